From an optimization exercise on the open Yosys and OpenROAD flow, aimed at small area; shortcuts taken in it are not production practice.
Where RTL was checked, it was by simulation tests only, not by an equivalence proof against the original.
Runs are listed by start time; runs that overlapped did not see each other's results, and the first one shown may already differ from the original design.
The series may have gaps, and a smaller design here may also do less where the tests do not look.
Only the layout flow was run in runs 1, 2 and 4 to 6; the RTL was not checked for function there.
The flow treats the clock pin as an ideal source, which a real chip does not have.

**run.sh**
```bash
#!/bin/bash
# synth_recipe.tcl (not shown) runs the flow's synth.tcl, then flattens the netlist and writes it again
# the make line also repeats each setting of config.mk as NAME=value (left out here)
make -C /OpenROAD-flow-scripts/flow DESIGN_CONFIG=/design/flow/config.mk WORK_HOME=/design/flow/orfs CLKGATE_MAP_FILE= SYNTH_SCRIPT=/design/flow/synth_recipe.tcl finish
```
**config.mk**
```make
export PLATFORM = sky130hd
export DESIGN_NAME = battleship
export DESIGN_NICKNAME = battleship
export VERILOG_FILES = /design/flow/design.v
export SDC_FILE = /design/flow/constraint.sdc
export NUM_CORES = 4
export LEC_CHECK = 0
export CAP_MARGIN = 20
export CORE_MARGIN = 2
export CORE_UTILIZATION = 40
export SLEW_MARGIN = 20
```
**constraint.sdc**
```tcl
create_clock -name core_clock -period 10.0 [get_ports {clk}]
set_input_delay 2.0000 -clock core_clock [delete_from_list [all_inputs] [get_ports {clk}]]
set_output_delay 2.0000 -clock core_clock [all_outputs]
set_load 0.01 [all_outputs]
```
**design.v**
```verilog
module battleship (
    input            clk  ,
    input            rst  ,
    input            start,
    input      [1:0] X    ,
    input      [1:0] Y    ,
    input            pAb  ,
    input            pBb  ,
    output reg [7:0] disp0,
    output reg [7:0] disp1,
    output reg [7:0] disp2,
    output reg [7:0] disp3,
    output reg [7:0] led
  );
  parameter IDLE       = 4'b0000;
  parameter SHOW_A     = 4'b0001;
  parameter A_IN       = 4'b0010;
  parameter ERROR_A    = 4'b0011;
  parameter SHOW_B     = 4'b0100;
  parameter B_IN       = 4'b0101;
  parameter ERROR_B    = 4'b0110;
  parameter SHOW_SCORE = 4'b0111;
  parameter A_SHOOT    = 4'b1000;
  parameter A_SINK     = 4'b1001;
  parameter A_WIN      = 4'b1010;
  parameter B_SHOOT    = 4'b1011;
  parameter B_SINK     = 4'b1100;
  parameter B_WIN      = 4'b1101;
  parameter NEW  = 4'b1110;
  reg [3:0] state;
  reg [5:0] counter;
  reg [5:0] counter_error;
  reg [2:0] WinA;
  reg [2:0] WinB;
  reg check;
  reg [2:0] input_counter;
  reg [15:0] A_MAP;
  reg [15:0] B_MAP;
  reg [1:0] roundCount;
  reg [1:0] scoreA;
  reg [1:0] scoreB;
  reg       nextStarter;
  always @(posedge clk or posedge rst)
    begin
      if (rst)
      begin
        state <= IDLE;
        counter <= 0;
        counter_error <= 0;
        WinA <= 0;
        WinB <= 0;
        input_counter <= 0;
        A_MAP <= 16'b0000000000000000;
        B_MAP <= 16'b0000000000000000;
        check <= 0;
        roundCount <= 0;
        scoreA <= 0;
        scoreB <= 0;
        nextStarter <= 0;
      end
      else
      begin
        case (state)
          IDLE:
            begin
              if (start) begin
                state <= SHOW_A;
              end
            end
          SHOW_A:
            begin
              counter <= counter + 1;
              if (counter == 49)
              begin
                counter <= 0;
                state <= A_IN;
              end
            end
          ERROR_A:
            begin
              counter_error <= counter_error + 1;
              if (counter_error == 49)
              begin
                counter_error <= 0;
                state <= A_IN;
              end
            end
          A_IN:
            begin
              if (pAb)
              begin
                if (A_MAP[X*4+Y])
                  state <= ERROR_A;
                else
                begin
                  if (input_counter == 3)
                  begin
                    A_MAP[X*4+Y] <= 1;
                    input_counter <= 0;
                    if (nextStarter == 0)
                      state <= SHOW_B;
                    else
                      state <= SHOW_SCORE;
                  end
                  else
                  begin
                    input_counter <= input_counter + 1;
                    A_MAP[X*4+Y] <= 1;
                  end
                end
              end
            end
          B_IN:
            begin
              if (pBb)
              begin
                if (B_MAP[X*4+Y])
                  state <= ERROR_B;
                else
                begin
                  if (input_counter == 3)
                  begin
                    B_MAP[X*4+Y] <= 1;
                    input_counter <= 0;
                    if(nextStarter == 0)
                      state <= SHOW_SCORE;
                    else
                      state <= SHOW_A;
                  end
                  else
                  begin
                    input_counter <= input_counter + 1;
                    B_MAP[X*4+Y] <= 1;
                  end
                end
              end
            end
          SHOW_B:
            begin
              counter <= counter + 1;
              if (counter == 49)
              begin
                counter <= 0;
                state <= B_IN;
              end
            end
          ERROR_B:
            begin
              counter_error <= counter_error + 1;
              if (counter_error == 49)
              begin
                counter_error <= 0;
                state <= B_IN;
              end
            end
          SHOW_SCORE:
            begin
              counter <= counter + 1;
              if (counter == 49)
              begin
                counter <= 0;
                if(nextStarter == 0)
                begin
                  state <= A_SHOOT;
                end
                else
                begin
                  state <= B_SHOOT;
                end
              end
            end
          A_SHOOT:
            begin
              if (pAb)
              begin
                if (B_MAP[X*4+Y])
                begin
                  WinA <= WinA + 1;
                  B_MAP[X*4+Y] <= 0;
                  check <= 1;
                end
                else
                begin
                  check <= 0;
                  WinA <= WinA;
                end
                state <= A_SINK;  
              end
              else
              begin
                check <= 0;
                WinA <= WinA;
                state <= A_SHOOT;
              end
            end
          A_SINK:
            begin
              counter <= counter + 1;
              if (counter == 49)
              begin
                counter <= 0;
                if(WinA > 3) begin
                  scoreA <= scoreA + 1;
                  nextStarter <= 0;
                  if(scoreA == 1) begin
                    state <= A_WIN;
                  end
                  else begin
                    state <= NEW;
                  end
                end
                else begin
                  state <= B_SHOOT;
                end
              end
            end
          A_WIN:
            begin
              counter <= counter + 1;
            end
          NEW:
            begin
              counter <= counter + 1;
              A_MAP <= 16'b0000000000000000;
              B_MAP <= 16'b0000000000000000;
              WinA <= 0;
              WinB <= 0;
              check <= 0;
              input_counter <= 0;
              if (counter == 0) begin
                roundCount <= roundCount + 1;
              end
              if (counter == 49)
              begin
                counter <= 0;
                if(roundCount < 3) begin
                  if(nextStarter == 0)
                    state <= A_IN;
                  else
                    state <= B_IN;
                end
                else begin
                  state <= IDLE;
                end
              end
            end
          B_SHOOT:
            begin
              if (pBb)
              begin
                if (A_MAP[X*4+Y])
                begin
                  WinB <= WinB + 1;
                  A_MAP[X*4+Y] <= 0;
                  check <= 1;
                end
                else
                begin
                  check <= 0;
                  WinB <= WinB;
                end
                state <= B_SINK;  
              end
              else
              begin
                check <= 0;
                WinB <= WinB;
                state <= B_SHOOT;
              end
            end
          B_SINK:
          begin
            counter <= counter + 1;
            if (counter == 49)
            begin
              counter <= 0;
              if(WinB > 3) begin
                scoreB <= scoreB + 1;
                nextStarter <= 1;
                if(scoreB == 1) begin
                  state <= B_WIN;
                end
                else begin
                  state <= NEW;
                end
              end
              else begin
                state <= A_SHOOT;
              end
            end
          end
          B_WIN:
            begin
              counter <= counter + 1;
            end
          default:
            begin
              state <= IDLE;
            end
        endcase
      end
    end
  always @(*)
    begin
      case (state)
        IDLE:
          begin
            disp0 = 8'b01111001;  
            disp1 = 8'b00111000;  
            disp2 = 8'b01011110;  
            disp3 = 8'b00000110;  
            led   = 8'b10011001;
          end
        SHOW_A:
          begin
            disp0 = 8'b00000000;
            disp1 = 8'b00000000;
            disp2 = 8'b00000000;
            disp3 = 8'b01110111;  
            led   = 8'b10000000;
          end
        A_IN:
          begin
            disp3 = 8'b00000000;
            disp2 = 8'b00000000;
            led   = 8'b10000000;
            case (Y)
              2'b00: disp0 = 8'b00111111;
              2'b01: disp0 = 8'b00000110;
              2'b10: disp0 = 8'b01011011;
              2'b11: disp0 = 8'b01001111;
              default: disp0 = 8'b00000000;
            endcase
            case (X)
              2'b00: disp1 = 8'b00111111;
              2'b01: disp1 = 8'b00000110;
              2'b10: disp1 = 8'b01011011;
              2'b11: disp1 = 8'b01001111;
              default: disp1 = 8'b00000000;
            endcase
            case(input_counter)
              2'b00: led[5:4] = 2'b00;
              2'b01: led[5:4] = 2'b01;
              2'b10: led[5:4] = 2'b10;
              2'b11: led[5:4] = 2'b11;
              default: led[5:4] = 2'b00;
            endcase
          end
        ERROR_A:
          begin
            disp0 = 8'b00111111;  
            disp1 = 8'b01110111;  
            disp2 = 8'b01110111;  
            disp3 = 8'b01111001;  
            led   = 8'b10011001;
          end
        SHOW_B:
          begin
            disp0 = 8'b00000000;
            disp1 = 8'b00000000;
            disp2 = 8'b00000000;
            disp3 = 8'b01111100;  
            led   = 8'b00000001;
          end
        B_IN:
          begin
            disp3 = 8'b00000000;
            disp2 = 8'b00000000;
            led   = 8'b00000001;
            case (Y)
              2'b00: disp0 = 8'b00111111;
              2'b01: disp0 = 8'b00000110;
              2'b10: disp0 = 8'b01011011;
              2'b11: disp0 = 8'b01001111;
              default: disp0 = 8'b00000000;
            endcase
            case (X)
              2'b00: disp1 = 8'b00111111;
              2'b01: disp1 = 8'b00000110;
              2'b10: disp1 = 8'b01011011;
              2'b11: disp1 = 8'b01001111;
              default : disp1 = 8'b00000000;
            endcase
            case(input_counter)
              2'b00: led[3:2] = 2'b00;
              2'b01: led[3:2] = 2'b01;
              2'b10: led[3:2] = 2'b10;
              2'b11: led[3:2] = 2'b11;
              default: led[5:4] = 2'b00;
            endcase
          end
        ERROR_B:
          begin
            disp0 = 8'b00111111;  
            disp1 = 8'b01110111;  
            disp2 = 8'b01110111;  
            disp3 = 8'b01111001;  
            led   = 8'b10011001;
          end
        SHOW_SCORE:
          begin
            disp0 = 8'b00111111;  
            disp1 = 8'b01000000;  
            disp2 = 8'b00111111;  
            disp3 = 8'b00000000;
            led   = 8'b10011001;
          end
        A_SHOOT:
          begin
            disp2 = 8'b00000000;
            disp3 = 8'b00000000;
            led   = 8'b10000000;
            case (Y)
              2'b00: disp0 = 8'b00111111;
              2'b01: disp0 = 8'b00000110;
              2'b10: disp0 = 8'b01011011;
              2'b11: disp0 = 8'b01001111;
            default: disp0 = 8'b00000000;
            endcase
            case (X)
              2'b00: disp1 = 8'b00111111;
              2'b01: disp1 = 8'b00000110;
              2'b10: disp1 = 8'b01011011;
              2'b11: disp1 = 8'b01001111;
              default: disp1 = 8'b00000000;
            endcase
            case(WinA)
              2'b00: led[5:4] = 2'b00;
              2'b01: led[5:4] = 2'b01;
              2'b10: led[5:4] = 2'b10;
              2'b11: led[5:4] = 2'b11;
              default:  led[5:4] = 2'b00;
            endcase
            case(WinB)
              2'b00: led[3:2] = 2'b00;
              2'b01: led[3:2] = 2'b01;
              2'b10: led[3:2] = 2'b10;
              2'b11: led[3:2] = 2'b11;
              default:  led[3:2] = 2'b00;
            endcase
          end
        A_SINK:
          begin
            disp1 = 8'b01000000;
            disp3 = 8'b00000000;
            case(WinB)
              2'b00: disp0 = 8'b00111111;
              2'b01: disp0 = 8'b00000110;
              2'b10: disp0 = 8'b01011011;
              2'b11: disp0 = 8'b01001111;
              default: disp0 = 8'b00000000;
            endcase
            case(WinA)
              2'b00: disp2 = 8'b00111111;
              2'b01: disp2 = 8'b00000110;
              2'b10: disp2 = 8'b01011011;
              2'b11: disp2 = 8'b01001111;
              default: disp2 = 8'b00000000;
            endcase
            case(check)
              1'b0: led = 8'b00000000;
              1'b1: led = 8'b11111111;
              default: led = 8'b00000000;
            endcase
          end
        A_WIN:
          begin
            disp3 = 8'b01110111;  
            disp1 = 8'b01000000;  
            case(counter % 4)
              2'b00: led = 8'b10000001;
              2'b01: led = 8'b01000010;
              2'b10: led = 8'b00100100;
              2'b11: led = 8'b00011000;
              default: led = 8'b00000000;
            endcase
            case(WinB)
              2'b00: disp0 = 8'b00111111;
              2'b01: disp0 = 8'b00000110;
              2'b10: disp0 = 8'b01011011;
              2'b11: disp0 = 8'b01001111;
              default: disp0 = 8'b00000000;
            endcase
            disp2 = 8'b01100110;
          end
        B_SHOOT:
          begin
            disp2 = 8'b00000000;
            disp3 = 8'b00000000;
            led   = 8'b00000001;
            case (Y)
              2'b00: disp0 = 8'b00111111;
              2'b01: disp0 = 8'b00000110;
              2'b10: disp0 = 8'b01011011;
              2'b11: disp0 = 8'b01001111;
              default: disp0 = 8'b00000000;
            endcase
            case (X)
              2'b00: disp1 = 8'b00111111;
              2'b01: disp1 = 8'b00000110;
              2'b10: disp1 = 8'b01011011;
              2'b11: disp1 = 8'b01001111;
              default: disp1 = 8'b00000000;
            endcase
            case(WinA)
              2'b00: led[5:4] = 2'b00;
              2'b01: led[5:4] = 2'b01;
              2'b10: led[5:4] = 2'b10;
              2'b11: led[5:4] = 2'b11;
              default: led[5:4] = 2'b00;
            endcase
            case(WinB)
              2'b00: led[3:2] = 2'b00;
              2'b01: led[3:2] = 2'b01;
              2'b10: led[3:2] = 2'b10;
              2'b11: led[3:2] = 2'b11;
              default: led[3:2] = 2'b00;
            endcase
          end
        B_SINK:
          begin
            disp1 = 8'b01000000;
            disp3 = 8'b00000000;
            case(WinB)
              2'b00: disp0 = 8'b00111111;
              2'b01: disp0 = 8'b00000110;
              2'b10: disp0 = 8'b01011011;
              2'b11: disp0 = 8'b01001111;
              default: disp0 = 8'b00000000;
            endcase
            case(WinA)
              2'b00: disp2 = 8'b00111111;
              2'b01: disp2 = 8'b00000110;
              2'b10: disp2 = 8'b01011011;
              2'b11: disp2 = 8'b01001111;
              default: disp2 = 8'b00000000;
            endcase
            case(check)
              1'b0: led = 8'b00000000;
              1'b1: led = 8'b11111111;
              default: led = 8'b00000000;
            endcase
          end
        B_WIN:
          begin
            disp3 = 8'b01111100;  
            disp1 = 8'b01000000;  
            case(counter % 4)
              2'b00: led = 8'b10000001;
              2'b01: led = 8'b01000010;
              2'b10: led = 8'b00100100;
              2'b11: led = 8'b00011000;
              default: led = 8'b00000000;
            endcase
            disp0 = 8'b01100110;
            case(WinA)
              2'b00: disp2 = 8'b00111111;
              2'b01: disp2 = 8'b00000110;
              2'b10: disp2 = 8'b01011011;
              2'b11: disp2 = 8'b01001111;
              default: disp2 = 8'b00000000;
            endcase
          end
        NEW:
          begin
            disp1 = 8'b01000000;
            disp3 = 8'b00000000;
            case(scoreB)
              2'b00: disp0 = 8'b00111111;
              2'b01: disp0 = 8'b00000110;
              2'b10: disp0 = 8'b01011011;
              2'b11: disp0 = 8'b01001111;
            endcase
            case(scoreA)
              2'b00: disp2 = 8'b00111111;
              2'b01: disp2 = 8'b00000110;
              2'b10: disp2 = 8'b01011011;
              2'b11: disp2 = 8'b01001111;
            endcase
            led = 8'b10011001;
          end
        default :
          begin
            disp0 = 8'b00000000;
            disp1 = 8'b00000000;
            disp2 = 8'b00000000;
            disp3 = 8'b00000000;
            led   = 8'b00000000;
          end
        endcase
    end
endmodule
```
==> results of run 1 <==
-- flip-flops by register name, summed over array words and instances (netlist names) --
register and count:
scoreA 2, roundCount 2, check 1, counter 6
B_MAP 16, state 4, WinA 3, A_MAP 16
nextStarter 1, scoreB 2, WinB 3, input_counter 3
counter_error 6
-- through the flow --
stage	util, %	worst slack (ns)	area (um^2)
6_report	46.01	3.199	6312
5_1_grt	46.01	3.075	6312
4_1_cts	46.01	3.253	6312
3_5_place_dp	44.18	3.249	6061
3_3_place_gp	44.18	3.325	6061
2_1_floorplan	-	4.641	5585
-- per-layer routing --
layer	part of all wire, %	wire [um]	global-route usage, %
met2	47	8121	39.21
met3	5.1	879	4.588
met4	3.0	521	10.06
met5	0	0	0
met1	45	7675	31.98
-- layout make-up --
cell class                      instances  area, um^2
Clock buffer                           10       229.0
Clock inverter                          4       22.52
Fill cell                            1366        7407
Inverter                               34       127.6
Multi-Input combinational cell        541        3565
Sequential cell                        65        1628
Tap cell                              180       225.2
Timing Repair Buffer                   54       515.5
-- worst max path at each step --
stage	start	to	slack, ns	cells past startpoint
detailed placement	Y[1]	disp0[5]	3.25	8
CTS	Y[1]	disp0[4]	3.25	8
finish	Y[1]	disp0[5]	3.20	8
global placement	Y[1]	disp0[4]	3.33	8
floorplan	Y[1]	disp0[3]	4.64	8
global route	Y[1]	disp0[5]	3.08	8
-- synth_stat cells (7+ instances only) --
cell      count
clkbuf_1     32
buf_2         7
a22oi_1       7
dfrtp_1      65
nor2b_1      12
a21oi_1      37
o311ai_0     17
a21boi_0      8
o22ai_1      11
ha_1         42
nor3_1       18
inv_1        33
nand3_1      17
nand2_1      61
a211oi_1      7
mux2i_1      15
nor2_1       62
o221ai_1      7
o211ai_1     19
buf_1         7
o21ai_0      73
mux2_2        8
buf_4         7
-- cell families (layout without fill, tap and decap cells) --
| logic type | Yosys count | after routing | synth area share (%) |
|---|---|---|---|
| fa+ha+maj | 42 | 42 | 9.428 |
| mux | 26 | 26 | 5.118 |
| xor+xnor | 11 | 11 | 1.728 |
| simple gates | 216 | 216 | 18.63 |
| flops | 65 | 65 | 29.18 |
| compound gates | 242 | 242 | 28.71 |
| buf+inv | 90 | 102 | 7.138 |
| other cells | 1 | 4 | 0.06728 |
==> impl_metrics.yaml, run 1 <==
logic_synthesis:
  synthFlopType: "dfrtp_1"
  async_flop_share_pct: 100.0
  yosysWarnings: 1
  synth-seq-cells: 65
  synth_edf_count: 0
  yosys-top-cells-area: "dfrtp_1, ha_1, o21ai_0, nor2_1, nand2_1"
  netlist_instances: 693
  synth_cell_types: 72
  synth_area_leader_cell: "dfrtp_1"
  synthesis.area_um2: 5574
  seq_area_frac_synth_pct: 29.18
  synth.top_cell.area_share_pct: 29.18
  syn_avg_cell_area_um2: 8.043
worst_setup_path:
  crit_top_cell: "o21ai_0"
  reg2reg_setup_slack_ns: 6.49
  crit_arrival_ns: 4.80
  slowest_delay_ns: 0.80
  end_kind: "output port"
  rr_worst_depth: 7
  crit_chain: "clkdlybuf4s50_1 > inv_1 > ha_1 > o21ai_0 > o21ai_0 > a221oi_1 > o21ai_0 > clkdlybuf4s50_1"
  path_delay_family: "buffers and inverters"
  slowest_stage: "clkdlybuf4s50_1"
  worstSetupStartpointType: "primary input"
  path_buf_inv: 3
  worstPathMaxFanout: 15
  crit_type: "in -> out"
  r2r-end: "B_MAP[11]$_DFFE_PP0P_"
  reg2reg_from: "state[2]$_DFFE_PP0P_"
  crit_required_ns: 8.00
global_route:
  antenna_found_initial: 0
  grt_pass1_vias: 5276
  grt_max_degree: 71
  grt-ovfl-total: 0
  grt.total_usage_pct: 24.32
  grt_pass1_wl_um: 28160
cells_and_area:
  fin_cells: 888
  nets: 756
  final_cell_mix: "o21ai_0, dfrtp_1, nor2_1"
  n_antenna_cell: 0
  syn_to_final_growth_pct: 13.24
  layout_commonest_cell: "o21ai_0"
  drive_above_1_share_pct: 6.638
sta:
  hold_slack_ns: 0.4782
  fin_crit_sh_pct: 68.01
  setup_viol_count_final: 0
  drv_slew: 0
  finalSetupTns_ns: 0
  min_period_ns: 6.801
  grt_setup_unrepaired: "no"
  skew_ns: 0.01192
  worst_pin_slew_ns: 1.014
  fmax_mhz: 147.0
  slew_headroom_pct: 32.42
  finalHoldViolCount: 0
floorplanning:
  fp-row-count: 43
  die_w_um: 122.0
  initial_core_util_pct: 40.63
  die_h_um: 122.0
  fp.dieArea_um2: 14900
  core_um2: 13720
  ios: 49
worst_hold_path:
  hold_class: "reg -> reg"
  worst_hold_path.endpoint: "roundCount[0]$_DFFE_PP0P_"
  hold_depth: 1
  min_from: "roundCount[0]$_DFFE_PP0P_"
placement:
  gp_congestion: 0.9103
  numPortBuffers: 44
  place_inst: 874
  hpwl_um: 12180
routing:
  first_pass_iters: 5
  wire_per_inst_um: 19.37
  wl_um: 17200
  antenna_left: 0
  drt-initial-drc-count: 612
  dr_total_vias: 5449
  viasPerCell: 6.136
  drc: 0
run:
  maxCapViolCount: 0
clocking:
  cts_made_buffers: 9
  postCtsHoldBufs: 0
  cts_sinks: 65
  clk_pin_slew_ns: 0.05
  htreeDepth: 3
  post_cts_resized: 0
  clk_latency_ns: 0.34
  cts_tree: "built"
  cts_root_buf: "clkbuf_16"
  clockBufferDepth: 2
  postCtsSetupRepairBufs: 0
status:
  status: "timing/DRC/antenna clean"
Power of run 1 is not shown: the default activity estimate is doubtful for this run.
==> run 2: changes to the inputs <==
==> design.v (replaced) <==
module battleship (
    input            clk  ,
    input            rst  ,
    input            start,
    input      [1:0] X    ,
    input      [1:0] Y    ,
    input            pAb  ,
    input            pBb  ,
    output reg [7:0] disp0,
    output reg [7:0] disp1,
    output reg [7:0] disp2,
    output reg [7:0] disp3,
    output reg [7:0] led
  );
  localparam [2:0] T_IN    = 3'd0;  
  localparam [2:0] T_SHOOT = 3'd1;  
  localparam [2:0] T_SHOW  = 3'd2;  
  localparam [2:0] T_ERR   = 3'd3;  
  localparam [2:0] T_SINK  = 3'd4;  
  localparam [2:0] T_WIN   = 3'd5;  
  localparam [2:0] T_NEW   = 3'd6;  
  localparam [2:0] T_MISC  = 3'd7;  
  reg  [2:0] t;
  reg        p;
  reg  [5:0] cnt;       
  reg  [1:0] wa, wb;    
  reg        chk;       
  reg        sca, scb;  
  reg        ns;        
  reg [15:0] ma, mb;    
  wire [3:0] idx  = {X, Y};
  wire       ra   = ma[idx];
  wire       rb   = mb[idx];
  wire       own  = p ? rb : ra;
  wire       oth  = p ? ra : rb;
  wire       btn  = p ? pBb : pAb;
  wire [1:0] myw  = p ? wb : wa;
  wire       mysc = p ? scb : sca;
  wire       done = cnt[5] & cnt[4] & cnt[0];    
  wire idle  = (t == T_MISC) & ~p;
  wire clr   = idle | (t == T_NEW);
  wire win4  = chk & (myw == 2'd0);
  wire place = (t == T_IN) & btn & ~own;
  wire hit   = (t == T_SHOOT) & btn & oth;
  wire inc   = place | hit | (t == T_WIN);
  wire count = ~((t == T_IN) | (t == T_SHOOT) | idle);
  always @(posedge clk or posedge rst)
    if (rst) begin
      t <= T_MISC;
      p <= 1'b0;
    end else begin
      case (t)
        T_IN:
          if (btn) begin
            if (own)
              t <= T_ERR;
            else if (myw == 2'd3) begin
              if (p == ns) begin
                t <= T_SHOW;
                p <= ~p;
              end else begin
                t <= T_MISC;
                p <= 1'b1;
              end
            end
          end
        T_SHOOT:
          if (btn) t <= T_SINK;
        T_SHOW, T_ERR, T_NEW:
          if (done) t <= T_IN;
        T_SINK:
          if (done) begin
            if (win4)
              t <= mysc ? T_WIN : T_NEW;
            else begin
              t <= T_SHOOT;
              p <= ~p;
            end
          end
        T_WIN: ;
        default:  
          if (~p) begin
            if (start) t <= T_SHOW;
          end else if (done) begin
            t <= T_SHOOT;
            p <= ns;
          end
      endcase
    end
  always @(posedge clk) begin
    cnt <= (count & ~done) ? cnt + 6'd1 : 6'd0;
    if (t != T_SINK) chk <= oth;
    if (clr) begin
      wa <= 2'd0;
      wb <= 2'd0;
      ma <= 16'd0;
      mb <= 16'd0;
    end else begin
      if (inc & ~p) wa <= wa + 2'd1;
      if (inc &  p) wb <= wb + 2'd1;
      if (btn & (((t == T_IN) & ~p) | ((t == T_SHOOT) & p)))
        ma[idx] <= (t == T_IN);
      if (btn & (((t == T_IN) & p) | ((t == T_SHOOT) & ~p)))
        mb[idx] <= (t == T_IN);
    end
    if (idle) begin
      sca <= 1'b0;
      scb <= 1'b0;
      ns  <= 1'b0;
    end else if ((t == T_SINK) & done & win4) begin
      if (~p) sca <= 1'b1;
      if (p)  scb <= 1'b1;
      ns <= p;
    end
  end
  function [7:0] dig;
    input [1:0] v;
    case (v)
      2'd0: dig = 8'b00111111;
      2'd1: dig = 8'b00000110;
      2'd2: dig = 8'b01011011;
      default: dig = 8'b01001111;
    endcase
  endfunction
  function [7:0] rot;
    input [1:0] v;
    case (v)
      2'd0: rot = 8'b10000001;
      2'd1: rot = 8'b01000010;
      2'd2: rot = 8'b00100100;
      default: rot = 8'b00011000;
    endcase
  endfunction
  always @(*) begin
    disp0 = 8'b00000000;
    disp1 = 8'b00000000;
    disp2 = 8'b00000000;
    disp3 = 8'b00000000;
    led   = 8'b10011001;
    case (t)
      T_IN, T_SHOOT: begin
        disp0 = dig(Y);
        disp1 = dig(X);
        led   = {~p, 1'b0, wa, wb, 1'b0, p};
      end
      T_SHOW: begin
        disp3 = p ? 8'b01111100 : 8'b01110111;
        led   = {~p, 6'b000000, p};
      end
      T_ERR: begin
        disp0 = 8'b00111111;
        disp1 = 8'b01110111;
        disp2 = 8'b01110111;
        disp3 = 8'b01111001;
      end
      T_SINK: begin
        disp0 = (p & win4) ? 8'b00000000 : dig(wb);
        disp1 = 8'b01000000;
        disp2 = (~p & win4) ? 8'b00000000 : dig(wa);
        led   = {8{chk}};
      end
      T_WIN: begin
        disp0 = p ? 8'b01100110 : dig(wb);
        disp1 = 8'b01000000;
        disp2 = p ? dig(wa) : 8'b01100110;
        disp3 = p ? 8'b01111100 : 8'b01110111;
        led   = rot(myw);
      end
      T_NEW: begin
        disp0 = dig({1'b0, scb});
        disp1 = 8'b01000000;
        disp2 = dig({1'b0, sca});
      end
      default:
        if (~p) begin
          disp0 = 8'b01111001;
          disp1 = 8'b00111000;
          disp2 = 8'b01011110;
          disp3 = 8'b00000110;
        end else begin
          disp0 = 8'b00111111;
          disp1 = 8'b01000000;
          disp2 = 8'b00111111;
        end
    endcase
  end
endmodule
--- a/config.mk
+++ b/config.mk
@@ -7,2 +7,3 @@
 export LEC_CHECK = 0
+export ABC_AREA = 1
 export CAP_MARGIN = 20
==> run 2 against run 1 <==
Hold slack got worse by 0.023 ns. Setup slack improved by 0.088 ns. Still clean. Critical path depth decreased by 1.
==> impl_metrics.yaml, run 2 <==
logic_synthesis:
  yosys.cell_count.top_type: "nand2_1"
  synth_edf_count: 1
  async_flop_share_pct: 8.000
  yosys-top-cells-count: "nand2_1, inv_1, o21ai_0, nor2_1"
  syn_avg_cell_area_um2: 6.384
  yosysWarnings: 1
  synthFlopType: "dfxtp_1"
  netlist_instances: 586
  yosys-top-cells-area: "dfxtp_1, nand2_1, o21ai_0, inv_1, a21oi_1"
  synth_cell_types: 46
  synth_area_leader_cell: "dfxtp_1"
  synth-seq-cells: 50
  synth.top_cell.area_share_pct: 24.08
  seq_area_frac_synth_pct: 27.66
  synthesis.area_um2: 3741
sta:
  skew_ns: 0.009582
  worst_pin_slew_ns: 0.9030
  grt_setup_unrepaired: "no"
  drv_slew: 0
  finalSetupTns_ns: 0
  fmax_mhz: 149.0
  fin_crit_sh_pct: 67.13
  min_period_ns: 6.713
  post-route-worst-setup-slack_ns: 3.287
  slew_headroom_pct: 39.80
  setup_viol_count_final: 0
  finalHoldViolCount: 0
routing:
  drc: 0
  antenna_left: 0
  dr_total_vias: 3768
  wire_per_inst_um: 14.31
  first_pass_iters: 4
  wl_um: 10390
  viasPerCell: 5.190
  drt-initial-drc-count: 107
worst_setup_path:
  worstSetupStartpointType: "primary input"
  reg2reg_from: "p$_DFFE_PP0P_"
  worstPathMaxFanout: 24
  end_kind: "output port"
  rr_worst_depth: 8
  cp-startpoint: "Y[0]"
  crit_required_ns: 8.00
  reg2reg_setup_slack_ns: 7.25
  r2r-end: "mb[0]$_SDFFE_PP0P_"
  crit_type: "in -> out"
  crit_arrival_ns: 4.71
run:
  maxCapViolCount: 0
placement:
  pre_cts_ws_ns: 3.328
  gp_congestion: 0.9067
  numPortBuffers: 44
  place_inst: 718
  dpl_cell_area_um2: 4138
  hpwl_um: 8117
floorplanning:
  ios: 49
  fp.dieArea_um2: 10140
  core_um2: 9153
  initial_core_util_pct: 40.87
  fp-row-count: 35
  die_h_um: 100.7
  die_w_um: 100.7
cells_and_area:
  reg.largest.list: "ma: 16 flops, mb: 16 flops, cnt: 6 flops"
  final_area_um2: 4250
  final_cell_mix: "nand2_1, inv_1, o21ai_0"
  layout_commonest_cell: "nand2_1"
  fin_cells: 726
  nets: 641
  syn_to_final_growth_pct: 13.61
  drive_above_1_share_pct: 8.130
  n_antenna_cell: 0
worst_hold_path:
  min_from: "cnt[5]$_SDFF_PN0_"
  hold_depth: 2
  worst_hold_path.endpoint: "cnt[5]$_SDFF_PN0_"
  hold_class: "reg -> reg"
clocking:
  post_cts_resized: 0
  postCtsSetupRepairBufs: 0
  cts_tree: "built"
  clockBufferDepth: 2
  clk_pin_slew_ns: 0.10
  cts_sinks: 50
  cts_root_buf: "clkbuf_8"
  postCtsHoldBufs: 0
  clk_latency_ns: 0.31
  htreeDepth: 2
  cts_made_buffers: 5
global_route:
  grt_pass1_vias: 3637
  grt_max_degree: 29
  grt.total_usage_pct: 21.26
  grt_pass1_wl_um: 17370
  grt-ovfl-total: 0
  antenna_found_initial: 0
status:
  status: "timing/DRC/antenna clean"
## run 2: cell count changes in the layout (fill, tap and decap cells not counted), sizes merged, moves of 12 or more
cell / previous run / this run
nand3: 17 / 48
nor2b: 12 / 0
mux2i: 15 / 0
ha: 42 / 18
o311ai: 18 / 0
nand2: 61 / 153
o211ai: 19 / 4
inv: 33 / 85
o21ai: 74 / 61
dfrtp: 65 / 1
dfxtp: 0 / 45
## run 2: cells by family (layout without fill, tap and decap cells)
group	count (synthesis)	in the layout	share of synthesized area [%]
other	1	4	0.1002
DFF	50	50	27.66
AOI/OAI and AO/OA	122	122	17.89
and+or+nand+nor	282	282	33.38
xor gates and xnor gates	3	3	1.204
buffers and inverters	110	136	13.75
adders and majority gates	18	18	6.020
## run 2: area by class of cell
| cell class | count | area (um^2) |
|---|---|---|
| fill | 997 | 4902 |
| multi-input combinational | 429 | 2203 |
| sequential | 50 | 1035 |
| timing repair buffer | 44 | 440.4 |
| inverter | 84 | 320.3 |
| tap | 111 | 138.9 |
| clock buffer | 5 | 68.82 |
| clock inverter | 3 | 43.79 |
## run 2: per-layer routing
layer / vias to the layer above / part of all wire [%] / track usage, %
li1: 1939 / - / -
met1: 1737 / 45 / 26.69
met2: 73 / 49 / 37.28
met3: 19 / 3.1 / 2.635
met4: 0 / 2.9 / 7.587
met5: - / 0 / 0
## run 2: how the worst max path moves through the flow
stage	endpoint	slack, ns	depth (start not counted)
global route	disp0[2]	3.08	7
finish	disp0[2]	3.29	7
global placement	disp0[2]	3.34	7
detailed placement	disp0[2]	3.33	7
floorplan	disp0[2]	5.01	7
CTS	disp0[2]	3.31	7
## run 2: through the flow
step / hold slack [ns] / utilization (%)
floorplan: 0.4261 / -
global placement: 0.4379 / 45.21
detailed placement: 0.4446 / 45.21
CTS: 0.4600 / 46.44
global route: 0.4837 / 46.44
finish: 0.4555 / 46.44
## run 2: worst max-delay path: stages
cell and delay, ns:
clkdlybuf4s50_1 0.84, inv_2 0.53, ha_1 0.38, nor2_1 0.08, nor4_1 0.27, a21oi_1 0.10
clkdlybuf4s50_1 0.50
Power of run 2 is not shown: the default activity estimate is doubtful for this run.
==> run 3: changes to the inputs <==
--- a/design.v
+++ b/design.v
@@ -89,2 +89,9 @@
     end
+  wire       wea = btn & (((t == T_IN) & ~p) | ((t == T_SHOOT) & p));
+  wire       web = btn & (((t == T_IN) & p) | ((t == T_SHOOT) & ~p));
+  wire       v   = (t == T_IN);
+  wire [3:0] rxa = ({4{wea}} & (4'b0001 << X)) | {4{clr}};
+  wire [3:0] rxb = ({4{web}} & (4'b0001 << X)) | {4{clr}};
+  wire [3:0] cy  = (4'b0001 << Y) | {4{clr}};
+  integer i;
   always @(posedge clk) begin
@@ -95,4 +102,2 @@
       wb <= 2'd0;
-      ma <= 16'd0;
-      mb <= 16'd0;
     end else begin
@@ -100,6 +105,6 @@
       if (inc &  p) wb <= wb + 2'd1;
-      if (btn & (((t == T_IN) & ~p) | ((t == T_SHOOT) & p)))
-        ma[idx] <= (t == T_IN);
-      if (btn & (((t == T_IN) & p) | ((t == T_SHOOT) & ~p)))
-        mb[idx] <= (t == T_IN);
+    end
+    for (i = 0; i < 16; i = i + 1) begin
+      if (rxa[i/4] & cy[i%4]) ma[i] <= v;
+      if (rxb[i/4] & cy[i%4]) mb[i] <= v;
     end
==> run 3 against run 2 <==
Still clean on timing, DRC and antenna. Non-clock buffer count grew 2. Final cell count shrank 18%. Hold slack gained 0.018 ns. Via count decreased by 20%. Area after synthesis is 13% lower. Global-route usage decreased by 1.2 points. Sequential cell count unchanged. Count of clock-buffer cells in the layout did not move. Register-to-register slack improved by 0.23 ns. Sequential share of layout area grew 11 points. Core utilization rose by 2.4 points. Design area fell by 10%. Highest routed layer unchanged.
==> impl_metrics.yaml, run 3 <==
cells_and_area:
  register_area_um2: 1355
  n_antenna_cell: 0
  multi_input_area_um2: 1603
  reg.largest.list: "ma: 16 flops, mb: 16 flops, cnt: 6 flops"
  nets: 513
  num-fill-cells: 782
  syn_to_final_growth_pct: 17.25
  final_area_um2: 3810
  final_core_util_pct: 48.80
  final_cell_mix: "nand2_1, nor2_1, clkdlybuf4s50_1"
  layout_commonest_cell: "nand2_1"
  drive_above_1_share_pct: 6.694
routing:
  viasPerCell: 5.097
  wl_um: 8571
  first_pass_iters: 6
  antenna_left: 0
  wire_per_inst_um: 14.41
  drt-initial-drc-count: 198
  drc: 0
  dr_total_vias: 3033
sta:
  slew_headroom_pct: 43.45
  setup_viol_count_final: 0
  worst_pin_slew_ns: 0.8482
  finalHoldViolCount: 0
  fmax_mhz: 162.7
  drv_slew: 0
  grt_setup_unrepaired: "no"
  hold_slack_ns: 0.4733
  finalSetupTns_ns: 0
  min_period_ns: 6.146
  skew_ns: 0.007669
  fin_crit_sh_pct: 61.46
worst_setup_path:
  slowest_delay_ns: 0.78
  end_kind: "output port"
  path_delay_family: "buffers and inverters"
  cp.depth: 5
  crit_chain: "clkdlybuf4s50_1 > clkinv_1 > o21ai_0 > a41oi_1 > clkdlybuf4s50_1"
  worstSetupStartpointType: "primary input"
  crit_top_cell: "clkdlybuf4s50_1"
  rr_worst_depth: 8
  path_buf_inv: 3
  worstPathMaxFanout: 13
  crit_arrival_ns: 4.15
  crit_required_ns: 8.00
  crit_type: "in -> out"
  slowest_stage: "clkdlybuf4s50_1"
floorplanning:
  ios: 49
  die_w_um: 94.13
  die_h_um: 94.13
  fp-row-count: 32
  fp.dieArea_um2: 8860
  initial_core_util_pct: 41.62
  core_um2: 7807
clocking:
  cts_root_buf: "clkbuf_8"
  clk_latency_ns: 0.30
  cts_made_buffers: 5
  postCtsHoldBufs: 0
  clockBufferDepth: 2
  cts_tree: "built"
  post_cts_resized: 0
  postCtsSetupRepairBufs: 0
  htreeDepth: 2
  cts_sinks: 50
  clk_pin_slew_ns: 0.10
run:
  maxCapViolCount: 0
worst_hold_path:
  hold_class: "reg -> reg"
  hold_depth: 1
global_route:
  antenna_found_initial: 0
  grt_max_degree: 39
  grt_pass1_vias: 2849
  grt_pass1_wl_um: 13770
  grt-ovfl-total: 0
  grt.total_usage_pct: 20.04
placement:
  hpwl_um: 6435
  numPortBuffers: 44
  gp_congestion: 0.8689
  dpl_cell_area_um2: 3721
logic_synthesis:
  seq_area_frac_synth_pct: 41.70
  synthesis.area_um2: 3249
  synth_edf_count: 33
  async_flop_share_pct: 8.000
  synth-seq-cells: 50
  yosysWarnings: 1
  yosys.cell_count.top_type: "nand2_1"
  netlist_instances: 455
  yosys-top-cells-area: "edfxtp_1, nand2_1, nor2_1, dfxtp_1, ha_1"
  synth_cell_types: 38
  synthFlopType: "edfxtp_1"
  syn_avg_cell_area_um2: 7.141
  synth_area_leader_cell: "edfxtp_1"
  yosys-top-cells-count: "nand2_1, nor2_1, inv_1, edfxtp_1, o21ai_0"
  synth.top_cell.area_share_pct: 30.50
status:
  status: "timing/DRC/antenna clean"
-- run 3: logic make-up after synthesis --
family / after synthesis / share of synthesized area (%)
buffers and inverters: 67 / 9.318
other: 1 / 0.1154
and+or+nand+nor: 257 / 32.04
xor gates and xnor gates: 2 / 0.5392
AOI/OAI and AO/OA: 65 / 11.36
muxes: 1 / 0.3081
DFF: 50 / 41.70
adders and majority gates: 12 / 4.621
-- run 3: final cells by class --
type | count | share of cell area [%]
clock buffers | 5 | 1.806
repair buffers | 46 | 11.95
inverters | 48 | 4.729
clock inverters | 3 | 0.5255
multi-input cells | 341 | 42.07
flip-flops and latches | 50 | 35.57
well taps | 102 | 3.350
-- run 3: worst paths after layout --
path | start | slack, ns | to
setup / recovery | Y[1] | 3.85 | disp0[2]
hold / removal | cnt[0]$_SDFF_PN0_ | 0.47 | cnt[0]$_SDFF_PN0_
setup reg to reg | t[2]$_DFFE_PP1P_ | 7.48 | mb[7]$_DFFE_PP_
hold reg to reg | cnt[0]$_SDFF_PN0_ | 0.47 | cnt[0]$_SDFF_PN0_
max in group asynchronous | rst | 7.92 | t[2]$_DFFE_PP1P_
min in group asynchronous | rst | 1.85 | p$_DFFE_PP0P_
-- run 3: per-stage QoR --
stage	std cells	setup WS, ns
global route	595	3.691
floorplan	458	5.335
CTS	595	3.868
detailed placement	587	3.866
global placement	587	3.907
finish	595	3.854
-- run 3: routing by layer --
layer,global-route usage (%),part of all wire [%],vias to the layer above
li1,-,-,1526
met1,26.17,45,1395
met2,34.17,49,97
met3,3.130,4.6,15
met4,5.918,1.8,0
met5,0,0,-
Power of run 3 is not shown: the default activity estimate is doubtful for this run.
==> run 4: changes to the inputs <==
--- a/design.v
+++ b/design.v
@@ -38,3 +38,3 @@
   wire       mysc = p ? scb : sca;
-  wire       done = cnt[5] & cnt[4] & cnt[0];    
+  wire       done = cnt[5] & cnt[4] & cnt[1] & cnt[0];  
   wire idle  = (t == T_MISC) & ~p;
@@ -97,3 +97,3 @@
   always @(posedge clk) begin
-    cnt <= (count & ~done) ? cnt + 6'd1 : 6'd0;
+    cnt <= (count & ~done) ? {cnt[4:0], ~(cnt[5] ^ cnt[0])} : 6'd0;
     if (t != T_SINK) chk <= oth;
==> flow/run.sh (new file) <==
#!/bin/bash
# Standard synthesis, then the combinational logic remapped by ABC for area
# (flip-flops, their cells and names untouched), then the standard layout
# with minimum-size port buffers and a lighter clock tree.
set -euo pipefail
LIB=$FLOW_HOME/platforms/$FLOW_PLATFORM/lib/sky130_fd_sc_hd__tt_025C_1v80.lib
R=orfs/results/$FLOW_PLATFORM/battleship/base

bash standard.sh synth > std_synth.log 2>&1
cp $R/1_2_yosys.v std_1_2_yosys.v

yosys -l resynth.log -q -p "
read_liberty -ignore_miss_func $LIB
read_verilog std_1_2_yosys.v
hierarchy -top $FLOW_TOP
setattr -mod -set keep_hierarchy 1 sky130_fd_sc_hd__df* sky130_fd_sc_hd__edf*
flatten -wb
select $FLOW_TOP
opt -purge
abc -script flow/area.abc -liberty $LIB -dont_use *lpflow* -dont_use *probe* -dont_use *clkdly* -dont_use *dlygate* -dont_use *dlymetal*
opt_clean -purge
hilomap -singleton -hicell sky130_fd_sc_hd__conb_1 HI -locell sky130_fd_sc_hd__conb_1 LO
splitnets
opt_clean -purge
insbuf -buf sky130_fd_sc_hd__buf_1 A X
opt_clean -purge
write_verilog -noattr -noexpr -nohex -nodec -selected resynth.v
tee -o resynth_stat.txt stat -liberty $LIB
"
cp resynth.v $R/1_2_yosys.v
rm -f $R/1_synth.odb $R/1_synth.sdc

bash standard.sh \
  "BUFFER_PORTS_ARGS=-buffer_cell sky130_fd_sc_hd__buf_1" \
  "CTS_ARGS=-sink_clustering_enable -repair_clock_nets -dont_use_dummy_load -buf_list sky130_fd_sc_hd__clkbuf_8" \
  finish > std_finish.log 2>&1
==> flow/area.abc (new file) <==
strash
dch
map -a
==> standard.sh (new file) <==
#!/bin/bash
# synth_recipe.tcl (not shown) runs the flow's synth.tcl, then flattens the netlist and writes it again
# the make line also repeats each setting of config.mk as NAME=value (left out here)
make -C /OpenROAD-flow-scripts/flow DESIGN_CONFIG=/design/flow/config.mk WORK_HOME=/design/flow/orfs CLKGATE_MAP_FILE= SYNTH_SCRIPT=/design/flow/synth_recipe.tcl "${@:-finish}"
removed: run.sh
==> run 4 against run 3 <==
Global-route usage is 0.50 points higher. Via count is 13% lower. Still clean. Register-to-register slack worse by 0.71 ns. Wire length fell by 14%. Die area decreased by 15%.
==> impl_metrics.yaml, run 4 <==
clocking:
  cts_made_buffers: 5
  cts_root_buf: "clkbuf_8"
  postCtsSetupRepairBufs: 0
  cts_sinks: 50
  htreeDepth: 2
  clk_pin_slew_ns: 0.08
  postCtsHoldBufs: 0
  post_cts_resized: 0
  clk_latency_ns: 0.30
  cts_tree: "built"
  clockBufferDepth: 2
global_route:
  grt.total_usage_pct: 20.55
  grt_pass1_wl_um: 11860
  grt_max_degree: 37
  grt-ovfl-total: 0
  grt_pass1_vias: 2406
  antenna_found_initial: 0
logic_synthesis:
  synthesis.area_um2: 2738
  syn_avg_cell_area_um2: 7.889
  yosysWarnings: 1
  netlist_instances: 347
worst_setup_path:
  reg2reg_setup_slack_ns: 6.77
  worstSetupStartpointType: "primary input"
  crit_path_end: "disp0[2]"
  rr_worst_depth: 10
  worstPathMaxFanout: 10
  crit_arrival_ns: 3.46
  cp-startpoint: "Y[1]"
  r2r-end: "ma[6]$_DFFE_PP_"
  crit_type: "in -> out"
  end_kind: "output port"
  reg2reg_from: "t[0]$_DFFE_PP1P_"
  crit_required_ns: 8.00
sta:
  drv_slew: 0
  grt_setup_unrepaired: "no"
  slew_headroom_pct: 47.55
  fmax_mhz: 183.3
  worst_pin_slew_ns: 0.7839
  fin_crit_sh_pct: 54.56
  finalHoldViolCount: 0
  min_period_ns: 5.456
  setup_viol_count_final: 0
  skew_ns: 0.01771
  finalSetupTns_ns: 0
routing:
  dr_total_vias: 2636
  antenna_left: 0
  wl_um: 7376
  drt-initial-drc-count: 217
  viasPerCell: 5.573
  drc: 0
  first_pass_iters: 5
  wire_per_inst_um: 15.59
cells_and_area:
  multi_input_area_um2: 1195
  num-fill-cells: 693
  final_cell_mix: "nor2_1, clkinv_1, buf_1"
  layout_commonest_cell: "nor2_1"
  syn_to_final_growth_pct: 11.93
  reg.largest.list: "ma: 16 flops, mb: 16 flops, cnt: 6 flops"
  nets: 404
  n_antenna_cell: 0
  drive_above_1_share_pct: 4.326
  register_area_um2: 1355
floorplanning:
  core_um2: 6719
  fp.dieArea_um2: 7522
  fp-row-count: 30
  initial_core_util_pct: 40.74
  ios: 49
  die_h_um: 86.73
  die_w_um: 86.73
placement:
  hpwl_um: 5555
  gp_congestion: 0.9806
  numPortBuffers: 44
run:
  maxCapViolCount: 0
worst_hold_path:
  hold_class: "reg -> reg"
status:
  status: "timing/DRC/antenna clean"
## run 4: cell count changes in the layout (fill, tap and decap cells not counted), sizes merged, moves of 12 or more
cell           before  now
nor2               75   88
ha                 12    0
nand2             156   39
clkinv              2   46
inv                48    0
buf                 2   45
clkdlybuf4s50      44    0
## run 4: final cells by class
| class | instances | area share, % |
|---|---|---|
| sequential | 50 | 44.22 |
| timing repair buffer | 45 | 5.635 |
| inverter | 46 | 5.635 |
| tap | 80 | 3.267 |
| clock buffer | 5 | 2.246 |
| multi-input combinational | 247 | 39.00 |
## run 4: how the worst min path moves through the flow
stage	depth (start not counted)	from	end
after floorplan	2	cnt[2]$_SDFF_PN0_	cnt[3]$_SDFF_PN0_
after detailed placement	2	cnt[3]$_SDFF_PN0_	cnt[4]$_SDFF_PN0_
after global routing	2	cnt[3]$_SDFF_PN0_	cnt[4]$_SDFF_PN0_
after CTS	2	cnt[3]$_SDFF_PN0_	cnt[4]$_SDFF_PN0_
final	2	cnt[3]$_SDFF_PN0_	cnt[4]$_SDFF_PN0_
after global placement	2	cnt[3]$_SDFF_PN0_	cnt[4]$_SDFF_PN0_
## run 4: metal layers
metal / vias to the layer above / wire [um] / track usage [%] / share of wire (%)
li1: 1293 / - / - / -
met1: 1201 / 3340 / 28.73 / 45
met2: 125 / 3294 / 31.05 / 45
met3: 17 / 522 / 3.714 / 7.1
met4: 0 / 218 / 9.233 / 3.0
met5: - / 0 / 0 / 0
## run 4: worst max-delay path: stages
cell,delay [ns]
buf_1,0.15
clkinv_1,0.11
nor2_1,0.56
nand2_1,0.11
a221oi_1,0.25
o21ai_0,0.13
buf_1,0.15
## run 4: stage by stage
stage | util [%] | instance area (um^2) | cells | worst slack [ns] | hold slack [ns]
2_1_floorplan | - | 2749 | 350 | 5.111 | 0.3884
4_1_cts | 45.61 | 3064 | 473 | 4.543 | 0.4076
6_report | 45.61 | 3064 | 473 | 4.544 | 0.4056
3_5_place_dp | 44.58 | 2995 | 468 | 4.549 | 0.3950
3_3_place_gp | 44.58 | 2995 | 468 | 4.614 | 0.3896
5_1_grt | 45.61 | 3064 | 473 | 4.333 | 0.4146
Power of run 4 is not shown: the default activity estimate is doubtful for this run.
==> run 5: changes to the inputs <==
--- a/design.v
+++ b/design.v
@@ -26,5 +26,5 @@
   reg  [1:0] wa, wb;    
-  reg        chk;       
   reg        sca, scb;  
   reg        ns;        
+  wire       chk = ns;
   reg [15:0] ma, mb;    
@@ -98,3 +98,2 @@
     cnt <= (count & ~done) ? {cnt[4:0], ~(cnt[5] ^ cnt[0])} : 6'd0;
-    if (t != T_SINK) chk <= oth;
     if (clr) begin
@@ -118,3 +117,4 @@
       ns <= p;
-    end
+    end else if (t == T_SHOOT)
+      ns <= oth;
   end
--- a/config.mk
+++ b/config.mk
@@ -10,3 +10,3 @@
 export CORE_MARGIN = 2
-export CORE_UTILIZATION = 40
+export CORE_UTILIZATION = 60
 export SLEW_MARGIN = 20
==> run 5 against run 4 <==
Synthesized cell count is 2.0% higher. Count of clock-buffer cells in the layout stayed put. Global-route usage is 7.7 points higher. Highest routed layer unchanged.
==> impl_metrics.yaml, run 5 <==
status:
  status: "timing/DRC/antenna clean"
sta:
  grt_setup_unrepaired: "no"
  fmax_mhz: 183.2
  finalSetupTns_ns: 0
  min_period_ns: 5.458
  setup_viol_count_final: 0
  worst_pin_slew_ns: 0.8065
  drv_slew: 0
  finalHoldViolCount: 0
  fin_crit_sh_pct: 54.58
  slew_headroom_pct: 46.04
  skew_ns: 0.01032
clocking:
  htreeDepth: 2
  cts_tree: "built"
  cts_made_buffers: 5
  cts_root_buf: "clkbuf_8"
  postCtsHoldBufs: 0
  post_cts_resized: 0
  clockBufferDepth: 2
  clk_pin_slew_ns: 0.08
  cts_sinks: 49
  postCtsSetupRepairBufs: 0
  clk_latency_ns: 0.29
cells_and_area:
  final_core_util_pct: 69.04
  reg.largest.list: "ma: 16 flops, mb: 16 flops, cnt: 6 flops"
  layout_commonest_cell: "nor2_1"
  multi_input_area_um2: 1204
  register_area_um2: 1325
  num-fill-cells: 416
  syn_to_final_growth_pct: 10.66
  nets: 411
  final_area_um2: 3027
  drive_above_1_share_pct: 4.500
  n_antenna_cell: 0
  final_cell_mix: "nor2_1, clkinv_1, nand2_1"
global_route:
  grt_pass1_vias: 2458
  antenna_found_initial: 0
  grt_pass1_wl_um: 11320
  grt_max_degree: 35
  grt.total_usage_pct: 28.25
  grt-ovfl-total: 0
worst_setup_path:
  crit_type: "in -> out"
  path_buf_inv: 3
  worstPathMaxFanout: 10
  crit_chain: "buf_1 > clkinv_1 > nor2_1 > nor2_1 > nor3_1 > o221ai_1 > buf_1"
  cp-startpoint: "Y[1]"
  slowest_stage: "nor2_1"
  crit_required_ns: 8.00
  path_delay_family: "simple AND/OR/NAND/NOR gates"
  crit_arrival_ns: 3.46
  slowest_delay_ns: 0.55
  worstSetupStartpointType: "primary input"
  reg2reg_from: "t[1]$_DFFE_PP1P_"
  reg2reg_setup_slack_ns: 6.49
  end_kind: "output port"
logic_synthesis:
  netlist_instances: 354
  syn_avg_cell_area_um2: 7.726
  yosysWarnings: 1
  synthesis.area_um2: 2735
floorplanning:
  fp-row-count: 24
  die_h_um: 71.52
  die_w_um: 71.52
  core_um2: 4384
  initial_core_util_pct: 62.39
  ios: 49
  fp.dieArea_um2: 5114
run:
  maxCapViolCount: 0
routing:
  first_pass_iters: 5
  drc: 0
  drt-initial-drc-count: 257
  antenna_left: 0
  wl_um: 6911
  wire_per_inst_um: 15.29
  dr_total_vias: 2691
  viasPerCell: 5.954
worst_hold_path:
  min_from: "cnt[2]$_SDFF_PN0_"
  hold_class: "reg -> reg"
placement:
  hpwl_um: 5177
  dpl_cell_area_um2: 2958
  numPortBuffers: 44
  gp_congestion: 0.9824
## run 5: area by class of cell
cell class	instances	area share (%)
well taps	52	2.150
flip-flops and latches	49	43.78
clock buffers	5	2.274
inverters	51	6.325
repair buffers	45	5.705
multi-input cells	250	39.77
## run 5: path summary, 6_finish.rpt
kind	end	depth (start not counted)
worst max-delay path	disp0[2]	7
worst min-delay path	cnt[3]$_SDFF_PN0_	2
worst max register to register	mb[4]$_DFFE_PP_	10
worst min register to register	cnt[3]$_SDFF_PN0_	2
max in group asynchronous	t[2]$_DFFE_PP1P_	2
min in group asynchronous	p$_DFFE_PP0P_	2
## run 5: worst register-to-register path, cell delays in order (launching register included)
cell and delay [ns]:
dfstp_2 0.61, clkinv_1 0.16, nor2_1 0.33, clkinv_1 0.20
nor2_1 0.13, clkinv_1 0.09, nor2_1 0.33, clkinv_1 0.32
nand2_1 0.53, nor2_1 0.30, nor2_1 0.22
## run 5: routing by layer
metal / track usage [%] / vias to the layer above / part of all wire [%] / wire, um
met5: 0 / - / 0 / 0
met1: 35.59 / 1238 / 40 / 2773
met4: 12.58 / 0 / 2.6 / 179
met3: 5.485 / 21 / 7.5 / 517
li1: - / 1292 / - / -
met2: 47.33 / 140 / 50 / 3441
## run 5: per-stage QoR
step / std cells / hold slack [ns] / setup slack [ns]
2_1_floorplan: 357 / 0.3884 / 5.135
3_3_place_gp: 447 / 0.3889 / 4.647
3_5_place_dp: 447 / 0.4015 / 4.558
4_1_cts: 452 / 0.4141 / 4.560
5_1_grt: 452 / 0.4242 / 4.341
6_report: 452 / 0.4073 / 4.542
Power of run 5 is not shown: the default activity estimate is doubtful for this run.
==> run 6: changes to the inputs <==
--- a/config.mk
+++ b/config.mk
@@ -10,3 +10,3 @@
 export CORE_MARGIN = 2
-export CORE_UTILIZATION = 60
+export CORE_UTILIZATION = 80
 export SLEW_MARGIN = 20
==> run 6 against run 5 <==
Still clean on timing, DRC and antenna. Critical endpoint unchanged. Setup slack worse by 0.13 ns. Sequential share of layout area rose by 0.11 points. Wire length is 15% higher. Register-to-register slack lost 0.18 ns.
==> impl_metrics.yaml, run 6 <==
status:
  status: "timing/DRC/antenna clean"
worst_setup_path:
  r2r-end: "ma[5]$_DFFE_PP_"
  worstSetupStartpointType: "primary input"
  slowest_delay_ns: 0.62
  path_buf_inv: 3
  cp-startpoint: "Y[1]"
  reg2reg_from: "t[1]$_DFFE_PP1P_"
  worstPathMaxFanout: 10
  reg2reg_setup_slack_ns: 6.31
  crit_required_ns: 8.00
  rr_worst_depth: 10
  crit_type: "in -> out"
  crit_path_end: "disp0[2]"
  slowest_stage: "nor2_1"
  crit_arrival_ns: 3.59
  crit_chain: "buf_1 > clkinv_1 > nor2_1 > nor2_1 > nor3_1 > o221ai_1 > buf_1"
  path_delay_family: "simple AND/OR/NAND/NOR gates"
  end_kind: "output port"
  cp.depth: 7
global_route:
  grt_pass1_wl_um: 12870
  grt-ovfl-total: 0
  grt_pass1_vias: 2739
  grt.total_usage_pct: 42.23
  antenna_found_initial: 0
  grt_max_degree: 36
cells_and_area:
  drive_above_1_share_pct: 4.500
  final_cell_mix: "nor2_1, clkinv_1, nand2_1"
  reg.largest.list: "ma: 16 flops, mb: 16 flops, cnt: 6 flops"
  layout_commonest_cell: "nor2_1"
  nets: 411
  fin_cells: 446
  num-fill-cells: 146
  syn_to_final_growth_pct: 10.38
  n_antenna_cell: 0
clocking:
  cts_root_buf: "clkbuf_8"
  post_cts_resized: 0
  clk_latency_ns: 0.30
  postCtsSetupRepairBufs: 0
  htreeDepth: 2
  postCtsHoldBufs: 0
  clk_pin_slew_ns: 0.07
  cts_made_buffers: 5
  cts_sinks: 49
  clockBufferDepth: 2
  cts_tree: "built"
routing:
  drc: 0
  dr_total_vias: 3022
  wl_um: 7965
  antenna_left: 0
  wire_per_inst_um: 17.86
  viasPerCell: 6.776
  first_pass_iters: 9
  drt-initial-drc-count: 588
logic_synthesis:
  yosysWarnings: 1
  synthesis.area_um2: 2735
  syn_avg_cell_area_um2: 7.726
  netlist_instances: 354
floorplanning:
  ios: 49
  die_h_um: 62.47
  fp.dieArea_um2: 3903
  core_um2: 3311
  die_w_um: 62.47
  fp-row-count: 21
  initial_core_util_pct: 82.62
sta:
  grt_setup_unrepaired: "no"
  min_period_ns: 5.586
  drv_slew: 0
  slew_headroom_pct: 46.75
  fmax_mhz: 179.0
  finalSetupTns_ns: 0
  post-route-worst-setup-slack_ns: 4.414
  worst_pin_slew_ns: 0.7958
  fin_crit_sh_pct: 55.86
  setup_viol_count_final: 0
  skew_ns: 0.009689
  finalHoldViolCount: 0
worst_hold_path:
  hold_class: "reg -> reg"
run:
  maxCapViolCount: 0
placement:
  numPortBuffers: 44
  place_inst: 441
  gp_congestion: 1.094
  hpwl_um: 5322
  pre_cts_ws_ns: 4.576
## run 6: worst reg2reg max path: stages (launching register included)
cell and delay [ns]:
dfstp_2 0.61, clkinv_1 0.15, nor2_1 0.34, clkinv_1 0.21, nor2_1 0.13, clkinv_1 0.10
nor2_1 0.33, clkinv_1 0.34, nand2_1 0.57, nor2_1 0.35, nor2_1 0.26
## run 6: cell type report
type                    instances  area (um^2)  area share [%]
inverters                      51        191.4           6.341
multi-input cells             250         1204           39.87
repair buffers                 45        172.7           5.719
well taps                      46        57.56           1.906
clock buffers                   5        68.82           2.279
flip-flops and latches         49         1325           43.89
## run 6: how the worst min path moves through the flow
stage / cells after the start / startpoint / slack (ns) / to
CTS: 2 / cnt[2]$_SDFF_PN0_ / 0.41 / cnt[3]$_SDFF_PN0_
global route: 2 / cnt[3]$_SDFF_PN0_ / 0.44 / cnt[4]$_SDFF_PN0_
floorplan: 2 / cnt[2]$_SDFF_PN0_ / 0.39 / cnt[3]$_SDFF_PN0_
finish: 2 / cnt[2]$_SDFF_PN0_ / 0.41 / cnt[3]$_SDFF_PN0_
detailed placement: 2 / cnt[3]$_SDFF_PN0_ / 0.41 / cnt[4]$_SDFF_PN0_
global placement: 2 / cnt[2]$_SDFF_PN0_ / 0.39 / cnt[3]$_SDFF_PN0_
## run 6: metal layers
layer / GRT usage (%) / part of all wire (%) / vias up
met3: 7.748 / 13 / 77
met5: 0 / 0 / -
met2: 72.18 / 47 / 311
met4: 25.28 / 6.7 / 0
met1: 49.63 / 34 / 1329
li1: - / - / 1305
## run 6: per-stage QoR
step	utilization [%]	hold slack [ns]	area, um^2
4_1_cts	91.19	0.4071	3019
5_1_grt	91.19	0.4415	3019
6_report	91.19	0.4061	3019
3_5_place_dp	89.12	0.4063	2950
3_3_place_gp	89.12	0.3893	2950
2_1_floorplan	-	0.3884	2746
Power of run 6 is not shown: the default activity estimate is doubtful for this run.
==> run 7: changes to the inputs <==
--- a/design.v
+++ b/design.v
@@ -21,3 +21,3 @@
   localparam [2:0] T_NEW   = 3'd6;  
-  localparam [2:0] T_MISC  = 3'd7;  
+  localparam [2:0] T_IDLE  = 3'd7;  
   reg  [2:0] t;
@@ -28,4 +28,4 @@
   reg        ns;        
+  reg [15:0] ma, mb;    
   wire       chk = ns;
-  reg [15:0] ma, mb;    
   wire [3:0] idx  = {X, Y};
@@ -39,5 +39,6 @@
   wire       done = cnt[5] & cnt[4] & cnt[1] & cnt[0];  
-  wire idle  = (t == T_MISC) & ~p;
-  wire clr   = idle | (t == T_NEW);
+  wire idle  = (t == T_IDLE);
   wire win4  = chk & (myw == 2'd0);
+  wire rwin  = (t == T_SINK) & done & win4;         
+  wire clr   = idle | rwin;
   wire place = (t == T_IN) & btn & ~own;
@@ -46,5 +47,6 @@
   wire count = ~((t == T_IN) | (t == T_SHOOT) | idle);
+  wire nz    = wa[0] | wb[0];                       
   always @(posedge clk or posedge rst)
     if (rst) begin
-      t <= T_MISC;
+      t <= T_IDLE;
       p <= 1'b0;
@@ -57,9 +59,4 @@
             else if (myw == 2'd3) begin
-              if (p == ns) begin
-                t <= T_SHOW;
-                p <= ~p;
-              end else begin
-                t <= T_MISC;
-                p <= 1'b1;
-              end
+              t <= (p == ns) ? T_SHOW : T_NEW;
+              p <= ~p;
             end
@@ -68,4 +65,6 @@
           if (btn) t <= T_SINK;
-        T_SHOW, T_ERR, T_NEW:
+        T_SHOW, T_ERR:
           if (done) t <= T_IN;
+        T_NEW:
+          if (done) t <= nz ? T_IN : T_SHOOT;
         T_SINK:
@@ -81,8 +80,3 @@
         default:  
-          if (~p) begin
-            if (start) t <= T_SHOW;
-          end else if (done) begin
-            t <= T_SHOOT;
-            p <= ns;
-          end
+          if (start) t <= T_SHOW;
       endcase
@@ -98,5 +92,8 @@
     cnt <= (count & ~done) ? {cnt[4:0], ~(cnt[5] ^ cnt[0])} : 6'd0;
-    if (clr) begin
+    if (idle | ((t == T_NEW) & done)) begin
       wa <= 2'd0;
       wb <= 2'd0;
+    end else if (rwin & ~mysc) begin
+      wa <= {1'b0, sca | ~p};
+      wb <= {1'b0, scb | p};
     end else begin
@@ -113,3 +110,3 @@
       ns  <= 1'b0;
-    end else if ((t == T_SINK) & done & win4) begin
+    end else if (rwin) begin
       if (~p) sca <= 1'b1;
@@ -152,3 +149,3 @@
         disp3 = p ? 8'b01111100 : 8'b01110111;
-        led   = {~p, 6'b000000, p};
+        led   = {~p, 1'b0, wa, wb, 1'b0, p};
       end
@@ -174,17 +171,12 @@
       T_NEW: begin
-        disp0 = dig({1'b0, scb});
+        disp0 = dig(wb);
         disp1 = 8'b01000000;
-        disp2 = dig({1'b0, sca});
+        disp2 = dig(wa);
       end
-      default:
-        if (~p) begin
-          disp0 = 8'b01111001;
-          disp1 = 8'b00111000;
-          disp2 = 8'b01011110;
-          disp3 = 8'b00000110;
-        end else begin
-          disp0 = 8'b00111111;
-          disp1 = 8'b01000000;
-          disp2 = 8'b00111111;
-        end
+      default: begin
+        disp0 = 8'b01111001;
+        disp1 = 8'b00111000;
+        disp2 = 8'b01011110;
+        disp3 = 8'b00000110;
+      end
     endcase
==> flow/area.abc (replaced) <==
strash
&get -n
&deepsyn -T 30
&put
dch -f
map -a
--- a/config.mk
+++ b/config.mk
@@ -10,3 +10,3 @@
 export CORE_MARGIN = 2
-export CORE_UTILIZATION = 80
+export CORE_UTILIZATION = 60
 export SLEW_MARGIN = 20
==> run 7 against run 6 <==
Still clean. Wire length fell by 18%. Sequential share of layout area rose by 1.3 points. Global-route usage is 15 points lower. Non-clock buffer count increased by 1. Final cell count down 1.8%. Hold slack improved by 0.015 ns. Synthesized cell count is 4.2% lower. Area after synthesis down 3.7%. Die area grew 27%. Register-to-register slack gained 0.55 ns. Setup slack gained 0.51 ns. Core utilization down 23 points. Critical path type unchanged. Highest routed layer unchanged.
==> impl_metrics.yaml, run 7 <==
worst_setup_path:
  cp-startpoint: "Y[0]"
  rr_worst_depth: 12
  reg2reg_from: "t[0]$_DFFE_PP1P_"
  end_kind: "output port"
  crit_arrival_ns: 3.08
  worstPathMaxFanout: 5
  worstSetupStartpointType: "primary input"
  reg2reg_setup_slack_ns: 6.86
  r2r-end: "t[0]$_DFFE_PP1P_"
  crit_path_end: "disp0[3]"
  crit_required_ns: 8.00
  crit_type: "in -> out"
sta:
  finalSetupTns_ns: 0
  min_period_ns: 5.078
  grt_setup_unrepaired: "no"
  drv_slew: 0
  setup_viol_count_final: 0
  hold_slack_ns: 0.4210
  fmax_mhz: 196.9
  slew_headroom_pct: 56.94
  worst_pin_slew_ns: 0.6410
  skew_ns: 0.01772
  fin_crit_sh_pct: 50.78
  finalHoldViolCount: 0
cells_and_area:
  syn_to_final_growth_pct: 11.35
  n_antenna_cell: 0
  num-fill-cells: 379
  nets: 397
  layout_commonest_cell: "nor2_1"
  final_cell_mix: "nor2_1, o21ai_0, clkinv_1"
  drive_above_1_share_pct: 3.886
  reg.largest.list: "ma: 16 flops, mb: 16 flops, cnt: 6 flops"
floorplanning:
  fp-row-count: 24
  core_um2: 4294
  fp.dieArea_um2: 4938
  initial_core_util_pct: 61.36
  die_w_um: 70.27
  die_h_um: 70.27
  ios: 49
logic_synthesis:
  netlist_instances: 339
  syn_avg_cell_area_um2: 7.773
  yosysWarnings: 1
  synthesis.area_um2: 2635
global_route:
  grt_max_degree: 33
  antenna_found_initial: 0
  grt_pass1_vias: 2367
  grt.total_usage_pct: 27.48
  grt_pass1_wl_um: 10760
  grt-ovfl-total: 0
routing:
  wl_um: 6540
  drt-initial-drc-count: 250
  dr_total_vias: 2535
  wire_per_inst_um: 14.93
  antenna_left: 0
  first_pass_iters: 7
  viasPerCell: 5.788
  drc: 0
placement:
  numPortBuffers: 44
  gp_congestion: 0.9486
  hpwl_um: 4723
status:
  status: "timing/DRC/antenna clean"
clocking:
  post_cts_resized: 0
  cts_tree: "built"
  clk_pin_slew_ns: 0.08
  postCtsHoldBufs: 0
  cts_sinks: 49
  cts_root_buf: "clkbuf_8"
  clockBufferDepth: 2
  htreeDepth: 2
  postCtsSetupRepairBufs: 0
  clk_latency_ns: 0.30
  cts_made_buffers: 5
worst_hold_path:
  hold_class: "reg -> reg"
run:
  maxCapViolCount: 0
[run 7: changes by cell type in the layout (fill, tap and decap cells not counted), moves of 6 or more]
cell     change
a22o_2       -6
a22oi_1      -7
nand2_1     -10
nor2_1      -22
o21ai_0     +37
o22ai_1      +6
[run 7: how the worst min path moves through the flow]
stage	from	end	slack, ns	cells after the start
global route	cnt[2]$_SDFF_PN0_	cnt[3]$_SDFF_PN0_	0.44	2
global placement	cnt[3]$_SDFF_PN0_	cnt[4]$_SDFF_PN0_	0.39	2
CTS	cnt[2]$_SDFF_PN0_	cnt[3]$_SDFF_PN0_	0.42	2
detailed placement	cnt[2]$_SDFF_PN0_	cnt[3]$_SDFF_PN0_	0.41	2
finish	cnt[3]$_SDFF_PN0_	cnt[4]$_SDFF_PN0_	0.42	2
floorplan	cnt[2]$_SDFF_PN0_	cnt[3]$_SDFF_PN0_	0.39	2
[run 7: per-layer routing]
metal / up-vias / GRT usage [%] / share of wire, % / wire length [um]
met1: 1170 / 33.94 / 41 / 2690
met5: - / 0 / 0 / 0
met4: 0 / 11.11 / 2.4 / 158
met2: 100 / 47.48 / 51 / 3343
met3: 21 / 4.762 / 5.3 / 348
li1: 1244 / - / - / -
[run 7: area by class of cell]
cell class	instances	area, um^2	share of cell area, %
sequential	49	1325	45.16
clock buffer	5	68.82	2.345
multi-input combinational	238	1115	38.00
timing repair buffer	46	180.2	6.141
inverter	48	180.2	6.141
tap	52	65.06	2.217
[run 7: through the flow]
stage	cell area [um^2]	utilization, %	setup slack, ns	cells
floorplan	2646	-	5.168	342
global placement	2865	66.72	4.892	433
detailed placement	2865	66.72	4.752	433
CTS	2934	68.33	4.940	438
global route	2934	68.33	4.629	438
finish	2934	68.33	4.922	438
[run 7: worst max-delay path: stages]
cell and delay (ns):
buf_1 0.18, nor2_1 0.07, nor3_1 0.45, o21ai_0 0.21, buf_1 0.17
Power of run 7 is not shown: the default activity estimate is doubtful for this run.
==> run 8: changes to the inputs <==
==> flow/run.sh (replaced) <==
#!/bin/bash
# Standard synthesis, then the combinational logic remapped by ABC for area
# (flip-flops, their cells and names untouched; several randomised runs, the
# smallest kept), then the standard layout with minimum-size port buffers and
# the clock tree's buffers shrunk to what the clock-pin slew allows.
set -euo pipefail
LIB=$FLOW_HOME/platforms/$FLOW_PLATFORM/lib/sky130_fd_sc_hd__tt_025C_1v80.lib
R=orfs/results/$FLOW_PLATFORM/battleship/base
J=${NUM_CORES:-4}

bash standard.sh synth > std_synth.log 2>&1
cp $R/1_2_yosys.v std_1_2_yosys.v

# flatten every combinational cell into logic, keep the flip-flop cells
yosys -l resynth_prep.log -q -p "
read_liberty -ignore_miss_func $LIB
read_verilog std_1_2_yosys.v
hierarchy -top $FLOW_TOP
setattr -mod -set keep_hierarchy 1 sky130_fd_sc_hd__df* sky130_fd_sc_hd__edf*
flatten -wb
opt -purge
write_rtlil resynth_prep.il
"

mkdir -p resynth
run_one() {
  local seed=$1 mapper=$2 tag=$1_$2
  if [[ $mapper == map ]]; then m="dch -f; map -a"; else m="dch -f; &get -n; &nf -a; &put"; fi
  printf 'strash\n&get -n\n&deepsyn -T 15 -S %s\n&put\n%s\n' $seed "$m" | tr ';' '\n' > resynth/$tag.abc
  yosys -l resynth/$tag.log -q -p "
read_rtlil resynth_prep.il
select $FLOW_TOP
abc -script resynth/$tag.abc -liberty $LIB -dont_use *lpflow* -dont_use *probe* -dont_use *clkdly* -dont_use *dlygate* -dont_use *dlymetal*
opt_clean -purge
hilomap -singleton -hicell sky130_fd_sc_hd__conb_1 HI -locell sky130_fd_sc_hd__conb_1 LO
splitnets
opt_clean -purge
insbuf -buf sky130_fd_sc_hd__buf_1 A X
opt_clean -purge
write_verilog -noattr -noexpr -nohex -nodec -selected resynth/$tag.v
tee -q -o resynth/$tag.stat stat -liberty $LIB
" || true
}
n=0
for seed in 1 2 3 4 5 6 7 8; do
  for mapper in map nf; do
    run_one $seed $mapper &
    n=$((n+1))
    if (( n % J == 0 )); then wait; fi
  done
done
wait
best=$(for f in resynth/*.stat; do a=$(sed -n "s/.*Chip area for module .*: //p" $f); [[ -n $a && -s ${f%.stat}.v ]] && echo "$a ${f%.stat}.v"; done | sort -n | head -1)
echo "resynthesis results:" > resynth_choice.txt
for f in resynth/*.stat; do echo "$(sed -n "s/.*Chip area for module .*: //p" $f) $f"; done | sort -n >> resynth_choice.txt
echo "chosen: $best" >> resynth_choice.txt
cp ${best#* } resynth.v

cp resynth.v $R/1_2_yosys.v
rm -f $R/1_synth.odb $R/1_synth.sdc

bash standard.sh \
  "BUFFER_PORTS_ARGS=-buffer_cell sky130_fd_sc_hd__buf_1" \
  "CTS_ARGS=-sink_clustering_enable -repair_clock_nets -dont_use_dummy_load -buf_list sky130_fd_sc_hd__clkbuf_8" \
  "POST_CTS_TCL=$PWD/flow/shrink_clock.tcl" \
  finish > std_finish.log 2>&1
==> flow/shrink_clock.tcl (new file) <==
# Shrink the clock buffers CTS placed: each leaf buffer becomes the smallest
# clkbuf whose clock-pin slews stay under a target, the root the smallest
# that keeps every leaf within it.
set db [ord::get_db]
set block [ord::get_db_block]
set target [expr {[info exists ::env(CLK_SLEW_TARGET)] ? $::env(CLK_SLEW_TARGET) : 0.110}]
set sizes {sky130_fd_sc_hd__clkbuf_1 sky130_fd_sc_hd__clkbuf_2 sky130_fd_sc_hd__clkbuf_4 sky130_fd_sc_hd__clkbuf_8 sky130_fd_sc_hd__clkbuf_16}
proc sink_slew {} {
  set w 0
  foreach p [get_pins -hierarchical */CLK] {
    foreach s [list [get_property $p slew_max_rise] [get_property $p slew_max_fall]] {
      if {$s > $w} {set w $s}
    }
  }
  return $w
}
set bufs {}
set root ""
foreach inst [$block getInsts] {
  set n [$inst getName]
  if {[string match "clkbuf_*_clk" $n]} {
    if {$n eq "clkbuf_0_clk"} { set root $inst } else { lappend bufs $inst }
  }
}
foreach inst [concat $bufs [list $root]] {
  if {$inst eq ""} continue
  set orig [[$inst getMaster] getName]
  foreach m $sizes {
    $inst swapMaster [$db findMaster $m]
    estimate_parasitics -placement
    if {[sink_slew] <= $target} break
    if {$m eq $orig} break
  }
  puts "clock buffer [$inst getName]: $orig -> [[$inst getMaster] getName]"
}
puts "clock sink slew after shrinking: [sink_slew]"
removed: flow/area.abc
==> run 8 against run 7 <==
Still clean. Setup slack worse by 0.34 ns. Sequential cell count stayed put. Non-clock buffer count stayed put. Die area is 1.0% lower. Fmax is 6.3% lower.
==> impl_metrics.yaml, run 8 <==
sta:
  fin_crit_sh_pct: 54.21
  slew_headroom_pct: 45.95
  finalHoldViolCount: 0
  drv_slew: 0
  min_period_ns: 5.421
  worst_pin_slew_ns: 0.8078
  setup_viol_count_final: 0
  finalSetupTns_ns: 0
  grt_setup_unrepaired: "no"
  fmax_mhz: 184.5
  skew_ns: 0.02641
worst_setup_path:
  path_delay_family: "buffers and inverters"
  crit_required_ns: 8.00
  reg2reg_setup_slack_ns: 6.75
  worstPathMaxFanout: 9
  cp.depth: 6
  end_kind: "output port"
  rr_worst_depth: 11
  worstSetupStartpointType: "primary input"
  r2r-end: "p$_DFFE_PP0P_"
  reg2reg_from: "t[0]$_DFFE_PP1P_"
  crit_arrival_ns: 3.42
  slowest_delay_ns: 0.31
  crit_chain: "buf_1 > clkinv_1 > o22ai_1 > clkinv_1 > o21ai_0 > buf_1"
  slowest_stage: "o22ai_1"
  crit_type: "in -> out"
  path_buf_inv: 4
  cp-startpoint: "Y[1]"
  crit_path_end: "disp0[0]"
routing:
  drc: 0
  first_pass_iters: 5
  wire_per_inst_um: 15.47
  drt-initial-drc-count: 201
  dr_total_vias: 2491
  viasPerCell: 5.959
  wl_um: 6466
  antenna_left: 0
floorplanning:
  ios: 49
  die_w_um: 69.91
  fp.dieArea_um2: 4887
  initial_core_util_pct: 63.78
  die_h_um: 69.91
  fp-row-count: 23
  core_um2: 4086
placement:
  gp_congestion: 0.9582
  hpwl_um: 4663
  numPortBuffers: 44
global_route:
  grt_max_degree: 34
  grt_pass1_vias: 2179
  grt-ovfl-total: 0
  antenna_found_initial: 0
  grt.total_usage_pct: 26.63
  grt_pass1_wl_um: 10240
cells_and_area:
  nets: 379
  reg.largest.list: "ma: 16 flops, mb: 16 flops, cnt: 6 flops"
  syn_to_final_growth_pct: 10.75
  final_cell_mix: "nor2_1, clkinv_1, o21ai_0"
  layout_commonest_cell: "nor2_1"
  drive_above_1_share_pct: 3.533
  final_core_util_pct: 70.64
  n_antenna_cell: 0
logic_synthesis:
  synthesis.area_um2: 2606
  yosysWarnings: 1
  syn_avg_cell_area_um2: 8.119
  netlist_instances: 321
run:
  maxCapViolCount: 0
clocking:
  cts_sinks: 49
  cts_tree: "built"
  clk_latency_ns: 0.55
  clk_pin_slew_ns: 0.08
worst_hold_path:
  hold_class: "reg -> reg"
status:
  status: "timing/DRC/antenna clean"
==> run 8: layer usage <==
metal	part of all wire, %	up-vias	track usage (%)
li1	-	1220	-
met1	46	1143	40.55
met2	43	121	40.00
met3	9.5	7	4.618
met4	1.0	0	6.197
met5	0	-	0
==> run 8: final cells by class <==
| class | instances | area, um^2 |
|---|---|---|
| well taps | 50 | 62.56 |
| fillers | 355 | 1200 |
| clock buffers | 5 | 52.55 |
| repair buffers | 46 | 180.2 |
| flip-flops and latches | 49 | 1325 |
| inverters | 46 | 172.7 |
| multi-input cells | 222 | 1094 |
==> run 8: per-stage QoR <==
stage / worst slack [ns] / area (um^2) / hold slack (ns) / instances
final: 4.579 / 2887 / 0.4055 / 418
after global routing: 4.448 / 2887 / 0.4338 / 418
after detailed placement: 4.613 / 2834 / 0.3975 / 413
after global placement: 4.694 / 2834 / 0.3912 / 413
after floorplan: 5.051 / 2618 / 0.3884 / 324
==> run 8: worst min-delay path by stage <==
stage / to / cells after the start / from
global placement: cnt[3]$_SDFF_PN0_ / 2 / cnt[2]$_SDFF_PN0_
global route: cnt[4]$_SDFF_PN0_ / 2 / cnt[3]$_SDFF_PN0_
detailed placement: cnt[3]$_SDFF_PN0_ / 2 / cnt[2]$_SDFF_PN0_
floorplan: cnt[3]$_SDFF_PN0_ / 2 / cnt[2]$_SDFF_PN0_
finish: cnt[3]$_SDFF_PN0_ / 2 / cnt[2]$_SDFF_PN0_
==> run 8: worst min-delay path: stages, from the launching register on <==
cell	delay (ns)
dfxtp_1	0.31
clkinv_1	0.04
nor2_1	0.03
Power of run 8 is not shown: the default activity estimate is doubtful for this run.
==> run 9: changes to the inputs <==
--- a/flow/run.sh
+++ b/flow/run.sh
@@ -27,3 +27,7 @@
   local seed=$1 mapper=$2 tag=$1_$2
-  if [[ $mapper == map ]]; then m="dch -f; map -a"; else m="dch -f; &get -n; &nf -a; &put"; fi
+  case $mapper in
+    map)   m="dch -f; map -a" ;;
+    amap)  m="dch -f; amap -F 50 -A 50" ;;
+    amapm) m="dch -f; amap -m -F 50 -A 50" ;;
+  esac
   printf 'strash\n&get -n\n&deepsyn -T 15 -S %s\n&put\n%s\n' $seed "$m" | tr ';' '\n' > resynth/$tag.abc
@@ -45,3 +49,3 @@
 for seed in 1 2 3 4 5 6 7 8; do
-  for mapper in map nf; do
+  for mapper in map amap amapm; do
     run_one $seed $mapper &
==> run 9 against run 8 <==
Critical path depth is 7 higher. Count of clock-buffer cells in the layout stayed put. Synthesized cell count is 8.7% lower. Hold slack better by 0.021 ns. Core utilization hardly changed. Design area is 0.65% lower. Clock skew is 0.0077 ns lower. Sequential cell count stayed put. Final cell count is 6.7% lower. Critical path type is now reg -> out.
==> impl_metrics.yaml, run 9 <==
routing:
  viasPerCell: 6.208
  first_pass_iters: 5
  antenna_left: 0
  drc: 0
  wire_per_inst_um: 16.68
  drt-initial-drc-count: 432
  wl_um: 6506
  dr_total_vias: 2421
worst_setup_path:
  worstPathMaxFanout: 16
  path_buf_inv: 4
  slowest_stage: "dfrtp_1"
  reg2reg_from: "p$_DFFE_PP0P_"
  crit_top_cell: "nor2_1"
  end_kind: "output port"
  worstSetupStartpointType: "flip-flop"
  rr_worst_depth: 14
  crit_arrival_ns: 3.93
  reg2reg_setup_slack_ns: 6.33
  crit_type: "reg -> out"
  slowest_delay_ns: 0.68
  crit_chain: "clkinv_1 > o22ai_1 > nor2_1 > nand2_1 > nor2_1 > a311oi_1 > clkinv_1 > or3_1 > o211ai_1 > clkinv_1 > nor2_1 > nor2_1 > buf_1"
  path_delay_family: "buffers and inverters"
  crit_required_ns: 8.00
  r2r-end: "wb[0]$_SDFFE_PP0P_"
worst_hold_path:
  min_from: "cnt[4]$_SDFF_PN0_"
  worst_hold_path.endpoint: "cnt[5]$_SDFF_PN0_"
  hold_class: "reg -> reg"
  hold_depth: 2
global_route:
  grt_pass1_wl_um: 10300
  grt.total_usage_pct: 27.28
  grt_pass1_vias: 2187
  antenna_found_initial: 0
  grt-ovfl-total: 0
  grt_max_degree: 33
sta:
  drv_slew: 0
  fmax_mhz: 168.5
  worst_pin_slew_ns: 0.7557
  min_period_ns: 5.934
  grt_setup_unrepaired: "no"
  slew_headroom_pct: 49.43
  finalSetupTns_ns: 0
  skew_ns: 0.01868
  finalHoldViolCount: 0
  fin_crit_sh_pct: 59.34
  setup_viol_count_final: 0
cells_and_area:
  layout_commonest_cell: "nor2_1"
  num-fill-cells: 339
  syn_to_final_growth_pct: 11.10
  final_cell_mix: "nor2_1, o21ai_0, buf_1"
  drive_above_1_share_pct: 2.647
  n_antenna_cell: 0
  reg.largest.list: "ma: 16 flops, mb: 16 flops, cnt: 6 flops"
  nets: 351
logic_synthesis:
  yosysWarnings: 1
  syn_avg_cell_area_um2: 8.810
  netlist_instances: 293
  synthesis.area_um2: 2581
floorplanning:
  fp.dieArea_um2: 4843
  die_w_um: 69.59
  core_um2: 4058
  initial_core_util_pct: 63.61
  ios: 49
  die_h_um: 69.59
  fp-row-count: 23
placement:
  hpwl_um: 4791
  numPortBuffers: 44
  gp_congestion: 0.9427
clocking:
  clk_latency_ns: 0.57
  cts_sinks: 49
  cts_tree: "built"
  clk_pin_slew_ns: 0.08
run:
  maxCapViolCount: 0
status:
  status: "timing/DRC/antenna clean"
-- run 9: how the worst max path moves through the flow --
stage	start	end	slack, ns	depth (start not counted)
after global routing	p$_DFFE_PP0P_	disp0[5]	3.80	13
final	p$_DFFE_PP0P_	disp0[5]	4.07	13
after floorplan	Y[1]	disp0[3]	5.06	5
after global placement	X[1]	disp1[2]	4.46	6
after detailed placement	X[1]	disp1[5]	4.27	6
-- run 9: final cells by class --
class | count | area, um^2 | area share [%]
Timing Repair Buffer | 46 | 180.2 | 6.283
Clock buffer | 5 | 58.81 | 2.051
Multi-Input combinational cell | 198 | 1084 | 37.78
Tap cell | 50 | 62.56 | 2.182
Sequential cell | 49 | 1325 | 46.20
Inverter | 42 | 157.7 | 5.497
-- run 9: metrics by stage --
stage	worst slack (ns)	instance area (um^2)	util, %	cells	hold WS, ns
after global placement	4.461	2809	69.23	385	0.4107
final	4.066	2868	70.68	390	0.4260
after global routing	3.798	2868	70.68	390	0.4480
after floorplan	5.065	2592	-	296	0.4041
after detailed placement	4.274	2809	69.23	385	0.4133
-- run 9: metal layers --
layer / part of all wire [%] / vias up / global-route usage [%] / wire length (um)
li1: - / 1167 / - / -
met2: 53 / 123 / 48.82 / 3463
met4: 2.3 / 0 / 11.33 / 150
met3: 7.1 / 18 / 5.814 / 460
met1: 37 / 1113 / 31.50 / 2431
met5: 0 / - / 0 / 0
-- run 9: worst register-to-register path, cell delays in order, from the launching register on --
cell	delay, ns
dfrtp_1	0.68
clkinv_1	0.52
o22ai_1	0.32
clkinv_1	0.14
nor2_1	0.17
nand2_1	0.10
clkinv_1	0.08
nand4_1	0.17
nor2_1	0.24
clkinv_1	0.10
o32ai_1	0.17
nor3_1	0.13
or3_1	0.44
o211ai_1	0.19
o21ai_0	0.10
Power of run 9 is not shown: the default activity estimate is doubtful for this run.
==> run 10: changes to the inputs <==
--- a/config.mk
+++ b/config.mk
@@ -11,2 +11,3 @@
 export CORE_UTILIZATION = 60
+export GPL_TIMING_DRIVEN = 0
 export SLEW_MARGIN = 20
==> run 10 against run 9 <==
Global-route usage fell by 0.35 points. Critical endpoint is now disp0[3]. Setup slack improved by 0.023 ns. Core utilization rose by 0.62 points. Still clean. Clock skew rose by 0.020 ns. Non-clock buffer count rose by 6.
==> impl_metrics.yaml, run 10 <==
worst_setup_path:
  reg2reg_from: "p$_DFFE_PP0P_"
  crit_required_ns: 8.00
  crit_type: "reg -> out"
  cp-startpoint: "p$_DFFE_PP0P_"
  worstSetupStartpointType: "flip-flop"
  end_kind: "output port"
  worstPathMaxFanout: 16
  crit_arrival_ns: 3.91
routing:
  drc: 0
  wl_um: 6338
  wire_per_inst_um: 16.01
  dr_total_vias: 2404
  first_pass_iters: 5
  antenna_left: 0
  viasPerCell: 6.071
  drt-initial-drc-count: 311
sta:
  finalHoldViolCount: 0
  fmax_mhz: 169.2
  drv_slew: 0
  fin_crit_sh_pct: 59.11
  setup_viol_count_final: 0
  skew_ns: 0.03879
  min_period_ns: 5.911
  worst_pin_slew_ns: 0.8767
  slew_headroom_pct: 41.29
  finalSetupTns_ns: 0
  grt_setup_unrepaired: "no"
clocking:
  clk_latency_ns: 0.53
  cts_tree: "built"
  clk_pin_slew_ns: 0.08
  cts_sinks: 49
logic_synthesis:
  yosysWarnings: 1
  syn_avg_cell_area_um2: 8.810
  synthesis.area_um2: 2581
  netlist_instances: 293
floorplanning:
  fp.dieArea_um2: 4843
  core_um2: 4058
  initial_core_util_pct: 63.61
  die_w_um: 69.59
  die_h_um: 69.59
  fp-row-count: 23
  ios: 49
global_route:
  grt.total_usage_pct: 26.92
  grt-ovfl-total: 0
  grt_pass1_wl_um: 10360
  grt_max_degree: 33
  antenna_found_initial: 0
  grt_pass1_vias: 2202
cells_and_area:
  reg.largest.list: "ma: 16 flops, mb: 16 flops, cnt: 6 flops"
  layout_commonest_cell: "buf_1"
  n_antenna_cell: 0
  final_cell_mix: "buf_1, nor2_1, o21ai_0"
  syn_to_final_growth_pct: 12.07
  nets: 357
  drive_above_1_share_pct: 2.890
status:
  status: "timing/DRC/antenna clean"
worst_hold_path:
  min_from: "cnt[4]$_SDFF_PN0_"
  hold_class: "reg -> reg"
placement:
  hpwl_um: 4618
  numPortBuffers: 44
  gp_congestion: 0.9360
run:
  maxCapViolCount: 0
run 10: path summary, 6_finish.rpt:
check | cells past startpoint | slack, ns | end
max | 13 | 4.09 | disp0[3]
min | 2 | 0.42 | cnt[5]$_SDFF_PN0_
max reg2reg | 14 | 6.39 | wb[0]$_SDFFE_PP0P_
min reg2reg | 2 | 0.42 | cnt[5]$_SDFF_PN0_
max in group asynchronous | 2 | 8.47 | t[1]$_DFFE_PP1P_
min in group asynchronous | 2 | 1.32 | p$_DFFE_PP0P_
run 10: metal layers:
| metal | track usage (%) | up-vias | wire length [um] |
|---|---|---|---|
| li1 | - | 1174 | - |
| met1 | 32.72 | 1115 | 2505 |
| met2 | 48.40 | 101 | 3317 |
| met3 | 4.215 | 14 | 407 |
| met4 | 9.368 | 0 | 108 |
| met5 | 0 | - | 0 |
run 10: per-stage QoR:
step	cell area [um^2]	std cells	hold WS [ns]	worst slack [ns]	util, %
6_report	2893	396	0.4238	4.089	71.29
3_3_place_gp	2820	390	0.4108	4.243	69.50
5_1_grt	2893	396	0.4486	3.804	71.29
3_5_place_dp	2840	391	0.4140	4.201	70.00
2_1_floorplan	2592	296	0.4041	5.065	-
run 10: cell type report:
| type | count | area (um^2) |
|---|---|---|
| multi-input combinational | 198 | 1089 |
| inverter | 42 | 157.7 |
| timing repair buffer | 45 | 180.2 |
| tap | 50 | 62.56 |
| clock buffer | 5 | 52.55 |
| fill | 346 | 1165 |
| sequential | 49 | 1325 |
| buffer | 7 | 26.28 |
run 10: worst max-delay path, stage by stage (launching register included):
cell	delay [ns]
dfrtp_1	0.70
clkinv_1	0.53
o22ai_1	0.34
nor2_1	0.08
nand2_1	0.10
nor2_1	0.06
a311oi_1	0.39
clkinv_1	0.15
or3_1	0.41
o211ai_1	0.15
clkinv_1	0.12
o21ai_0	0.12
buf_1	0.11
buf_1	0.14
Power of run 10 is not shown: the default activity estimate is doubtful for this run.
==> run 11: changes to the inputs <==
--- a/design.v
+++ b/design.v
@@ -14,10 +14,10 @@
   );
-  localparam [2:0] T_IN    = 3'd0;  
-  localparam [2:0] T_SHOOT = 3'd1;  
-  localparam [2:0] T_SHOW  = 3'd2;  
-  localparam [2:0] T_ERR   = 3'd3;  
-  localparam [2:0] T_SINK  = 3'd4;  
-  localparam [2:0] T_WIN   = 3'd5;  
-  localparam [2:0] T_NEW   = 3'd6;  
-  localparam [2:0] T_IDLE  = 3'd7;  
+  localparam [2:0] T_IN    = 3'd6;  
+  localparam [2:0] T_SHOOT = 3'd7;  
+  localparam [2:0] T_SHOW  = 3'd1;  
+  localparam [2:0] T_ERR   = 3'd2;  
+  localparam [2:0] T_SINK  = 3'd3;  
+  localparam [2:0] T_WIN   = 3'd4;  
+  localparam [2:0] T_NEW   = 3'd5;  
+  localparam [2:0] T_IDLE  = 3'd0;  
   reg  [2:0] t;
@@ -59,3 +59,3 @@
             else if (myw == 2'd3) begin
-              t <= (p == ns) ? T_SHOW : T_NEW;
+              t <= ns ? T_SHOW : T_NEW;
               p <= ~p;
@@ -109,3 +109,3 @@
       scb <= 1'b0;
-      ns  <= 1'b0;
+      ns  <= 1'b1;
     end else if (rwin) begin
@@ -113,5 +113,7 @@
       if (p)  scb <= 1'b1;
-      ns <= p;
+      ns <= 1'b1;
     end else if (t == T_SHOOT)
       ns <= oth;
+    else if (place & (myw == 2'd3))
+      ns <= 1'b0;
   end
--- a/flow/run.sh
+++ b/flow/run.sh
@@ -48,3 +48,3 @@
 n=0
-for seed in 1 2 3 4 5 6 7 8; do
+for seed in 1 2 3 4 5 6 7 8 9 10 11 12; do
   for mapper in map amap amapm; do
@@ -69,2 +69,3 @@
   "POST_CTS_TCL=$PWD/flow/shrink_clock.tcl" \
+  "PRE_GLOBAL_PLACE_TCL=$PWD/flow/pre_place.tcl" \
   finish > std_finish.log 2>&1
==> flow/pre_place.tcl (new file) <==
# Drop the buffers synthesis inserted for pass-through and duplicated
# outputs before the ports get their own buffers.
remove_buffers
==> run 11 against run 10 <==
Still clean on timing, DRC and antenna. Hold slack better by 0.0072 ns. Area after synthesis down 1.4%. Sequential cell count unchanged. Design area down 2.2%. Global-route usage up 0.15 points. Critical path depth down 7. Core utilization down 1.1 points. First-iteration DRC count up 17%. Wire length down 2.5%. Non-clock buffer count down 7.
==> impl_metrics.yaml, run 11 <==
cells_and_area:
  final_cell_mix: "o21ai_0, nor2_1, buf_1"
  layout_commonest_cell: "o21ai_0"
  register_area_um2: 1321
  num-fill-cells: 362
  fin_cells: 380
  drive_above_1_share_pct: 2.121
  syn_to_final_growth_pct: 11.06
  n_antenna_cell: 0
  reg.largest.list: "ma: 16 flops, mb: 16 flops, cnt: 6 flops"
  nets: 341
  multi_input_area_um2: 1087
global_route:
  antenna_found_initial: 0
  grt_pass1_vias: 2136
  grt.total_usage_pct: 27.08
  grt_pass1_wl_um: 10410
  grt_max_degree: 33
  grt-ovfl-total: 0
routing:
  wire_per_inst_um: 16.26
  wl_um: 6177
  dr_total_vias: 2380
  antenna_left: 0
  drc: 0
  drt-initial-drc-count: 365
  viasPerCell: 6.263
  first_pass_iters: 7
logic_synthesis:
  syn_avg_cell_area_um2: 8.965
  synthesis.area_um2: 2546
  yosysWarnings: 1
  netlist_instances: 284
floorplanning:
  core_um2: 4029
  fp.dieArea_um2: 4781
  initial_core_util_pct: 63.20
  die_w_um: 69.15
  fp-row-count: 23
  die_h_um: 69.15
  ios: 49
sta:
  finalSetupTns_ns: 0
  min_period_ns: 5.764
  slew_headroom_pct: 38.10
  drv_slew: 0
  fmax_mhz: 173.5
  finalHoldViolCount: 0
  hold_slack_ns: 0.4310
  fin_crit_sh_pct: 57.64
  grt_setup_unrepaired: "no"
  setup_viol_count_final: 0
  skew_ns: 0.02877
  worst_pin_slew_ns: 0.9275
worst_setup_path:
  crit_required_ns: 8.00
  end_kind: "output port"
  crit_arrival_ns: 3.76
  crit_type: "in -> out"
  worstSetupStartpointType: "primary input"
  worstPathMaxFanout: 11
clocking:
  cts_tree: "built"
  clk_pin_slew_ns: 0.09
  cts_sinks: 49
  clk_latency_ns: 0.52
placement:
  place_inst: 375
  gp_congestion: 0.9376
  numPortBuffers: 44
  hpwl_um: 4420
status:
  status: "timing/DRC/antenna clean"
worst_hold_path:
  hold_class: "reg -> reg"
run:
  maxCapViolCount: 0
run 11: critical path: stages:
cell	delay, ns
buf_1	0.16
clkinv_1	0.11
nor2_1	0.54
clkinv_1	0.51
o21a_1	0.31
buf_1	0.13
run 11: final cells by class:
| class | instances | area share, % |
|---|---|---|
| Sequential cell | 49 | 46.73 |
| Multi-Input combinational cell | 197 | 38.45 |
| Timing Repair Buffer | 45 | 6.239 |
| Inverter | 34 | 4.513 |
| Tap cell | 50 | 2.212 |
| Clock buffer | 5 | 1.858 |
run 11: through the flow:
stage | utilization (%) | setup WS (ns) | area (um^2)
after floorplan | - | 5.071 | 2557
after global placement | 68.48 | 4.321 | 2759
after detailed placement | 68.88 | 4.252 | 2775
after global routing | 70.19 | 4.018 | 2828
final | 70.19 | 4.236 | 2828
run 11: final timing paths:
check                                  start                 to  slack, ns  cells past startpoint
max                                     X[0]           disp1[0]       4.24                      6
min                        cnt[1]$_SDFF_PN0_  cnt[2]$_SDFF_PN0_       0.43                      2
max reg2reg                    p$_DFFE_PP0P_    mb[0]$_DFFE_PP_       6.57                      7
min reg2reg                cnt[1]$_SDFF_PN0_  cnt[2]$_SDFF_PN0_       0.43                      2
max in group asynchronous                rst   t[1]$_DFFE_PP0P_       8.54                      2
min in group asynchronous                rst   t[0]$_DFFE_PP0P_       1.30                      2
run 11: routing by layer:
layer | share of wire [%] | track usage, % | vias up
met3 | 6.5 | 4.532 | 9
met1 | 47 | 41.72 | 1137
met4 | 1.5 | 7.843 | 0
met5 | 0 | 0 | -
li1 | - | - | 1140
met2 | 45 | 39.42 | 94
Power of run 11 is not shown: the default activity estimate is doubtful for this run.
==> run 12: changes to the inputs <==
--- a/design.v
+++ b/design.v
@@ -31,6 +31,12 @@
   wire [3:0] idx  = {X, Y};
-  wire       ra   = ma[idx];
-  wire       rb   = mb[idx];
-  wire       own  = p ? rb : ra;
-  wire       oth  = p ? ra : rb;
+  wire       clr;
+  wire       wea, web;
+  wire [3:0] rxa = ({4{wea}} & (4'b0001 << X)) | {4{clr}};
+  wire [3:0] rxb = ({4{web}} & (4'b0001 << X)) | {4{clr}};
+  wire [3:0] cy  = (4'b0001 << Y) | {4{clr}};
+  wire [15:0] dea = {{4{rxa[3]}} & cy, {4{rxa[2]}} & cy, {4{rxa[1]}} & cy, {4{rxa[0]}} & cy};
+  wire [15:0] deb = {{4{rxb[3]}} & cy, {4{rxb[2]}} & cy, {4{rxb[1]}} & cy, {4{rxb[0]}} & cy};
+  wire       rd   = |(ma & dea) | |(mb & deb);
+  wire       own  = rd;
+  wire       oth  = rd;
   wire       btn  = p ? pBb : pAb;
@@ -42,3 +48,3 @@
   wire rwin  = (t == T_SINK) & done & win4;         
-  wire clr   = idle | rwin;
+  assign clr = idle | rwin;
   wire place = (t == T_IN) & btn & ~own;
@@ -83,8 +89,5 @@
     end
-  wire       wea = btn & (((t == T_IN) & ~p) | ((t == T_SHOOT) & p));
-  wire       web = btn & (((t == T_IN) & p) | ((t == T_SHOOT) & ~p));
+  assign     wea = btn & (((t == T_IN) & ~p) | ((t == T_SHOOT) & p));
+  assign     web = btn & (((t == T_IN) & p) | ((t == T_SHOOT) & ~p));
   wire       v   = (t == T_IN);
-  wire [3:0] rxa = ({4{wea}} & (4'b0001 << X)) | {4{clr}};
-  wire [3:0] rxb = ({4{web}} & (4'b0001 << X)) | {4{clr}};
-  wire [3:0] cy  = (4'b0001 << Y) | {4{clr}};
   integer i;
@@ -103,4 +106,4 @@
     for (i = 0; i < 16; i = i + 1) begin
-      if (rxa[i/4] & cy[i%4]) ma[i] <= v;
-      if (rxb[i/4] & cy[i%4]) mb[i] <= v;
+      if (dea[i]) ma[i] <= v;
+      if (deb[i]) mb[i] <= v;
     end
==> run 12 against run 11 <==
Still clean. Setup slack improved by 0.80 ns. Via count fell by 2.9%. Fmax rose by 16%. Critical path depth fell by 1. Non-clock buffer count did not move. Count of clock-buffer cells in the layout did not move. Wire length fell by 6.4%. Sequential cell count did not move. Die area fell by 2.4%.
==> impl_metrics.yaml, run 12 <==
global_route:
  grt_pass1_wl_um: 9142
  antenna_found_initial: 0
  grt-ovfl-total: 0
  grt.total_usage_pct: 26.78
  grt_pass1_vias: 2003
  grt_max_degree: 25
placement:
  dpl_cell_area_um2: 2713
  pre_cts_ws_ns: 4.766
  gp_congestion: 0.9793
  numPortBuffers: 44
  hpwl_um: 4471
logic_synthesis:
  yosysWarnings: 1
  synthesis.area_um2: 2482
  netlist_instances: 302
  syn_avg_cell_area_um2: 8.220
run:
  maxCapViolCount: 0
floorplanning:
  core_um2: 4000
  fp-row-count: 23
  initial_core_util_pct: 62.06
  ios: 49
  fp.dieArea_um2: 4668
  die_w_um: 68.32
  die_h_um: 68.32
worst_setup_path:
  worstSetupStartpointType: "primary input"
  worstPathMaxFanout: 5
  crit_arrival_ns: 2.96
  crit_type: "in -> out"
  crit_required_ns: 8.00
  end_kind: "output port"
cells_and_area:
  final_cell_mix: "nor2_1, buf_1, clkinv_1, nand2_1, edfxtp_1"
  nets: 359
  reg.largest.list: "ma: 16 flops, mb: 16 flops, cnt: 6 flops"
  syn_to_final_growth_pct: 11.64
  n_antenna_cell: 0
  layout_commonest_cell: "nor2_1"
  final_area_um2: 2771
  drive_above_1_share_pct: 2.586
clocking:
  cts_tree: "built"
  clk_pin_slew_ns: 0.08
  clk_latency_ns: 0.51
  cts_sinks: 49
sta:
  worst_pin_slew_ns: 0.7556
  grt_setup_unrepaired: "no"
  slew_headroom_pct: 49.63
  drv_slew: 0
  fin_crit_sh_pct: 49.60
  min_period_ns: 4.960
  finalHoldViolCount: 0
  post-route-worst-setup-slack_ns: 5.040
  fmax_mhz: 201.6
  setup_viol_count_final: 0
  skew_ns: 0.01933
  finalSetupTns_ns: 0
  hold_slack_ns: 0.4081
routing:
  dr_total_vias: 2310
  drt-initial-drc-count: 189
  wire_per_inst_um: 14.52
  first_pass_iters: 5
  wl_um: 5780
  antenna_left: 0
  drc: 0
  viasPerCell: 5.804
status:
  status: "timing/DRC/antenna clean"
worst_hold_path:
  hold_class: "reg -> reg"
[run 12: layout make-up]
type | instances | area [um^2]
tap | 50 | 62.56
timing repair buffer | 45 | 180.2
sequential | 49 | 1321
fill | 337 | 1229
clock buffer | 5 | 58.81
multi-input combinational | 213 | 1013
inverter | 36 | 135.1
[run 12: per-stage QoR]
step | instances | util (%)
after global routing | 398 | 69.28
after global placement | 392 | 67.38
after detailed placement | 393 | 67.81
final | 398 | 69.28
after floorplan | 305 | -
[run 12: path summary, 6_finish.rpt]
path                                   start            endpoint  slack, ns  cells past startpoint
max in group asynchronous                rst    t[0]$_DFFE_PP0P_       8.56                      2
min in group asynchronous                rst       p$_DFFE_PP0P_       1.32                      2
setup / recovery                        Y[0]            disp0[3]       5.04                      5
hold / removal             cnt[3]$_SDFF_PN0_   cnt[4]$_SDFF_PN0_       0.41                      2
setup reg to reg               p$_DFFE_PP0P_  wb[1]$_SDFFE_PP0P_       5.16                     17
hold reg to reg            cnt[3]$_SDFF_PN0_   cnt[4]$_SDFF_PN0_       0.41                      2
[run 12: critical path: stages]
cell and delay, ns:
buf_1 0.17, o21ai_0 0.11, a31oi_1 0.32, o21ai_0 0.19, buf_1 0.16
[run 12: routing by layer]
metal | track usage (%) | wire length (um) | vias to the layer above
met1 | 32.91 | 2399 | 1053
met2 | 45.15 | 2876 | 108
met4 | 13.00 | 175 | 0
met5 | 0 | 0 | -
met3 | 4.934 | 329 | 19
li1 | - | - | 1130
Power of run 12 is not shown: the default activity estimate is doubtful for this run.
==> run 13: changes to the inputs <==
--- a/design.v
+++ b/design.v
@@ -14,9 +14,9 @@
   );
-  localparam [2:0] T_IN    = 3'd6;  
-  localparam [2:0] T_SHOOT = 3'd7;  
-  localparam [2:0] T_SHOW  = 3'd1;  
-  localparam [2:0] T_ERR   = 3'd2;  
-  localparam [2:0] T_SINK  = 3'd3;  
-  localparam [2:0] T_WIN   = 3'd4;  
-  localparam [2:0] T_NEW   = 3'd5;  
+  localparam [2:0] T_IN    = 3'd4;  
+  localparam [2:0] T_SHOOT = 3'd1;  
+  localparam [2:0] T_SHOW  = 3'd5;  
+  localparam [2:0] T_ERR   = 3'd6;  
+  localparam [2:0] T_SINK  = 3'd2;  
+  localparam [2:0] T_WIN   = 3'd3;  
+  localparam [2:0] T_NEW   = 3'd7;  
   localparam [2:0] T_IDLE  = 3'd0;  
@@ -91,3 +91,3 @@
   assign     web = btn & (((t == T_IN) & p) | ((t == T_SHOOT) & ~p));
-  wire       v   = (t == T_IN);
+  wire       v   = t[2];
   integer i;
==> run 13 against run 12 <==
Register-to-register slack lost 0.46 ns. Hold slack improved by 0.033 ns. Clock skew grew 0.0081 ns. First-iteration DRC count grew 35%. Sequential cell count unchanged. Via count fell by 0.17%. Critical path depth is 8 higher. Setup slack got worse by 1.4 ns. Critical path type is now reg -> out. Largest cell class unchanged. Highest routed layer unchanged.
==> impl_metrics.yaml, run 13 <==
worst_setup_path:
  crit_required_ns: 8.00
  crit_type: "reg -> out"
  worstPathMaxFanout: 35
  crit_arrival_ns: 4.34
  end_kind: "output port"
  worstSetupStartpointType: "flip-flop"
global_route:
  antenna_found_initial: 0
  grt.total_usage_pct: 27.66
  grt_pass1_vias: 2145
  grt_max_degree: 36
  grt-ovfl-total: 0
  grt_pass1_wl_um: 9549
cells_and_area:
  final_core_util_pct: 68.78
  syn_to_final_growth_pct: 10.67
  n_antenna_cell: 0
  layout_commonest_cell: "nor2_1"
  reg.largest.list: "ma: 16 flops, mb: 16 flops, cnt: 6 flops"
  final_cell_mix: "nor2_1, buf_1, clkinv_1"
  nets: 340
  drive_above_1_share_pct: 1.216
  num-fill-cells: 324
sta:
  grt_setup_unrepaired: "no"
  min_period_ns: 6.337
  worst_pin_slew_ns: 0.9467
  fin_crit_sh_pct: 63.37
  fmax_mhz: 157.8
  finalHoldViolCount: 0
  slew_headroom_pct: 36.89
  setup_viol_count_final: 0
  skew_ns: 0.02746
  drv_slew: 0
  finalSetupTns_ns: 0
clocking:
  cts_tree: "built"
  cts_sinks: 49
  clk_latency_ns: 0.59
  clk_pin_slew_ns: 0.09
floorplanning:
  ios: 49
  core_um2: 4000
  die_w_um: 68.37
  fp.dieArea_um2: 4674
  fp-row-count: 23
  die_h_um: 68.37
  initial_core_util_pct: 62.15
logic_synthesis:
  netlist_instances: 284
  syn_avg_cell_area_um2: 8.754
  yosysWarnings: 1
  synthesis.area_um2: 2486
routing:
  dr_total_vias: 2306
  antenna_left: 0
  wl_um: 5998
  viasPerCell: 6.084
  drt-initial-drc-count: 256
  wire_per_inst_um: 15.83
  first_pass_iters: 5
  drc: 0
run:
  maxCapViolCount: 0
status:
  status: "timing/DRC/antenna clean"
worst_hold_path:
  hold_class: "reg -> reg"
placement:
  gp_congestion: 0.8435
  hpwl_um: 4573
  numPortBuffers: 44
-- run 13: changes by cell type in the layout (fill, tap and decap cells not counted), sizes merged, moves of 4 or more --
cell,change
a22oi,-16
nand2,-26
o22ai,+5
a21oi,-14
a22o,+16
nor4,+4
o21a,+6
a31oi,+4
-- run 13: path summary, 6_finish.rpt --
check	from	to	slack, ns	cells past startpoint
max reg2reg	t[2]$_DFFE_PP0P_	wa[1]$_SDFFE_PP0P_	4.70	15
min reg2reg	cnt[1]$_SDFF_PN0_	cnt[2]$_SDFF_PN0_	0.44	2
max in group asynchronous	rst	t[2]$_DFFE_PP0P_	8.60	2
min in group asynchronous	rst	p$_DFFE_PP0P_	1.26	2
max	t[2]$_DFFE_PP0P_	disp2[3]	3.66	13
min	cnt[1]$_SDFF_PN0_	cnt[2]$_SDFF_PN0_	0.44	2
-- run 13: layout make-up --
type	count	area, um^2	share of cell area (%)
repair buffers	44	165.2	6.003
well taps	50	62.56	2.274
inverters	35	131.4	4.775
clock buffers	5	52.55	1.910
multi-input cells	196	1018	37.02
flip-flops and latches	49	1321	48.02
-- run 13: stage by stage --
| stage | cells | setup WS, ns | area (um^2) | hold WS (ns) |
|---|---|---|---|---|
| final | 379 | 3.663 | 2751 | 0.4412 |
| after global placement | 374 | 4.389 | 2699 | 0.4146 |
| after floorplan | 287 | 4.827 | 2497 | 0.4041 |
| after detailed placement | 374 | 4.342 | 2699 | 0.4258 |
| after global routing | 379 | 3.097 | 2751 | 0.4646 |
-- run 13: per-layer routing --
layer  vias to the layer above  wire length (um)  GRT usage [%]
li1                       1106                 -              -
met2                       122              3055          48.79
met3                         9               460          6.086
met5                         -                 0              0
met1                      1069              2376          33.58
met4                         0               105          8.500
-- run 13: worst max-delay path: stages, from the launching register on --
cell and delay (ns):
dfrtp_1 0.97, clkinv_1 0.42, o21ai_0 0.75, o21ai_0 0.27
nand2_1 0.23, clkinv_1 0.11, a21oi_1 0.19, o21a_1 0.21
nor2_1 0.07, nor2_1 0.09, nor2_1 0.07, nor2_1 0.21
nor2_1 0.06, buf_1 0.13
Power of run 13 is not shown: the default activity estimate is doubtful for this run.
==> run 14: changes to the inputs <==
--- a/flow/run.sh
+++ b/flow/run.sh
@@ -32,3 +32,3 @@
   esac
-  printf 'strash\n&get -n\n&deepsyn -T 15 -S %s\n&put\n%s\n' $seed "$m" | tr ';' '\n' > resynth/$tag.abc
+  printf 'strash\n&get -n\n&deepsyn -T 20 -S %s\n&put\n%s\n' $seed "$m" | tr ';' '\n' > resynth/$tag.abc
   yosys -l resynth/$tag.log -q -p "
@@ -48,4 +48,4 @@
 n=0
-for seed in 1 2 3 4 5 6 7 8 9 10 11 12; do
-  for mapper in map amap amapm; do
+for seed in 1 2 3 4 5 6 7 8 9 10 11 12 13 14 15 16; do
+  for mapper in amap map; do
     run_one $seed $mapper &
==> run 14 against run 13 <==
Still clean on timing, DRC and antenna. Critical path depth stayed put. Register-to-register slack is essentially flat. Area after synthesis unchanged. Global-route usage unchanged. Core utilization unchanged. Synthesized cell count is the same. Die area unchanged. Design area did not move. Wire length stayed put. First-iteration DRC count unchanged. Sequential cell count did not move. Critical path type unchanged. Largest cell class unchanged.
==> impl_metrics.yaml, run 14 <==
status:
  status: "timing/DRC/antenna clean"
sta:
  drv_slew: 0
  slew_headroom_pct: 36.89
  grt_setup_unrepaired: "no"
  setup_viol_count_final: 0
  fmax_mhz: 157.8
  min_period_ns: 6.337
  finalSetupTns_ns: 0
  finalHoldViolCount: 0
  skew_ns: 0.02746
  worst_pin_slew_ns: 0.9467
  fin_crit_sh_pct: 63.37
global_route:
  grt-ovfl-total: 0
  use_met3_pct: 6.086
  top_usage_layer: "met2"
  grt_use_met2_pct: 48.79
  grt_max_degree: 36
  grt_pass1_wl_um: 9549
  grtUsageMet1_pct: 33.58
  grt.total_usage_pct: 27.66
  grt_pass1_vias: 2145
  antenna_found_initial: 0
worst_setup_path:
  slowest_stage: "dfrtp_1"
  crit_required_ns: 8.00
  slowest_delay_ns: 0.97
  worstSetupStartpointType: "flip-flop"
  crit_top_cell: "nor2_1"
  crit_type: "reg -> out"
  crit_arrival_ns: 4.34
  end_kind: "output port"
  path_buf_inv: 3
  path_delay_family: "compound AO/OA/AOI/OAI gates"
  crit_chain: "clkinv_1 > o21ai_0 > o21ai_0 > nand2_1 > clkinv_1 > a21oi_1 > o21a_1 > nor2_1 > nor2_1 > nor2_1 > nor2_1 > nor2_1 > buf_1"
  worstPathMaxFanout: 35
clocking:
  cts_tree: "built"
  cts_sinks: 49
  clk_pin_slew_ns: 0.09
  clk_latency_ns: 0.59
floorplanning:
  initial_core_util_pct: 62.15
  fp.dieArea_um2: 4674
  fp-row-count: 23
  core_um2: 4000
  die_w_um: 68.37
  ios: 49
  die_h_um: 68.37
placement:
  numPortBuffers: 44
  dpl_cell_area_um2: 2699
  place_inst: 374
  hpwl_um: 4573
  gp_congestion: 0.8435
cells_and_area:
  nets: 340
  syn_to_final_growth_pct: 10.67
  fin_cells: 379
  drive_above_1_share_pct: 1.216
  final_area_um2: 2751
  reg.largest.list: "ma: 16 flops, mb: 16 flops, cnt: 6 flops"
  final_cell_mix: "nor2_1, buf_1, clkinv_1"
  n_antenna_cell: 0
  layout_commonest_cell: "nor2_1"
worst_hold_path:
  hold_class: "reg -> reg"
routing:
  viasPerCell: 6.084
  first_pass_iters: 5
  antenna_left: 0
  drt-initial-drc-count: 256
  dr_total_vias: 2306
  drc: 0
  wl_um: 5998
  wire_per_inst_um: 15.83
run:
  maxCapViolCount: 0
logic_synthesis:
  syn_avg_cell_area_um2: 8.754
  yosysWarnings: 1
  synthesis.area_um2: 2486
  netlist_instances: 284
[run 14: layer usage]
layer  routed length [um]  up-vias  share of wire, %
li1                     -     1106                 -
met1                 2376     1069                40
met2                 3055      122                51
met3                  460        9               7.7
met4                  105        0               1.8
met5                    0        -                 0
[run 14: cell type report]
cell class                 instances  area, um^2
sequential                        49        1321
timing repair buffer              44       165.2
clock buffer                       5       52.55
inverter                          35       131.4
tap                               50       62.56
multi-input combinational        196        1018
fill                             324        1249
[run 14: tightest hold or removal path: stages (launching register included)]
cell and delay, ns:
dfxtp_1 0.31, clkinv_1 0.05, nor2_1 0.04
[run 14: stage by stage]
step	utilization, %	hold slack, ns	setup WS (ns)
finish	68.78	0.4412	3.663
floorplan	-	0.4041	4.827
detailed placement	67.47	0.4258	4.342
global route	68.78	0.4646	3.097
global placement	67.47	0.4146	4.389
[run 14: final timing paths]
check | startpoint | endpoint | slack, ns | cells past startpoint
min | cnt[1]$_SDFF_PN0_ | cnt[2]$_SDFF_PN0_ | 0.44 | 2
max | t[2]$_DFFE_PP0P_ | disp2[3] | 3.66 | 13
min reg2reg | cnt[1]$_SDFF_PN0_ | cnt[2]$_SDFF_PN0_ | 0.44 | 2
max in group asynchronous | rst | t[2]$_DFFE_PP0P_ | 8.60 | 2
max reg2reg | t[2]$_DFFE_PP0P_ | wa[1]$_SDFFE_PP0P_ | 4.70 | 15
min in group asynchronous | rst | p$_DFFE_PP0P_ | 1.26 | 2
Power of run 14 is not shown: the default activity estimate is doubtful for this run.
==> run 15: changes to the inputs <==
--- a/flow/run.sh
+++ b/flow/run.sh
@@ -32,3 +32,3 @@
   esac
-  printf 'strash\n&get -n\n&deepsyn -T 20 -S %s\n&put\n%s\n' $seed "$m" | tr ';' '\n' > resynth/$tag.abc
+  printf 'strash\n&get -n\n&deepsyn -T 15 -S %s\n&put\n%s\n' $seed "$m" | tr ';' '\n' > resynth/$tag.abc
   yosys -l resynth/$tag.log -q -p "
@@ -48,4 +48,4 @@
 n=0
-for seed in 1 2 3 4 5 6 7 8 9 10 11 12 13 14 15 16; do
-  for mapper in amap map; do
+for seed in 1 2 3 4 5 6 7 8 9 10 11 12; do
+  for mapper in map amap amapm; do
     run_one $seed $mapper &
--- a/config.mk
+++ b/config.mk
@@ -12,2 +12,3 @@
 export GPL_TIMING_DRIVEN = 0
+export PLACE_DENSITY = 0.85
 export SLEW_MARGIN = 20
==> run 15 against run 14 <==
Clock skew about the same. Design area unchanged. Synthesized cell count unchanged. Fmax up 0.76%. Non-clock buffer count unchanged. Wire length down 5.1%. Die area unchanged. Register-to-register slack better by 0.09 ns. Via count down 2.1%. Global-route usage down 0.98 points. Core utilization unchanged. Highest routed layer unchanged.
==> impl_metrics.yaml, run 15 <==
cells_and_area:
  n_antenna_cell: 0
  syn_to_final_growth_pct: 10.67
  reg.largest.list: "ma: 16 flops, mb: 16 flops, cnt: 6 flops"
  final_cell_mix: "nor2_1, buf_1, clkinv_1"
  drive_above_1_share_pct: 1.216
  layout_commonest_cell: "nor2_1"
  nets: 340
  num-fill-cells: 344
  final_area_um2: 2751
worst_setup_path:
  crit_arrival_ns: 4.29
  worstSetupStartpointType: "flip-flop"
  crit_type: "reg -> out"
  worstPathMaxFanout: 35
  end_kind: "output port"
  crit_required_ns: 8.00
sta:
  finalSetupTns_ns: 0
  min_period_ns: 6.289
  finalHoldViolCount: 0
  drv_slew: 0
  fmax_mhz: 159.0
  fin_crit_sh_pct: 62.89
  setup_viol_count_final: 0
  slew_headroom_pct: 39.45
  worst_pin_slew_ns: 0.9082
  grt_setup_unrepaired: "no"
  skew_ns: 0.02756
  hold_slack_ns: 0.4262
floorplanning:
  die_h_um: 68.37
  core_um2: 4000
  die_w_um: 68.37
  initial_core_util_pct: 62.15
  ios: 49
  fp-row-count: 23
  fp.dieArea_um2: 4674
routing:
  wire_per_inst_um: 15.02
  wl_met2_um: 2802
  viasPerCell: 5.958
  dr_total_vias: 2258
  drt-initial-drc-count: 332
  antenna_left: 0
  top_layer_used: "met4"
  met3_wirelength_um: 437
  drc: 0
  first_pass_iters: 5
  wl_um: 5692
  wl_met1_um: 2347
run:
  maxCapViolCount: 0
logic_synthesis:
  netlist_instances: 284
  syn_avg_cell_area_um2: 8.754
  synthesis.area_um2: 2486
  yosysWarnings: 1
clocking:
  clk_latency_ns: 0.56
  cts_sinks: 49
  cts_tree: "built"
  clk_pin_slew_ns: 0.08
placement:
  dpl_cell_area_um2: 2699
  gp_congestion: 0.8950
  hpwl_um: 4309
  numPortBuffers: 44
status:
  status: "timing/DRC/antenna clean"
global_route:
  grt-ovfl-total: 0
  grt_pass1_vias: 1980
  grt_max_degree: 36
  grt.total_usage_pct: 26.68
  grt_pass1_wl_um: 9080
  antenna_found_initial: 0
worst_hold_path:
  hold_class: "reg -> reg"
## run 15: layout make-up
class	instances	area, um^2	area share (%)
clock buffer	5	52.55	1.910
inverter	35	131.4	4.775
sequential	49	1321	48.02
multi-input combinational	196	1018	37.02
timing repair buffer	44	165.2	6.003
tap	50	62.56	2.274
## run 15: through the flow
stage	utilization [%]	cells	setup WS (ns)
after detailed placement	67.47	374	4.376
after global placement	67.47	374	4.457
after floorplan	-	287	4.827
final	68.78	379	3.711
after global routing	68.78	379	3.261
## run 15: critical path, stage by stage, from the launching register on
cell	delay (ns)
dfrtp_1	0.94
clkinv_1	0.40
o21ai_0	0.72
o21ai_0	0.28
nand2_1	0.23
clkinv_1	0.10
a21oi_1	0.19
o21a_1	0.22
nor2_1	0.08
nor2_1	0.09
nor2_1	0.08
nor2_1	0.21
nor2_1	0.07
buf_1	0.13
## run 15: worst paths after layout
path,startpoint,end,slack [ns],cells after the start
min in group asynchronous,rst,t[0]$_DFFE_PP0P_,1.29,2
worst min register to register,cnt[1]$_SDFF_PN0_,cnt[2]$_SDFF_PN0_,0.43,2
worst max register to register,t[2]$_DFFE_PP0P_,wa[1]$_SDFFE_PP0P_,4.79,15
max in group asynchronous,rst,t[1]$_DFFE_PP0P_,8.59,2
worst min-delay path,cnt[1]$_SDFF_PN0_,cnt[2]$_SDFF_PN0_,0.43,2
worst max-delay path,t[2]$_DFFE_PP0P_,disp2[5],3.71,13
## run 15: layer usage
metal  up-vias  global-route usage [%]
met2       106                   42.35
met3        12                   5.099
met4         0                   11.00
met5         -                       0
li1       1111                       -
met1      1029                   35.85
Power of run 15 is not shown: the default activity estimate is doubtful for this run.
==> run 16: changes to the inputs <==
--- a/config.mk
+++ b/config.mk
@@ -10,3 +10,3 @@
 export CORE_MARGIN = 2
-export CORE_UTILIZATION = 60
+export CORE_UTILIZATION = 80
 export GPL_TIMING_DRIVEN = 0
==> run 16 against run 15 <==
Die area fell by 24%. Sequential share of layout area rose by 0.37 points. Critical path depth did not move. Register-to-register slack got worse by 0.54 ns. Area after synthesis did not move. Hold slack improved by 0.0055 ns. Synthesized cell count did not move. Global-route usage rose by 15 points. Final cell count fell by 4.5%. Sequential cell count did not move. First-iteration DRC count rose by 46%. Core utilization rose by 22 points. Critical path type unchanged. Largest cell class unchanged. Highest routed layer unchanged.
==> impl_metrics.yaml, run 16 <==
placement:
  dpl_cell_area_um2: 2678
  numPortBuffers: 44
  hpwl_um: 4794
  gp_congestion: 0.9134
sta:
  setup_viol_count_final: 0
  fmax_mhz: 148.4
  skew_ns: 0.03472
  finalSetupTns_ns: 0
  drv_slew: 0
  hold_slack_ns: 0.4318
  fin_crit_sh_pct: 67.39
  worst_pin_slew_ns: 0.9912
  slew_headroom_pct: 33.92
  grt_setup_unrepaired: "no"
  finalHoldViolCount: 0
  min_period_ns: 6.739
worst_setup_path:
  worstPathMaxFanout: 35
  crit_top_cell: "nor2_1"
  worstSetupStartpointType: "flip-flop"
  slowest_delay_ns: 1.01
  end_kind: "output port"
  crit_arrival_ns: 4.74
  reg2reg_setup_slack_ns: 4.25
  reg2reg_from: "t[2]$_DFFE_PP0P_"
  rr_worst_depth: 15
  slowest_stage: "dfrtp_1"
  crit_type: "reg -> out"
  crit_chain: "clkinv_1 > o21ai_0 > o21ai_0 > nand2_1 > clkinv_1 > a21oi_1 > o21a_1 > nor2_1 > nor2_1 > nor2_1 > nor2_1 > nor2_1 > buf_1"
  crit_required_ns: 8.00
  r2r-end: "wb[1]$_SDFFE_PP0P_"
logic_synthesis:
  netlist_instances: 284
  yosysWarnings: 1
  syn_avg_cell_area_um2: 8.754
  synthesis.area_um2: 2486
status:
  status: "timing/DRC/antenna clean"
cells_and_area:
  layout_commonest_cell: "nor2_1"
  reg.largest.list: "ma: 16 flops, mb: 16 flops, cnt: 6 flops"
  n_antenna_cell: 0
  drive_above_1_share_pct: 1.216
  syn_to_final_growth_pct: 9.814
  nets: 340
  final_cell_mix: "nor2_1, buf_1, clkinv_1"
  final_area_um2: 2730
routing:
  dr_total_vias: 2650
  wl_um: 7296
  antenna_left: 0
  first_pass_iters: 8
  viasPerCell: 7.320
  drc: 0
  drt-initial-drc-count: 486
  wire_per_inst_um: 20.15
clocking:
  clk_latency_ns: 0.61
  cts_sinks: 49
  clk_pin_slew_ns: 0.10
  cts_tree: "built"
floorplanning:
  core_um2: 3003
  fp-row-count: 20
  initial_core_util_pct: 82.79
  fp.dieArea_um2: 3569
  die_w_um: 59.75
  ios: 49
  die_h_um: 59.75
worst_hold_path:
  min_from: "cnt[1]$_SDFF_PN0_"
  worst_hold_path.endpoint: "cnt[2]$_SDFF_PN0_"
  hold_depth: 2
  hold_class: "reg -> reg"
global_route:
  grt_max_degree: 36
  antenna_found_initial: 0
  grt-ovfl-total: 0
  grt_pass1_vias: 2341
  grt_pass1_wl_um: 10830
  grt.total_usage_pct: 41.74
run:
  maxCapViolCount: 0
## run 16: worst max path at each step
stage | from | to | slack (ns) | depth (start not counted)
floorplan | t[2]$_DFFE_PP0P_ | disp0[3] | 4.83 | 10
global placement | t[2]$_DFFE_PP0P_ | disp2[5] | 4.40 | 13
detailed placement | t[2]$_DFFE_PP0P_ | disp2[5] | 4.21 | 13
global route | t[2]$_DFFE_PP0P_ | disp2[5] | 2.90 | 13
finish | t[2]$_DFFE_PP0P_ | disp2[5] | 3.26 | 13
## run 16: metrics by stage
stage | setup slack, ns | instances | util (%)
after floorplan | 4.827 | 287 | -
after global placement | 4.395 | 357 | 89.17
after detailed placement | 4.207 | 357 | 89.17
after global routing | 2.899 | 362 | 90.92
final | 3.261 | 362 | 90.92
## run 16: cell type report
class | count | area [um^2]
clock buffers | 5 | 52.55
flip-flops and latches | 49 | 1321
repair buffers | 44 | 165.2
well taps | 33 | 41.29
fillers | 136 | 272.8
multi-input cells | 196 | 1018
inverters | 35 | 131.4
## run 16: worst max-delay path, delay by kind of cell, from the launching register on
family          cells  cell delay, ns
compound gates      4            1.58
buf+inv             3            0.75
flops               1            1.01
simple gates        6            0.79
## run 16: metal layers
| layer | global-route usage, % | vias to the layer above | share of wire, % |
|---|---|---|---|
| met5 | 0 | - | 0 |
| met4 | 20.00 | 0 | 7.6 |
| met3 | 11.90 | 87 | 13 |
| met2 | 69.41 | 309 | 47 |
| met1 | 49.64 | 1144 | 33 |
| li1 | - | 1110 | - |
Power of run 16 is not shown: the default activity estimate is doubtful for this run.
==> run 17: changes to the inputs <==
--- a/design.v
+++ b/design.v
@@ -15,9 +15,9 @@
   localparam [2:0] T_IN    = 3'd4;  
-  localparam [2:0] T_SHOOT = 3'd1;  
-  localparam [2:0] T_SHOW  = 3'd5;  
-  localparam [2:0] T_ERR   = 3'd6;  
-  localparam [2:0] T_SINK  = 3'd2;  
+  localparam [2:0] T_SHOOT = 3'd0;  
+  localparam [2:0] T_SHOW  = 3'd6;  
+  localparam [2:0] T_ERR   = 3'd7;  
+  localparam [2:0] T_SINK  = 3'd1;  
   localparam [2:0] T_WIN   = 3'd3;  
-  localparam [2:0] T_NEW   = 3'd7;  
-  localparam [2:0] T_IDLE  = 3'd0;  
+  localparam [2:0] T_NEW   = 3'd5;  
+  localparam [2:0] T_IDLE  = 3'd2;  
   reg  [2:0] t;
--- a/config.mk
+++ b/config.mk
@@ -10,5 +10,4 @@
 export CORE_MARGIN = 2
-export CORE_UTILIZATION = 80
+export CORE_UTILIZATION = 60
 export GPL_TIMING_DRIVEN = 0
-export PLACE_DENSITY = 0.85
 export SLEW_MARGIN = 20
==> run 17 against run 16 <==
Final cell count increased by 1.7%. Clock skew increased by 0.0027 ns. Hold slack got worse by 0.010 ns. Non-clock buffer count unchanged. First-iteration DRC count decreased by 42%. Sequential cell count unchanged. Count of clock-buffer cells in the layout unchanged. Wire length decreased by 16%. Via count decreased by 14%. Critical path type unchanged. Critical endpoint unchanged. Largest cell class unchanged. Highest routed layer unchanged.
==> impl_metrics.yaml, run 17 <==
status:
  status: "timing/DRC/antenna clean"
routing:
  drc: 0
  wire_per_inst_um: 16.62
  viasPerCell: 6.182
  dr_total_vias: 2275
  wl_um: 6117
  first_pass_iters: 5
  drt-initial-drc-count: 281
  antenna_left: 0
global_route:
  grt_pass1_vias: 2040
  grtUsageMet1_pct: 35.37
  grt_pass1_wl_um: 9646
  use_met3_pct: 6.579
  grt_use_met2_pct: 47.82
  grt-ovfl-total: 0
  grt_max_degree: 42
  grt.total_usage_pct: 28.30
  top_usage_layer: "met2"
  antenna_found_initial: 0
floorplanning:
  fp.dieArea_um2: 4641
  initial_core_util_pct: 62.13
  die_h_um: 68.13
  core_um2: 3971
  ios: 49
  die_w_um: 68.13
  fp-row-count: 23
cells_and_area:
  reg.largest.list: "ma: 16 flops, mb: 16 flops, cnt: 6 flops"
  nets: 329
  layout_commonest_cell: "nor2_1"
  final_cell_mix: "nor2_1, buf_1, clkinv_1, edfxtp_1, o21ai_0"
  syn_to_final_growth_pct: 10.60
  drive_above_1_share_pct: 2.201
  n_antenna_cell: 0
logic_synthesis:
  netlist_instances: 273
  yosysWarnings: 1
  synthesis.area_um2: 2467
  syn_avg_cell_area_um2: 9.038
sta:
  drv_slew: 0
  slew_headroom_pct: 46.62
  skew_ns: 0.03737
  finalHoldViolCount: 0
  finalSetupTns_ns: 0
  min_period_ns: 5.263
  grt_setup_unrepaired: "no"
  fmax_mhz: 190.0
  worst_pin_slew_ns: 0.8006
  setup_viol_count_final: 0
  fin_crit_sh_pct: 52.63
worst_hold_path:
  hold_depth: 2
  hold_class: "reg -> reg"
  min_from: "cnt[1]$_SDFF_PN0_"
  worst_hold_path.endpoint: "cnt[2]$_SDFF_PN0_"
worst_setup_path:
  reg2reg_from: "p$_DFFE_PP0P_"
  r2r-end: "wa[1]$_SDFFE_PP0P_"
  rr_worst_depth: 17
  worstPathMaxFanout: 14
  crit_required_ns: 8.00
  crit_type: "reg -> out"
  worstSetupStartpointType: "flip-flop"
  crit_arrival_ns: 3.26
  reg2reg_setup_slack_ns: 4.82
  end_kind: "output port"
clocking:
  cts_tree: "built"
  clk_latency_ns: 0.39
  clk_pin_slew_ns: 0.07
  cts_sinks: 49
placement:
  numPortBuffers: 44
  gp_congestion: 0.9323
  hpwl_um: 4604
run:
  maxCapViolCount: 0
-- run 17: layout make-up --
cell class,instances,area [um^2]
Timing Repair Buffer,44,165.2
Tap cell,50,62.56
Multi-Input combinational cell,188,1010
Sequential cell,49,1324
Fill cell,343,1242
Clock buffer,5,47.55
Inverter,32,120.1
-- run 17: critical path: stages (launching register included) --
cell	delay (ns)
dfrtp_1	0.61
clkinv_1	0.48
o22ai_1	0.46
nor3_1	0.13
clkinv_1	0.13
a22oi_1	0.10
o21ai_0	0.45
o21a_1	0.21
a21boi_0	0.17
buf_1	0.17
-- run 17: worst max path at each step --
| stage | startpoint | end | depth (start not counted) |
|---|---|---|---|
| after floorplan | t[2]$_DFFE_PP0P_ | disp2[5] | 8 |
| after global placement | t[2]$_DFFE_PP0P_ | wa[1]$_SDFFE_PP0P_ | 17 |
| after detailed placement | t[2]$_DFFE_PP0P_ | wa[1]$_SDFFE_PP0P_ | 17 |
| after global routing | p$_DFFE_PP0P_ | wa[1]$_SDFFE_PP0P_ | 17 |
| final | p$_DFFE_PP0P_ | disp2[5] | 9 |
-- run 17: per-layer routing --
layer | share of wire [%] | vias up | routed length, um
li1 | - | 1087 | -
met1 | 39 | 1050 | 2400
met2 | 51 | 119 | 3109
met3 | 7.8 | 19 | 478
met4 | 2.1 | 0 | 129
met5 | 0 | - | 0
-- run 17: metrics by stage --
stage	cells	area [um^2]	hold slack, ns	setup slack [ns]	utilization [%]
after floorplan	276	2479	0.4041	5.211	-
after global placement	363	2680	0.4128	4.561	67.49
after global routing	368	2729	0.4519	4.303	68.71
final	368	2729	0.4215	4.737	68.71
after detailed placement	363	2680	0.4116	4.382	67.49
Power of run 17 is not shown: the default activity estimate is doubtful for this run.
==> run 18: changes to the inputs <==
--- a/design.v
+++ b/design.v
@@ -16,8 +16,8 @@
   localparam [2:0] T_SHOOT = 3'd0;  
-  localparam [2:0] T_SHOW  = 3'd6;  
+  localparam [2:0] T_SHOW  = 3'd5;  
   localparam [2:0] T_ERR   = 3'd7;  
-  localparam [2:0] T_SINK  = 3'd1;  
-  localparam [2:0] T_WIN   = 3'd3;  
-  localparam [2:0] T_NEW   = 3'd5;  
-  localparam [2:0] T_IDLE  = 3'd2;  
+  localparam [2:0] T_SINK  = 3'd2;  
+  localparam [2:0] T_WIN   = 3'd1;  
+  localparam [2:0] T_NEW   = 3'd6;  
+  localparam [2:0] T_IDLE  = 3'd3;  
   reg  [2:0] t;
==> run 18 against run 17 <==
Global-route usage up 1.2 points. Final cell count is 1.1% higher. Critical path depth up 2. Design area grew 0.83%. Register-to-register slack better by 0.54 ns. Sequential cell count unchanged. Critical endpoint is now disp0[5]. Largest cell class unchanged. Highest routed layer unchanged.
==> impl_metrics.yaml, run 18 <==
floorplanning:
  die_w_um: 68.23
  fp.dieArea_um2: 4655
  ios: 49
  core_um2: 3971
  initial_core_util_pct: 62.32
  fp-row-count: 23
  die_h_um: 68.23
clocking:
  clk_pin_slew_ns: 0.08
  clk_latency_ns: 0.32
  cts_sinks: 49
  cts_tree: "built"
worst_setup_path:
  reg2reg_setup_slack_ns: 5.36
  end_kind: "output port"
  crit_arrival_ns: 3.23
  rr_worst_depth: 16
  crit_type: "reg -> out"
  worstPathMaxFanout: 9
  reg2reg_from: "t[2]$_DFFE_PP0P_"
  worstSetupStartpointType: "flip-flop"
  r2r-end: "wb[1]$_SDFFE_PP0P_"
  cp-startpoint: "t[0]$_DFFE_PP1P_"
  crit_required_ns: 8.00
placement:
  numPortBuffers: 44
  gp_congestion: 0.9115
  hpwl_um: 4841
cells_and_area:
  n_antenna_cell: 0
  layout_commonest_cell: "nor2_1"
  final_cell_mix: "nor2_1, buf_1, edfxtp_1"
  num-fill-cells: 342
  register_area_um2: 1325
  nets: 333
  drive_above_1_share_pct: 2.484
  reg.largest.list: "ma: 16 flops, mb: 16 flops, cnt: 6 flops"
  multi_input_area_um2: 1020
  syn_to_final_growth_pct: 11.17
global_route:
  grt_max_degree: 41
  grt-ovfl-total: 0
  grt.total_usage_pct: 29.45
  grt_pass1_vias: 2163
  antenna_found_initial: 0
  grt_pass1_wl_um: 9991
routing:
  viasPerCell: 6.183
  wl_um: 6456
  drc: 0
  antenna_left: 0
  drt-initial-drc-count: 311
  wire_per_inst_um: 17.35
  dr_total_vias: 2300
  first_pass_iters: 5
sta:
  finalSetupTns_ns: 0
  setup_viol_count_final: 0
  fmax_mhz: 191.2
  slew_headroom_pct: 50.37
  worst_pin_slew_ns: 0.7445
  skew_ns: 0.03308
  fin_crit_sh_pct: 52.29
  grt_setup_unrepaired: "no"
  min_period_ns: 5.229
  drv_slew: 0
  finalHoldViolCount: 0
logic_synthesis:
  yosysWarnings: 1
  synthesis.area_um2: 2475
  syn_avg_cell_area_um2: 8.935
  netlist_instances: 277
worst_hold_path:
  min_from: "cnt[4]$_SDFF_PN0_"
  hold_class: "reg -> reg"
  worst_hold_path.endpoint: "cnt[5]$_SDFF_PN0_"
  hold_depth: 2
run:
  maxCapViolCount: 0
status:
  status: "timing/DRC/antenna clean"
[run 18: changes by cell type in the layout (fill, tap and decap cells not counted), sizes merged, moves of 2 or more]
cell    previous run  this run
o311ai             2         0
o211ai             2         0
o221ai             1         4
a21oi             14        11
o21a              10         7
nor2              61        70
a31oi              8        13
nand2             11         9
[run 18: worst max path at each step]
stage	endpoint	slack (ns)
floorplan	disp0[3]	5.06
global placement	wb[1]$_SDFFE_PP0P_	4.90
detailed placement	wb[1]$_SDFFE_PP0P_	4.80
global route	disp0[5]	4.41
finish	disp0[5]	4.77
[run 18: final cells by class]
cell class | count | share of cell area [%]
multi-input cells | 193 | 37.06
repair buffers | 44 | 6.003
flip-flops and latches | 49 | 48.16
clock buffers | 5 | 2.274
inverters | 31 | 4.229
well taps | 50 | 2.274
[run 18: layer usage]
metal  share of wire (%)  track usage [%]
met1                  40            33.94
met3                 6.0            5.263
met2                  52            53.88
met4                 1.8            11.25
met5                   0                0
[run 18: worst max-delay path, stage by stage (launching register included)]
cell	delay, ns
dfstp_2	0.60
clkinv_1	0.25
nor2_1	0.21
clkinv_1	0.22
nand2_1	0.29
o21ai_0	0.15
a31oi_1	0.29
o21ai_0	0.15
a31oi_1	0.30
clkinv_1	0.10
o21ai_0	0.18
buf_1	0.17
[run 18: through the flow]
stage	setup slack (ns)	area [um^2]	util [%]	std cells	hold slack, ns
global route	4.411	2751	69.28	372	0.4540
floorplan	5.056	2486	-	280	0.4041
detailed placement	4.802	2688	67.67	367	0.4264
global placement	4.903	2688	67.67	367	0.4114
finish	4.771	2751	69.28	372	0.4356
Power of run 18 is not shown: the default activity estimate is doubtful for this run.

## re-timing with driven ports
The results above use ideal ports. As a check the final layouts listed here were re-extracted and re-timed, cells and wires unchanged.
Step 1, drivers: a clkbuf_16 drives clk and a buf_2 each remaining input, both assumed.
Step 2, shift: input delay + t, output delay - t, t = (earliest + latest rising clock arrival at the registers) / 2. This alone moves slack from input paths to output paths.
Slacks: no drivers / after step 1 / after step 2; pairs: no drivers / after step 1.
run	t (ns)	setup WS [ns]	worst setup path at the end	clock arrival spread, ns
run 1	0.379	3.199 / 3.153 / 3.153	input to output	0.012 / 0.012
run 2	0.338	3.287 / 3.264 / 3.264	input to output	0.010 / 0.009
run 3	0.333	3.854 / 3.829 / 3.829	input to output	0.008 / 0.008
run 4	0.327	4.544 / 4.518 / 4.518	input to output	0.018 / 0.018
run 5	0.314	4.542 / 4.518 / 4.518	input to output	0.011 / 0.010
run 6	0.329	4.414 / 4.392 / 4.392	input to output	0.009 / 0.009
run 7	0.320	4.922 / 4.896 / 4.630	input to register	0.018 / 0.018
run 8	0.557	4.579 / 4.555 / 4.555	input to output	0.026 / 0.026
run 9	0.589	4.066 / 4.038 / 4.257	input to output	0.018 / 0.019
run 10	0.530	4.089 / 4.065 / 4.140	input to output	0.039 / 0.039
run 11	0.534	4.236 / 4.210 / 4.210	input to output	0.028 / 0.029
run 12	0.530	5.040 / 5.013 / 4.675	input to register	0.020 / 0.019
run 13	0.596	3.663 / 3.638 / 4.234	register to output	0.027 / 0.028
run 14	0.596	3.663 / 3.638 / 4.234	register to output	0.027 / 0.028
run 15	0.571	3.711 / 3.684 / 4.255	register to output	0.028 / 0.028
run 16	0.613	3.261 / 3.237 / 3.849	register to output	0.035 / 0.035
run 17	0.396	4.737 / 4.713 / 4.541	input to register	0.037 / 0.038
run 18	0.333	4.771 / 4.742 / 4.740	input to register	0.033 / 0.033
After both steps every run listed still meets setup and hold. The setup slack of run 12, which loses most, moves by -0.027 ns with the drivers and by -0.365 ns with both steps.
